Context: an optimization exercise on an open-source flow, tuned for small area. The choices shown serve that exercise and are no tape-out recipe. At most, simulation tests tie the RTL to the original design; equivalence was not proved. Runs are listed by start time; runs that overlapped did not see each other's results, and the first one shown may already differ from the original design. The series may have gaps, and a smaller design here may also do less where the tests do not look. The RTL of run 3 was laid out without a check of its function. The flow treats the clock pin as an ideal source. Dropping or thinning the clock tree relies on that and would not hold on a real chip. No activity file was given, so power comes from the tool's default toggle rates.

<file path="design/flow/design.v">
module calculator(
	input newkey,
	input [4:0] keycode,
	input clk,
	input rst,
	output reg [19:0] x,
	output reg led							 
	);
	localparam PLUS = 1'd0;					 
	localparam TIMES = 1'd1;				 
	localparam CLEAR20 = 20'd0;				 
	localparam CLEAR2 = 2'd0;				 
	localparam CLEAR1 = 1'd0;				 
	reg [19:0] y;
	reg op;
	reg [19:0] nextX;
	reg [19:0] nextY;
	reg nextOp;
	reg nextLED;
	reg [2:0] select;
	wire [19:0] sum;
	wire [19:0] product;
	wire [19:0] result;
	wire [19:0] ovp;						 
	wire ovs;								 
	always @ (posedge clk)
		begin
			if (rst)
				begin
					x <= CLEAR20;
					y <= CLEAR20;
					op <= CLEAR1;
					led <= CLEAR1;
				end
			else
				begin
					x <= nextX;
					y <= nextY;
					op <= nextOp;
					led <= nextLED;
				end
		end
  always @ (select, x, y, op, led, result, ovp, ovs, keycode)
		case(select)
			3'd0:						 
				begin
              		nextX = x;
					nextY = y;
					nextOp = op;
					nextLED = led;
				end
			3'd1:						 
				begin
              		nextX = CLEAR20;
					nextY = x;
					nextOp = PLUS;
					nextLED = CLEAR1;
				end
			3'd2:						 
				begin
              		nextX = CLEAR20;
					nextY = x;
					nextOp = TIMES;
					nextLED = CLEAR1;
				end
			3'd3:						 
				begin
              		nextX = result;
					nextY = y;
					nextOp = op;
					nextLED = op ? (ovp != 0) : ovs;
				end	
			3'd4:						 
				begin
              		nextX = CLEAR20;
					nextY = CLEAR20;
					nextOp = CLEAR1;				 
					nextLED = CLEAR1;
				end
			3'd7:						 
				begin
              		nextX = {x[15:0],keycode[3:0]};	 
					nextY = y;
					nextOp = op;
					nextLED = CLEAR1;
				end
			default:					 
				begin
              		nextX = x;
					nextY = y;
					nextOp = op;
					nextLED = led;
				end
		endcase
	always @ (newkey, keycode)
		begin
			if(!newkey)	select <= 3'd0;				 
			else if(keycode[4]) select <= 3'd7;		 
			else select <= keycode[2:0];			 
		end
	assign result = op ? product : sum;				 
	assign {ovp, product} = x * y;					 
	assign {ovs, sum} = x + y;						 
endmodule	
</file>
<file path="design/flow/run.sh">
#!/bin/bash
# synth_recipe.tcl (not shown) runs the flow's synth.tcl, then flattens the netlist and writes it again
# the make line also repeats each setting of config.mk as NAME=value (left out here)
make -C /OpenROAD-flow-scripts/flow DESIGN_CONFIG=/design/flow/config.mk WORK_HOME=/design/flow/orfs CLKGATE_MAP_FILE= SYNTH_SCRIPT=/design/flow/synth_recipe.tcl finish
</file>
<file path="design/flow/config.mk">
export PLATFORM = sky130hd
export DESIGN_NAME = calculator
export DESIGN_NICKNAME = calculator
export VERILOG_FILES = /design/flow/design.v
export SDC_FILE = /design/flow/constraint.sdc
export NUM_CORES = 4
export LEC_CHECK = 0
export CAP_MARGIN = 20
export CORE_MARGIN = 2
export CORE_UTILIZATION = 40
export SLEW_MARGIN = 20
</file>
<file path="design/flow/constraint.sdc">
create_clock -name core_clock -period 10.0 [get_ports {clk}]
set_input_delay 2.0000 -clock core_clock [delete_from_list [all_inputs] [get_ports {clk}]]
set_output_delay 2.0000 -clock core_clock [all_outputs]
set_load 0.01 [all_outputs]
</file>
==> results.yml, run 1 <==
clock_tree:
  cts_tree: "done"
  postCtsSetupBuffers: 0
  clk_latency_ns: 0.30
  cts_buffer_depth: 2
  cts_resized: 0
  clock-sinks: 42
  clkSlewWorstSetupHoldPaths_ns: 0.07
  h-tree-depth: 2
  cts-root-buf: "clkbuf_16"
  cts-buffers-inserted: 5
  cts_hold_buffers: 0
worst_setup_path:
  crit_arrival_ns: 7.92
  crit_chain: "and2_1 -> fa_1 -> inv_1 -> fa_1 -> fa_1 -> fa_1 -> inv_1 -> fa_1 -> fa_1 -> inv_1 -> fa_1 -> inv_1 -> ha_1 -> nand3_1 -> or4b_1 -> and3b_1 -> a21oi_1 -> mux2i_1 -> a211oi_1 -> or4_4 -> nor4_2 -> a21oi_1"
  worstPathMaxFanout: 24
  path_buf_inv: 4
  crit_required_ns: 10.19
  rrSetupSlack_ns: 2.27
  worst-setup-path-type: "reg2reg"
  start_kind: "register"
  worstRegToRegCells: 22
  r2r_start: "x[9]"
  cp_top_family: "adder cells"
  crit_path_end_kind: "register"
  cp_common_cell: "fa_1"
  crit_path_top_delay_cell: "dfxtp_1"
  critical-path-max-stage-delay_ns: 1.08
  r2r_end: "led"
grt:
  grt_pass1_wl_mm: 79.67
  grt_pass1_vias: 13940
  grt_max_degree: 34
  grt_usage_pct: 24.47
  antenna_found_initial: 0
  grt_overflow: 0
synthesis:
  netlist_instances: 1871
  syn_nets: 2370
  synthFlopType: "dfxtp_1"
  syn-cell-area_mm2: 0.01634
  yosysSeqAreaShare_pct: 5.144
  synth_edf_count: 0
  ys_seq_elements: 42
  async_reset_ff_share_pct: 0
  ys_types: 81
  yosys_warnings: 1
  avgSynthCellArea_um2: 8.736
sta:
  finalSetupViolations: 0
  fin_setup_tns_ns: 0
  min_period_over_period_pct: 77.31
  rsz0062_at_grt: "false"
  min_period_ns: 7.731
  hold_viol_final: 0
  clock_skew_ns: 0.003346
  maxSlewViolCount: 0
  max_slew_margin_pct: 23.52
  fmax_mhz: 129.4
  tightest_slew_ns: 1.146
die:
  die_w_um: 206.1
  rows: 74
  die_h_um: 206.1
  fp.dieArea_mm2: 0.04249
  core_mm2: 0.04055
  pin_count: 29
  start_util_pct: 40.30
routing:
  postRouteAntennaNets: 0
  drc: 0
  vias_per_cell: 5.562
  wire_per_inst_um: 20.91
  drtIter0Drc: 946
  vias: 13130
  routed_wl_mm: 49.34
  firstDrtPassIters: 6
power:
  power_density_mw_per_mm2: 54.12
  power.total_uw: 934.4
  vdd_ir_drop_max_mv: 0.06264
  leakage_uw: 0.007801
finish:
  antenna_cells: 0
  num-fill-cells: 4102
  finalNetCount: 2326
  synthToLayoutAreaGrowth_pct: 5.634
  drive_gt1_share_pct: 4.486
  final_cells: 2360
placement:
  dp_hpwl_mm: 39.69
  port_buffers: 28
  globalplace.congestion: 0.9135
  dp_cells: 2352
min_path:
  hp-start: "x[1]"
  hp-class: "reg2reg"
  holdPathEnd: "y[1]"
  hold_depth: 1
status:
  outcome: "timing/DRC/antenna clean"
flow_run:
  maxCapViolations: 0
through the flow:
stage / hold WS, ns / setup slack, ns / cell area [um2] / utilization [%]
after global routing: 0.5560 / 1.975 / 17270 / 42.57
after global placement: 0.5089 / 2.400 / 17100 / 42.16
after CTS: 0.5336 / 2.296 / 17270 / 42.57
after detailed placement: 0.5129 / 2.357 / 17100 / 42.16
final: 0.5325 / 2.269 / 17270 / 42.57
after floorplan: 0.5345 / 3.096 / 16340 / -
cells in the final DEF, fill, tap and decap left out, drive strengths merged, types with 4 or more instances in the layout:
master / count
o211ai: 11
and3: 9
xor2: 16
a21oi: 64
nor2: 49
nand2: 224
o221a: 21
a221oi: 6
clkbuf: 6
xnor2: 23
and4: 4
or3: 6
a31oi: 13
a31o: 5
nor3: 25
dfxtp: 42
a311oi: 4
fa: 321
inv: 326
o2111ai: 5
o21ai: 47
a21o: 22
a211oi: 13
o21a: 12
and2: 217
ha: 170
nand4: 10
o21bai: 5
nor4: 6
clkdlybuf4s50: 28
nor2b: 5
buf: 33
nand3: 18
mux2i: 8
per-layer routing:
| metal | up-vias | GRT usage (%) | wire (um) |
|---|---|---|---|
| met5 | - | 0 | 0 |
| met4 | 0 | 6.888 | 1600 |
| met3 | 91 | 3.611 | 3327 |
| met2 | 500 | 41.14 | 23480 |
| met1 | 6676 | 32.80 | 20930 |
| li1 | 5860 | - | - |
registers in the layout, indices dropped and copies added, names as in the netlist:
name and cells:
y 20, led 1, x 20, op 1
cells by family (layout without fill, tap and decap cells):
logic type | Yosys count | count (layout) | share of synthesized area, %
AND/OR/NAND/NOR | 584 | 584 | 18.08
adder cells (fa/ha/maj) | 491 | 491 | 52.33
buffers and inverters | 438 | 395 | 10.20
AO/OA/AOI/OAI | 267 | 267 | 11.53
flip-flops | 42 | 42 | 5.144
XOR/XNOR | 39 | 39 | 2.090
multiplexers | 10 | 10 | 0.6277
how the worst max path moves through the flow:
stage | slack (ns) | end | depth (start not counted) | start
6_report | 2.27 | led | 22 | x[9]
5_1_grt | 1.97 | led | 22 | x[11]
4_1_cts | 2.30 | led | 22 | x[9]
3_5_place_dp | 2.36 | led | 22 | x[9]
3_3_place_gp | 2.40 | led | 22 | x[9]
2_1_floorplan | 3.10 | led | 24 | x[12]
power by group:
part           internal [uW]  switching, uW
Clock                    118           77.6
Sequential               178           51.8
Combinational            193            315
Total                    490            445
final cells by class:
type                    instances  area (um2)  share of cell area [%]
clock buffers                   6       128.9                  0.7464
inverters                     326        1224                   7.087
clock inverters                 2       37.54                  0.2174
multi-input cells            1391       13840                   80.17
flip-flops and latches         42       840.8                   4.870
well taps                     532       665.6                   3.855
repair buffers                 61       528.0                   3.058
synthesized netlist by cell type, drive strengths merged, types with 4 or more instances:
| cell type | instances | area [um2] |
|---|---|---|
| xnor2 | 23 | 201.4 |
| o21ai | 47 | 235.2 |
| fa | 321 | 6426 |
| a311oi | 4 | 35.03 |
| a21oi | 64 | 320.3 |
| xor2 | 16 | 140.1 |
| a31oi | 13 | 87.58 |
| o211ai | 11 | 87.58 |
| a21o | 22 | 167.7 |
| nor3 | 25 | 125.1 |
| or3 | 6 | 37.54 |
| and2 | 217 | 1358 |
| clkbuf | 109 | 420.4 |
| inv | 326 | 1224 |
| ha | 170 | 2127 |
| nor2b | 5 | 31.28 |
| o21bai | 5 | 37.54 |
| dfxtp | 42 | 840.8 |
| o2111ai | 5 | 43.79 |
| and4 | 4 | 36.29 |
| o221a | 21 | 236.5 |
| o21a | 12 | 90.09 |
| nor2 | 49 | 183.9 |
| and3 | 9 | 57.56 |
| a221oi | 6 | 52.55 |
| nand3 | 18 | 90.09 |
| nand4 | 10 | 62.56 |
| a31o | 5 | 43.79 |
| a211oi | 13 | 102.6 |
| nor4 | 6 | 43.79 |
| mux2i | 8 | 80.08 |
| nand2 | 224 | 840.8 |
==> run 2, diff against run 1 <==
==> design/flow/design.v (replaced) <==
module calculator(
	input newkey,
	input [4:0] keycode,
	input clk,
	input rst,
	output reg [19:0] x,
	output reg led
	);
	reg [19:0] y;
	reg op;				 
	reg [4:0] cnt;		 
	wire kdig = keycode[4] | (keycode[2:0] == 3'd7);
	wire kop  = ~keycode[4] & ((keycode[2:0] == 3'd1) | (keycode[2:0] == 3'd2));
	wire keq  = ~keycode[4] & (keycode[2:0] == 3'd3);
	wire kca  = ~keycode[4] & (keycode[2:0] == 3'd4);
	wire busy   = ~(cnt[4] & cnt[2]);
	wire eqmode = ~cnt[4] | ~(cnt[3] | cnt[2]);
	wire mul    = eqmode & op;
	wire [19:0] t = {x[18:0], x[19]};
	wire xi = t[0];
	wire en = eqmode & (op ? xi : (cnt == 5'd19));
	wire [20:0] m;
	genvar g;
	generate for (g = 0; g < 20; g = g + 1) begin : gm
		assign m[g] = (cnt >= g);
	end endgenerate
	assign m[20] = 1'b0;
	wire [19:0] yen = y & {20{en}};
	wire [20:0] c;
	wire [19:0] s;
	wire a0 = t[0] & ~mul;
	assign s[0] = a0 ^ yen[0];
	assign c[1] = a0 & yen[0];
	assign c[0] = 1'b0;
	generate for (g = 1; g < 20; g = g + 1) begin : ga
		wire ya = yen[g] & m[g];
		wire ci = c[g] & m[g];
		assign s[g] = t[g] ^ ya ^ ci;
		assign c[g+1] = (t[g] & ya) | (t[g] & ci) | (ya & ci);
	end endgenerate
	wire [20:0] drop = {1'b0, yen} & ~m;
	wire ovf = |(({c[20:1], 1'b0} | drop) & ~m);
	always @(posedge clk) begin
		if (rst) begin
			x <= 20'd0;
			y <= 20'd0;
			op <= 1'b0;
			led <= 1'b0;
			cnt <= 5'd20;
		end else if (newkey) begin
			if (kdig) begin
				x[19:16] <= keycode[3:0];
				led <= 1'b0;
				cnt <= 5'd24;
			end else if (kop) begin
				y <= x;
				x <= 20'd0;
				op <= keycode[1];
				led <= 1'b0;
			end else if (keq) begin
				led <= 1'b0;
				cnt <= 5'd0;
			end else if (kca) begin
				x <= 20'd0;
				y <= 20'd0;
				op <= 1'b0;
				led <= 1'b0;
			end
		end else if (busy) begin
			x <= s;
			led <= led | ovf;
			cnt <= cnt + 5'd1;
		end
	end
endmodule
==> run 2 against run 1 <==
The layout now fails its checks (negative setup slack). Clock-buffer cell count is the same. Combinational power shrank 87%. Clock power shrank 44%. First-iteration DRC count shrank 81%. Power shrank 60%. Register-to-register slack lost 3.5 ns. Routed wire length shrank 81%. Utilization grew 11 points. Sequential power shrank 16%. Setup slack lost 3.5 ns. Critical path type unchanged. Largest cell class unchanged.
==> results.yml, run 2 <==
synthesis:
  syn_nets: 428
  synthFlopType: "dfxtp_1"
  yosysMostFrequentCell: "nor2_1"
  syn-cell-area_mm2: 0.003209
  netlist_instances: 396
  ys_seq_elements: 47
  synth_top_area_share_pct: 29.32
  yosysSeqAreaShare_pct: 29.32
  ys_types: 58
  netlist_top_cells_count: "nor2_1, dfxtp_1, inv_1"
  async_reset_ff_share_pct: 0
  ys_top_cells_by_area: "dfxtp_1, fa_1, nor2_1"
  yosys_warnings: 1
  avgSynthCellArea_um2: 8.104
  synth_area_leader_cell: "dfxtp_1"
  synth_edf_count: 0
routing:
  routed_wl_mm: 9.325
  postRouteAntennaNets: 0
  wire_per_inst_um: 16.56
  firstDrtPassIters: 5
  drtIter0Drc: 182
  vias_per_cell: 5.586
  drc: 0
  vias: 3145
sta:
  finalSetupViolations: 5
  maxSlewViolCount: 0
  holdWs_ns: 0.5197
  setup_ws_ns: -1.277
  min_period_over_period_pct: 112.8
  tightest_slew_ns: 1.031
  fmax_mhz: 88.68
  hold_viol_final: 0
  fin_setup_tns_ns: -4.397
  rsz0062_at_grt: "true"
  clock_skew_ns: 0.006896
  min_period_ns: 11.28
  max_slew_margin_pct: 31.25
clock_tree:
  clkSlewWorstSetupHoldPaths_ns: 0.08
  cts-buffers-inserted: 5
  clk_latency_ns: 0.30
  h-tree-depth: 2
  cts_tree: "done"
  cts-root-buf: "clkbuf_8"
  clock-sinks: 47
  cts_buffer_depth: 2
grt:
  grt_max_degree: 48
  grt_pass1_wl_mm: 15.28
  grtUsageMet1_pct: 31.52
  use_met3_pct: 2.659
  use_met2_pct: 36.21
  grt_overflow: 0
  grt_usage_pct: 22.28
  grt_pass1_vias: 3047
  antenna_found_initial: 0
  top_usage_layer: "met2"
worst_setup_path:
  worstPathMaxFanout: 2
  crit_path_end_kind: "register"
  worstRegToRegCells: 46
  start_kind: "register"
  cp_common_cell: "fa_2"
  crit_arrival_ns: 11.43
  worst-setup-path-type: "reg2reg"
  crit_path_top_delay_cell: "fa_2"
  crit_required_ns: 10.15
  critical-path-max-stage-delay_ns: 0.55
finish:
  layout_common_cells: "nor2_1, buf_4, dfxtp_1"
  top_regs: "x x20, y x20, cnt x5"
  synthToLayoutAreaGrowth_pct: 29.79
  num-fill-cells: 775
  antenna_cells: 0
  final_cells: 563
  drive_gt1_share_pct: 27.98
  finalNetCount: 494
  mostFrequentLayoutCell: "nor2_1"
status:
  failed_checks: "negative setup slack"
  outcome: "finished with violations"
die:
  start_util_pct: 41.32
  rows: 32
  pin_count: 29
  fp.dieArea_mm2: 0.008755
  die_w_um: 93.57
  core_mm2: 0.007767
  die_h_um: 93.57
flow_run:
  maxCapViolations: 0
min_path:
  hp-class: "reg2reg"
  hold_depth: 2
placement:
  dp_cells: 540
  dp_hpwl_mm: 6.662
  globalplace.congestion: 0.9285
  port_buffers: 28
power:
  vdd_ir_drop_max_mv: 0.05043
  leakage_uw: 0.001443
  power_density_mw_per_mm2: 89.10
run 2: cell families after synthesis:
kind of cell / Yosys count / synth area share, %
flops: 47 / 29.32
compound gates: 114 / 25.42
fa+ha+maj: 24 / 13.80
mux: 2 / 0.6238
simple gates: 151 / 21.91
buf+inv: 55 / 8.109
xor+xnor: 3 / 0.8189
run 2: final timing paths:
check         start    end  slack (ns)
max reg2reg  cnt[1]  x[19]       -1.28
max          cnt[1]  x[19]       -1.28
min           y[11]  y[11]        0.52
min reg2reg   y[11]  y[11]        0.52
run 2: cell type report:
cell class,instances,area (um2),share of cell area [%]
well taps,102,127.6,3.064
repair buffers,88,725.7,17.42
inverters,26,97.59,2.343
multi-input cells,294,2196,52.72
clock buffers,6,72.57,1.742
flip-flops and latches,47,945.9,22.71
run 2: power by group:
group | switching (uW) | leakage (uW) | internal [uW]
combinational | 42.8 | 0.00102 | 24.6
clock | 63.2 | 0.0000371 | 46.8
sequential | 3.36 | 0.000381 | 190
total | 109 | 0.00144 | 262
run 2: routing by layer:
layer  routed length, um  part of all wire, %
met1                4514                   48
met4                 184                  2.0
met3                 322                  3.5
met2                4303                   46
met5                   0                    0
run 2: per-stage QoR:
| stage | area, um2 | worst slack (ns) | utilization (%) | power, uW |
|---|---|---|---|---|
| 6_report | 4165 | -1.277 | 53.62 | 371.1 |
| 2_1_floorplan | 3377 | -1.125 | - | 241.0 |
| 3_5_place_dp | 3941 | -1.315 | 50.74 | 263.9 |
| 5_1_grt | 4165 | -1.653 | 53.62 | 388.5 |
| 4_1_cts | 4084 | -1.283 | 52.58 | 374.1 |
| 3_3_place_gp | 3941 | -1.183 | 50.74 | 263.6 |
run 2: worst max-delay path: cells and delay by family, from the launching register on:
family                   cells  cell delay, ns
adder cells (fa/ha/maj)     21            6.67
AND/OR/NAND/NOR             20            3.48
AO/OA/AOI/OAI                4            0.57
flip-flops                   1            0.36
multiplexers                 1            0.07
run 2: timing repair:
item                       in CTS  in global routing
pin swaps                       3                  6
hold buffers                    0                  0
setup endpoints to repair       5                  6
setup buffers                   8                  9
gates resized for setup         3                  4
==> run 3, diff against run 2 <==
--- a/design/flow/design.v
+++ b/design/flow/design.v
@@ -20,25 +20,22 @@
 	wire xi = t[0];
 	wire en = eqmode & (op ? xi : (cnt == 5'd19));
-	wire [20:0] m;
+	wire [19:0] m;
 	genvar g;
 	generate for (g = 0; g < 20; g = g + 1) begin : gm
 		assign m[g] = (cnt >= g);
 	end endgenerate
-	assign m[20] = 1'b0;
-	wire [19:0] yen = y & {20{en}};
+	wire [19:0] ta = t & m;
+	wire [19:0] ya = y & m & {20{en}};
 	wire [20:0] c;
 	wire [19:0] s;
 	wire a0 = t[0] & ~mul;
-	assign s[0] = a0 ^ yen[0];
-	assign c[1] = a0 & yen[0];
+	assign s[0] = a0 ^ ya[0];
+	assign c[1] = a0 & ya[0];
 	assign c[0] = 1'b0;
 	generate for (g = 1; g < 20; g = g + 1) begin : ga
-		wire ya = yen[g] & m[g];
-		wire ci = c[g] & m[g];
-		assign s[g] = t[g] ^ ya ^ ci;
-		assign c[g+1] = (t[g] & ya) | (t[g] & ci) | (ya & ci);
+		assign {c[g+1], s[g]} = ta[g] + ya[g] + c[g];
 	end endgenerate
-	wire [20:0] drop = {1'b0, yen} & ~m;
-	wire ovf = |(({c[20:1], 1'b0} | drop) & ~m);
+	wire [19:0] nx = (s & m) | (t & ~m);
+	wire ovf = c[20] | |((c[19:1] | (y[19:1] & {19{en}})) & ~m[19:1]);
 	always @(posedge clk) begin
 		if (rst) begin
@@ -68,5 +65,5 @@
 			end
 		end else if (busy) begin
-			x <= s;
+			x <= nx;
 			led <= led | ovf;
 			cnt <= cnt + 5'd1;
==> run 3 against run 2 <==
Now clean on timing, DRC and antenna. First-iteration DRC count decreased by 14%. Routed wire length increased by 4.9%. Largest cell class unchanged. Via count decreased by 1.0%. Clock-buffer cell count unchanged. Sequential power grew 2%. Sequential share of layout area increased by 1.7 points. Highest routed layer unchanged. Cell count decreased by 4.4%. Clock power increased by 11%.
==> results.yml, run 3 <==
status:
  outcome: "timing/DRC/antenna clean"
finish:
  num-fill-cells: 820
  mostFrequentLayoutCell: "nor2_1"
  layout_common_cells: "nor2_1, dfxtp_1, a21oi_1"
  post-route-util_pct: 47.05
  antenna_cells: 0
  finalNetCount: 465
  synthToLayoutAreaGrowth_pct: 13.81
  top_regs: "x x20, y x20, cnt x5"
  drive_gt1_share_pct: 13.16
clock_tree:
  clkSlewWorstSetupHoldPaths_ns: 0.09
  h-tree-depth: 2
  clock-sinks: 47
  cts-root-buf: "clkbuf_8"
  clk_latency_ns: 0.31
  cts-buffers-inserted: 5
  cts_tree: "done"
  cts_hold_buffers: 0
  cts_buffer_depth: 2
synthesis:
  ys_top_cells_by_area: "dfxtp_1, fa_1, nor2_1"
  ys_types: 66
  synth_edf_count: 0
  yosysSeqAreaShare_pct: 27.70
  syn_nets: 443
  syn-cell-area_mm2: 0.003397
  netlist_top_cells_count: "nor2_1, dfxtp_1, a21oi_1"
  ys_seq_elements: 47
  avgSynthCellArea_um2: 8.265
  synth_area_leader_cell: "dfxtp_1"
  yosysMostFrequentCell: "nor2_1"
  synthFlopType: "dfxtp_1"
  synth_top_area_share_pct: 27.70
  netlist_instances: 411
  async_reset_ff_share_pct: 0
  yosys_warnings: 1
min_path:
  holdPathEnd: "x[5]"
  hp-class: "reg2reg"
  hold_depth: 2
  hp-start: "x[5]"
power:
  p_comb_share_pct: 22.8
  leakage_uw: 0.001509
  clock_power_share_pct: 29.4
  vdd_ir_drop_max_mv: 0.04058
  p_int_uw: 280.3
  p_switching_uw: 133.4
  pwr-share-seq_pct: 47.8
  swShare_pct: 32.24
  power_density_mw_per_mm2: 107.0
worst_setup_path:
  crit_path_end_kind: "register"
  crit_path_top_delay_cell: "fa_1"
  cp_common_cell: "fa_1"
  worstPathMaxFanout: 4
  r2r_end: "led"
  cp_top_family: "adder cells"
  crit_required_ns: 10.16
  worstRegToRegCells: 38
  crit_arrival_ns: 9.73
  rrSetupSlack_ns: 0.43
  r2r_start: "cnt[1]"
  critical-path-max-stage-delay_ns: 0.48
  start_kind: "register"
  path_buf_inv: 9
  worst-setup-path-type: "reg2reg"
sta:
  rsz0062_at_grt: "false"
  setup_ws_ns: 0.4252
  holdWs_ns: 0.5152
  finalSetupViolations: 0
  min_period_ns: 9.575
  maxSlewViolCount: 0
  fmax_mhz: 104.4
  max_slew_margin_pct: 34.34
  fin_setup_tns_ns: 0
  clock_skew_ns: 0.006768
  tightest_slew_ns: 0.9812
  hold_viol_final: 0
  min_period_over_period_pct: 95.75
routing:
  postRouteAntennaNets: 0
  wire_per_inst_um: 18.19
  firstDrtPassIters: 5
  vias: 3113
  vias_per_cell: 5.786
  routed_wl_mm: 9.784
  drtIter0Drc: 156
  drc: 0
die:
  fp.dieArea_mm2: 0.009246
  start_util_pct: 41.34
  die_w_um: 96.16
  pin_count: 29
  die_h_um: 96.16
  rows: 33
  core_mm2: 0.008217
grt:
  grt_max_degree: 48
  grt_pass1_wl_mm: 16.18
  grt_overflow: 0
  antenna_found_initial: 0
  grt_usage_pct: 22.77
  grt_pass1_vias: 3093
placement:
  globalplace.congestion: 0.9038
  dp_hpwl_mm: 7.079
  pre_cts_slack_ns: -0.03829
  port_buffers: 28
flow_run:
  maxCapViolations: 0
run 3: changes by cell type after synthesis, sizes merged, moves of 4 or more:
cell    previous run  this run
a21oi             25        33
nor2              73        59
a31oi             21         4
and2               2         8
nor3               6        16
inv               26        22
nand2             17        28
mux2i              2        14
nand3             18         9
nand2b             9         4
run 3: worst max path at each step:
stage          depth (start not counted)  slack (ns)  startpoint  end
2_1_floorplan                         39        0.21      cnt[1]  led
3_3_place_gp                          38        0.14      cnt[1]  led
3_5_place_dp                          38       -0.04      cnt[1]  led
4_1_cts                               38        0.04      cnt[1]  led
5_1_grt                               38       0.004      cnt[0]  led
6_report                              38        0.43      cnt[1]  led
run 3: stage by stage:
stage / std cells / instance area [um2] / total power, uW
6_report: 538 / 3866 / 413.7
2_1_floorplan: 411 / 3397 / 270.0
5_1_grt: 538 / 3866 / 434.6
4_1_cts: 537 / 3837 / 417.8
3_5_place_dp: 530 / 3741 / 295.7
3_3_place_gp: 530 / 3741 / 295.0
run 3: what timing repair did:
item	4_1_cts	5_1_grt
gates resized for setup	4	8
setup buffers	0	1
setup endpoints to repair	2	2
run 3: area by class of cell:
cell class,instances,area [um2],area share (%)
multi-input cells,309,2197,56.83
inverters,22,82.58,2.136
clock buffers,6,82.58,2.136
flip-flops and latches,47,942.2,24.37
well taps,105,131.4,3.398
clock inverters,1,5.005,0.1294
repair buffers,48,425.4,11.00
run 3: routing by layer:
layer / GRT usage (%) / up-vias / routed length [um]
met2: 37.33 / 90 / 4563
li1: - / 1485 / -
met1: 31.04 / 1522 / 4526
met3: 2.897 / 16 / 490
met5: 0 / - / 0
met4: 7.262 / 0 / 205
run 3: cell families (layout without fill, tap and decap cells):
kind of cell	Yosys count	in the layout	synth area share (%)
xor+xnor	2	2	0.7368
compound gates	114	114	23.28
simple gates	154	154	22.36
mux	14	14	4.125
fa+ha+maj	25	25	13.33
buf+inv	55	77	8.471
flops	47	47	27.70
run 3: tightest hold or removal path: stages, from the launching register on:
cell and delay [ns]:
dfxtp_1 0.35, nand2_1 0.07, a21oi_1 0.05
run 3: power groups by stage:
| stage | logic [uW] | clock network [uW] | registers (uW) |
|---|---|---|---|
| after floorplan | 69.3 | 0 | 201 |
| after global placement | 93.1 | 0 | 202 |
| after global routing | 103 | 133 | 199 |
| final | 94.4 | 122 | 198 |
| after detailed placement | 93.6 | 0 | 202 |
| after CTS | 94.0 | 126 | 198 |
==> run 4, diff against run 3 <==
--- a/design/flow/design.v
+++ b/design/flow/design.v
@@ -25,6 +25,5 @@
 		assign m[g] = (cnt >= g);
 	end endgenerate
-	wire [19:0] ta = t & m;
-	wire [19:0] ya = y & m & {20{en}};
+	wire [19:0] ya = y & {20{en}};
 	wire [20:0] c;
 	wire [19:0] s;
@@ -34,8 +33,8 @@
 	assign c[0] = 1'b0;
 	generate for (g = 1; g < 20; g = g + 1) begin : ga
-		assign {c[g+1], s[g]} = ta[g] + ya[g] + c[g];
+		assign {c[g+1], s[g]} = t[g] + ya[g] + c[g];
 	end endgenerate
 	wire [19:0] nx = (s & m) | (t & ~m);
-	wire ovf = c[20] | |((c[19:1] | (y[19:1] & {19{en}})) & ~m[19:1]);
+	wire ovf = c[20] | |((c[19:1] | ya[19:1]) & ~m[19:1]);
 	always @(posedge clk) begin
 		if (rst) begin
==> run 4 against run 3 <==
Power is 5.0% lower. Combinational power is 12% lower. Synthesized cell count down 3.2%. Sequential share of layout area grew 1.6 points. Area after synthesis decreased by 6.1%. Global-route usage down 0.64 points. Critical endpoint unchanged. Register-to-register slack better by 0.12 ns. Hold slack got worse by 0.0063 ns. Utilization is 0.065 points lower.
==> results.yml, run 4 <==
status:
  outcome: "timing/DRC/antenna clean"
finish:
  seq_area_um2: 942.2
  drive_gt1_share_pct: 9.615
  synthToLayoutAreaGrowth_pct: 13.80
  num-fill-cells: 750
  finalNetCount: 447
  final_area_mm2: 0.003631
  layout_common_cells: "nor2_1, nand2_1, dfxtp_1"
  antenna_cells: 0
  mostFrequentLayoutCell: "nor2_1"
  top_regs: "x x20, y x20, cnt x5"
  multi_input_area_mm2: 0.002024
clock_tree:
  clk_latency_ns: 0.30
  cts-buffers-inserted: 5
  clock-sinks: 47
  cts_tree: "done"
  clkSlewWorstSetupHoldPaths_ns: 0.09
  cts_hold_buffers: 0
  cts-root-buf: "clkbuf_8"
  cts_buffer_depth: 2
  h-tree-depth: 2
power:
  clock_power_share_pct: 28.8
  p_int_uw: 269.2
  p_switching_uw: 123.9
  swShare_pct: 31.53
  power_density_mw_per_mm2: 108.3
  leakage_uw: 0.001239
  vdd_ir_drop_max_mv: 0.07002
  p_comb_share_pct: 21.2
  pwr-share-seq_pct: 50.0
sta:
  rsz0062_at_grt: "false"
  max_slew_margin_pct: 33.67
  clock_skew_ns: 0.01439
  fin_setup_tns_ns: 0
  min_period_over_period_pct: 94.51
  holdWs_ns: 0.5089
  min_period_ns: 9.451
  maxSlewViolCount: 0
  tightest_slew_ns: 0.9949
  finalSetupViolations: 0
  hold_viol_final: 0
  fmax_mhz: 105.8
min_path:
  holdPathEnd: "x[6]"
  hold_depth: 2
  hp-start: "x[6]"
  hp-class: "reg2reg"
synthesis:
  syn-cell-area_mm2: 0.003191
  ys_types: 54
  async_reset_ff_share_pct: 0
  syn_nets: 430
  synthFlopType: "dfxtp_1"
  netlist_instances: 398
  synth_top_area_share_pct: 29.49
  yosysSeqAreaShare_pct: 29.49
  netlist_top_cells_count: "nor2_1, dfxtp_1, nand2_1"
  avgSynthCellArea_um2: 8.016
  synth_edf_count: 0
  yosysMostFrequentCell: "nor2_1"
  yosys_warnings: 1
  synth_area_leader_cell: "dfxtp_1"
  ys_seq_elements: 47
  ys_top_cells_by_area: "dfxtp_1, fa_1, a22oi_1"
placement:
  dp_hpwl_mm: 6.391
  port_buffers: 28
  globalplace.congestion: 0.9476
  place_area_mm2: 0.003526
grt:
  antenna_found_initial: 0
  grt_usage_pct: 22.13
  grt_pass1_wl_mm: 15.30
  grt_pass1_vias: 2972
  grt_overflow: 0
  grt_max_degree: 48
worst_setup_path:
  r2r_start: "cnt[0]"
  critical-path-max-stage-delay_ns: 0.46
  cp_common_cell: "fa_1"
  r2r_end: "led"
  crit_required_ns: 10.21
  worstPathMaxFanout: 3
  worstRegToRegCells: 35
  start_kind: "register"
  rrSetupSlack_ns: 0.55
  crit_path_top_delay_cell: "fa_1"
  worst-setup-path-type: "reg2reg"
  crit_path_end_kind: "register"
  crit_arrival_ns: 9.66
routing:
  firstDrtPassIters: 5
  postRouteAntennaNets: 0
  vias: 2972
  drc: 0
  wire_per_inst_um: 17.39
  drtIter0Drc: 207
  vias_per_cell: 5.737
  routed_wl_mm: 9.006
die:
  core_mm2: 0.007727
  fp.dieArea_mm2: 0.008707
  pin_count: 29
  die_w_um: 93.31
  rows: 32
  start_util_pct: 41.29
  die_h_um: 93.31
flow_run:
  maxCapViolations: 0
run 4: power groups by stage:
stage	clock network [uW]	logic, uW	registers, uW
5_1_grt	124	91.8	197
6_report	113	83.4	197
4_1_cts	115	82.4	197
3_3_place_gp	0	82.8	201
2_1_floorplan	0	56.7	201
3_5_place_dp	0	81.9	201
run 4: kinds of logic (layout without fill, tap and decap cells):
| group | Yosys count | after routing | share of synthesized area (%) |
|---|---|---|---|
| xor+xnor | 2 | 2 | 0.5491 |
| fa+ha+maj | 24 | 24 | 13.88 |
| compound gates | 123 | 123 | 26.27 |
| simple gates | 137 | 137 | 19.14 |
| mux | 9 | 9 | 2.902 |
| flops | 47 | 47 | 29.49 |
| buf+inv | 56 | 74 | 7.764 |
run 4: worst max-delay path, delay by kind of cell (launching register included):
family | cells | cell delay, ns
flops | 1 | 0.34
compound gates | 6 | 0.86
simple gates | 3 | 0.44
fa+ha+maj | 21 | 7.31
buf+inv | 5 | 0.39
run 4: layout make-up:
| class | count | share of cell area (%) |
|---|---|---|
| clock buffer | 7 | 2.102 |
| clock inverter | 1 | 0.1378 |
| inverter | 28 | 2.895 |
| multi-input combinational | 295 | 55.75 |
| sequential | 47 | 25.95 |
| tap | 102 | 3.515 |
| timing repair buffer | 38 | 9.649 |
run 4: how the worst max path moves through the flow:
stage / depth (start not counted) / start / slack, ns / to
2_1_floorplan: 36 / cnt[1] / 0.24 / led
3_3_place_gp: 34 / op / 0.38 / led
3_5_place_dp: 34 / op / 0.13 / led
4_1_cts: 34 / op / 0.09 / led
5_1_grt: 35 / cnt[1] / 0.02 / led
6_report: 35 / cnt[0] / 0.55 / led
run 4: layer usage:
metal / routed length [um] / global-route usage (%) / vias to the layer above
li1: - / - / 1418
met1: 4283 / 30.91 / 1435
met2: 4157 / 35.73 / 102
met3: 433 / 3.626 / 17
met4: 133 / 5.515 / 0
met5: 0 / 0 / -
run 4: repair_timing:
item / 4_1_cts / 5_1_grt
gates resized for setup: 0 / 11
setup endpoints to repair: 0 / 2
buffers inserted: 0 / 0
run 4: through the flow:
step	std cells	setup slack [ns]	power, uW	util (%)
3_5_place_dp	510	0.1297	282.9	45.63
2_1_floorplan	398	0.2403	257.7	-
6_report	518	0.5490	393.1	46.99
4_1_cts	518	0.08538	394.1	46.68
3_3_place_gp	510	0.3789	283.7	45.63
5_1_grt	518	0.01793	413.7	46.99
==> run 5, diff against run 4 <==
==> design/flow/flow/run.sh (new file) <==
#!/bin/bash
# Own flow: the standard synthesis, then the combinational logic between the
# registers is re-mapped for area (ABC deepsyn + area-oriented mapping); the
# registers stay exactly as the standard synthesis made them. The rest of the
# layout is the standard flow. Each tool's output goes to a log here.
set -euo pipefail
W=$PWD
F=$W/flow
R=$W/orfs/results/$FLOW_PLATFORM/calculator/base
LIB=$FLOW_HOME/platforms/sky130hd/lib/sky130_fd_sc_hd__tt_025C_1v80.lib
YOSYS=${YOSYS_EXE:-$(command -v yosys || echo $FLOW_HOME/../tools/install/yosys/bin/yosys)}

bash standard.sh synth > $W/log_1_standard_synth.log 2>&1

cp $R/1_2_yosys.v $W/std_1_2_yosys.v
python3 $F/genmodels.py $LIB $W/cellmodels.v > $W/log_2_models.log 2>&1
printf 'set_driving_cell sky130_fd_sc_hd__buf_1\nset_load 5\n' > $W/abc.constr
DU=$(sed 's/^/-dont_use /' $F/dont_use.txt | tr '\n' ' ')
cat > $W/remap.ys <<EOS
read_liberty -lib $LIB
read_verilog $W/std_1_2_yosys.v
hierarchy -top $FLOW_TOP
techmap -map $W/cellmodels.v
simplemap
opt -purge
abc -liberty $LIB $DU -script $F/area.abc -constr $W/abc.constr
opt_clean -purge
hilomap -singleton -hicell sky130_fd_sc_hd__conb_1 HI -locell sky130_fd_sc_hd__conb_1 LO
splitnets
opt_clean -purge
write_verilog -noattr -noexpr -nohex -nodec $W/remap_1_2_yosys.v
tee -o $W/remap_stat.txt stat -liberty $LIB
EOS
if $YOSYS -s $W/remap.ys > $W/log_3_remap.log 2>&1 \
   && python3 $F/samereg.py $W/std_1_2_yosys.v $W/remap_1_2_yosys.v > $W/log_4_samereg.log 2>&1; then
  cp $W/remap_1_2_yosys.v $R/1_2_yosys.v
  rm -f $R/1_synth.odb $R/1_synth.sdc
  echo "using the re-mapped netlist" > $W/log_5_choice.log
else
  echo "re-map failed; keeping the standard netlist" > $W/log_5_choice.log
fi

bash standard.sh finish > $W/log_6_standard_finish.log 2>&1
==> design/flow/flow/area.abc (new file) <==
strash; &get -n; &deepsyn -T 60 -S 1; &put; dch -f; &get -n; &nf -a; &put; topo; stime -c
==> design/flow/flow/dont_use.txt (new file) <==
sky130_fd_sc_hd__probe_p_8
sky130_fd_sc_hd__probec_p_8
sky130_fd_sc_hd__lpflow_bleeder_1
sky130_fd_sc_hd__lpflow_clkbufkapwr_1
sky130_fd_sc_hd__lpflow_clkbufkapwr_16
sky130_fd_sc_hd__lpflow_clkbufkapwr_2
sky130_fd_sc_hd__lpflow_clkbufkapwr_4
sky130_fd_sc_hd__lpflow_clkbufkapwr_8
sky130_fd_sc_hd__lpflow_clkinvkapwr_1
sky130_fd_sc_hd__lpflow_clkinvkapwr_16
sky130_fd_sc_hd__lpflow_clkinvkapwr_2
sky130_fd_sc_hd__lpflow_clkinvkapwr_4
sky130_fd_sc_hd__lpflow_clkinvkapwr_8
sky130_fd_sc_hd__lpflow_decapkapwr_12
sky130_fd_sc_hd__lpflow_decapkapwr_3
sky130_fd_sc_hd__lpflow_decapkapwr_4
sky130_fd_sc_hd__lpflow_decapkapwr_6
sky130_fd_sc_hd__lpflow_decapkapwr_8
sky130_fd_sc_hd__lpflow_inputiso0n_1
sky130_fd_sc_hd__lpflow_inputiso0p_1
sky130_fd_sc_hd__lpflow_inputiso1n_1
sky130_fd_sc_hd__lpflow_inputiso1p_1
sky130_fd_sc_hd__lpflow_inputisolatch_1
sky130_fd_sc_hd__lpflow_isobufsrc_1
sky130_fd_sc_hd__lpflow_isobufsrc_16
sky130_fd_sc_hd__lpflow_isobufsrc_2
sky130_fd_sc_hd__lpflow_isobufsrc_4
sky130_fd_sc_hd__lpflow_isobufsrc_8
sky130_fd_sc_hd__lpflow_isobufsrckapwr_16
sky130_fd_sc_hd__lpflow_lsbuf_lh_hl_isowell_tap_1
sky130_fd_sc_hd__lpflow_lsbuf_lh_hl_isowell_tap_2
sky130_fd_sc_hd__lpflow_lsbuf_lh_hl_isowell_tap_4
sky130_fd_sc_hd__lpflow_lsbuf_lh_isowell_4
sky130_fd_sc_hd__lpflow_lsbuf_lh_isowell_tap_1
sky130_fd_sc_hd__lpflow_lsbuf_lh_isowell_tap_2
sky130_fd_sc_hd__lpflow_lsbuf_lh_isowell_tap_4
==> design/flow/flow/genmodels.py (new file) <==
# Writes a Verilog model (assign statements) for every combinational cell of a liberty file.
# usage: genmodels.py LIB OUT.v
import re,sys
t=open(sys.argv[1]).read()
cells=re.split(r'\n\s*cell\s*\(',t)[1:]
out=[]
for c in cells:
    name=re.match(r'\s*"?(\w+)"?',c).group(1)
    if re.search(r'\b(ff|latch|statetable)\s*\(',c): continue
    pins=re.findall(r'\n\s*pin\s*\(\s*"?(\w+)"?\s*\)\s*\{(.*?)\n\s{8}\}',c,re.S)
    if not pins: continue
    ins=[];outs=[]
    for p,body in pins:
        d=re.search(r'direction\s*:\s*"?(\w+)',body)
        if not d: continue
        if d.group(1)=='input': ins.append(p)
        elif d.group(1)=='output':
            f=re.search(r'function\s*:\s*"([^"]*)"',body)
            if not f: break
            outs.append((p,f.group(1)))
    else:
        if not outs: continue
        if 'lpflow' in name or 'probe' in name: continue
        expr=lambda f: f.replace('!','~').replace('+','|').replace('*','&')
        ports=ins+[o for o,_ in outs]
        s=f"module {name}({', '.join(ports)});\n"
        for i in ins: s+=f"  input {i};\n"
        for o,f in outs: s+=f"  output {o};\n  assign {o} = {expr(f)};\n"
        s+="endmodule\n"
        out.append(s)
open(sys.argv[2],'w').write('\n'.join(out))
print(len(out), 'cell models')
==> design/flow/flow/samereg.py (new file) <==
# Checks that two netlists have the same sequential cells: same instance names,
# same cell types, same clock. usage: samereg.py std.v new.v
import re, sys
def regs(path):
    t = open(path).read()
    out = {}
    for m in re.finditer(r'(sky130_fd_sc_hd__(?:df|ed|sdf|dl)\w*)\s+(\S+)\s*\((.*?)\);', t, re.S):
        conns = dict(re.findall(r'\.(\w+)\(([^()]*)\)', m.group(3)))
        out[m.group(2)] = (m.group(1), conns.get('CLK','').strip())
    return out
a, b = regs(sys.argv[1]), regs(sys.argv[2])
print(len(a), 'registers in the standard netlist,', len(b), 'in the re-mapped one')
bad = [k for k in set(a) | set(b) if a.get(k) != b.get(k)]
for k in bad[:20]:
    print('differs:', k, a.get(k), b.get(k))
sys.exit(1 if bad or not a else 0)
==> design/flow/standard.sh (new file) <==
#!/bin/bash
# synth_recipe.tcl (not shown) runs the flow's synth.tcl, then flattens the netlist and writes it again
# the make line also repeats each setting of config.mk as NAME=value (left out here)
make -C /OpenROAD-flow-scripts/flow DESIGN_CONFIG=/design/flow/config.mk WORK_HOME=/design/flow/orfs CLKGATE_MAP_FILE= SYNTH_SCRIPT=/design/flow/synth_recipe.tcl "${@:-finish}"
removed: design/flow/run.sh
==> run 5 against run 4 <==
Largest cell class unchanged. Area after synthesis shrank 21%. Register-to-register slack gained 0.62 ns. Setup slack gained 0.62 ns. Clock-buffer cell count grew 1. Cell area shrank 17%. Power shrank 11%. Still clean. Routed wire length shrank 24%. Utilization grew 3.2 points. Combinational power shrank 67%. Synthesized cell count shrank 24%. Via count shrank 17%. Die area shrank 20%.
==> results.yml, run 5 <==
clock_tree:
  cts_tree: "done"
  cts-root-buf: "clkbuf_8"
  h-tree-depth: 2
  cts_buffer_depth: 2
  cts-buffers-inserted: 5
  cts_hold_buffers: 0
  clk_latency_ns: 0.30
  cts_resized: 0
  clkSlewWorstSetupHoldPaths_ns: 0.09
  clock-sinks: 47
  postCtsSetupBuffers: 0
sta:
  fmax_mhz: 113.2
  holdWs_ns: 0.5032
  min_period_over_period_pct: 88.35
  rsz0062_at_grt: "false"
  max_slew_margin_pct: 40.14
  hold_viol_final: 0
  fin_setup_tns_ns: 0
  finalSetupViolations: 0
  tightest_slew_ns: 0.8979
  maxSlewViolCount: 0
  clock_skew_ns: 0.01138
  min_period_ns: 8.835
min_path:
  holdPathEnd: "x[12]"
  hp-class: "reg2reg"
  hold_depth: 2
  hp-start: "x[12]"
finish:
  multi_input_area_mm2: 0.001577
  mostFrequentLayoutCell: "dfxtp_1"
  finalNetCount: 348
  seq_area_um2: 940.9
  top_regs: "x x20, y x20, cnt x5"
  num-fill-cells: 628
  synthToLayoutAreaGrowth_pct: 19.64
  drive_gt1_share_pct: 3.226
  antenna_cells: 0
  final_cells: 416
  layout_common_cells: "dfxtp_1, a21oi_1, o21ai_0"
die:
  pin_count: 29
  core_mm2: 0.006026
  rows: 28
  die_h_um: 83.51
  start_util_pct: 41.96
  fp.dieArea_mm2: 0.006974
  die_w_um: 83.51
placement:
  port_buffers: 28
  dp_cells: 408
  dp_hpwl_mm: 4.757
  globalplace.congestion: 0.8378
status:
  outcome: "timing/DRC/antenna clean"
worst_setup_path:
  worstPathMaxFanout: 6
  worstRegToRegCells: 22
  worst-setup-path-type: "reg2reg"
  r2r_end: "x[19]"
  crit_arrival_ns: 9.05
  r2r_start: "x[19]"
  rrSetupSlack_ns: 1.17
  start_kind: "register"
  crit_required_ns: 10.22
  crit_path_end_kind: "register"
grt:
  grt_pass1_vias: 2303
  grt_overflow: 0
  antenna_found_initial: 0
  grt_usage_pct: 20.46
  grt_max_degree: 23
  grt_pass1_wl_mm: 11.67
power:
  power_density_mw_per_mm2: 116.0
  vdd_ir_drop_max_mv: 0.07907
  leakage_uw: 0.001117
routing:
  drc: 0
  vias_per_cell: 5.930
  drtIter0Drc: 170
  firstDrtPassIters: 4
  postRouteAntennaNets: 0
  wire_per_inst_um: 16.37
  routed_wl_mm: 6.809
  vias: 2467
synthesis:
  avgSynthCellArea_um2: 8.345
  syn-cell-area_mm2: 0.002529
  netlist_instances: 303
  syn_nets: 311
  yosys_warnings: 1
flow_run:
  maxCapViolations: 0
run 5: per-layer routing:
layer | global-route usage [%] | wire (um) | vias to the layer above
met4 | 5.132 | 72 | 0
met1 | 28.64 | 3383 | 1152
met2 | 31.89 | 3070 | 59
li1 | - | - | 1248
met5 | 0 | 0 | -
met3 | 4.748 | 283 | 8
run 5: worst max path at each step:
stage | endpoint | startpoint | cells past startpoint
floorplan | x[19] | x[19] | 22
global placement | x[19] | op | 22
detailed placement | x[19] | op | 22
CTS | x[19] | x[19] | 22
global route | x[19] | op | 22
finish | x[19] | x[19] | 22
run 5: power by group:
group | leakage [uW] | internal [uW] | total (uW) | switching (uW)
sequential | 0.000380 | 190 | 196 | 6.40
combinational | 0.000685 | 11.2 | 27.7 | 16.5
clock | 0.0000515 | 63.2 | 127 | 64.1
run 5: cell type report:
| class | instances | share of cell area, % |
|---|---|---|
| Clock buffer | 8 | 3.309 |
| Inverter | 5 | 0.6203 |
| Multi-Input combinational cell | 251 | 52.11 |
| Sequential cell | 47 | 31.10 |
| Tap cell | 75 | 3.102 |
| Timing Repair Buffer | 30 | 9.760 |
run 5: through the flow:
step / power (uW) / area, um2 / utilization [%] / setup WS, ns
after floorplan: 212.6 / 2529 / - / 1.601
after global placement: 227.8 / 2923 / 48.50 / 1.403
after detailed placement: 227.9 / 2923 / 48.50 / 1.209
after CTS: 353.6 / 3023 / 50.17 / 1.166
after global routing: 366.5 / 3025 / 50.21 / 0.7840
final: 351.0 / 3025 / 50.21 / 1.165
run 5: critical path: stages (launching register included):
cell and delay (ns):
dfxtp_1 0.38, and3b_1 0.22, maj3_1 0.40, maj3_1 0.42
maj3_1 0.41, maj3_1 0.43, maj3_1 0.43, maj3_1 0.42
maj3_1 0.42, maj3_1 0.42, maj3_1 0.42, maj3_1 0.40
maj3_1 0.42, maj3_1 0.40, maj3_1 0.40, maj3_1 0.40
maj3_1 0.41, maj3_1 0.44, maj3_1 0.42, maj3_1 0.40
or2_0 0.24, and4_1 0.20, o31ai_1 0.23
==> run 6, diff against run 5 <==
--- a/design/flow/design.v
+++ b/design/flow/design.v
@@ -26,4 +26,5 @@
 	end endgenerate
 	wire [19:0] ya = y & {20{en}};
+	wire [19:0] ta = t | ~m;
 	wire [20:0] c;
 	wire [19:0] s;
@@ -33,8 +34,8 @@
 	assign c[0] = 1'b0;
 	generate for (g = 1; g < 20; g = g + 1) begin : ga
-		assign {c[g+1], s[g]} = t[g] + ya[g] + c[g];
+		assign {c[g+1], s[g]} = ta[g] + ya[g] + c[g];
 	end endgenerate
 	wire [19:0] nx = (s & m) | (t & ~m);
-	wire ovf = c[20] | |((c[19:1] | ya[19:1]) & ~m[19:1]);
+	wire ovf = c[20];
 	always @(posedge clk) begin
 		if (rst) begin
--- a/design/flow/flow/run.sh
+++ b/design/flow/flow/run.sh
@@ -41,3 +41,7 @@
 fi
 
-bash standard.sh finish > $W/log_6_standard_finish.log 2>&1
+# Port buffers: the smallest buffer; clock tree: small clock buffers, no dummy loads.
+bash standard.sh \
+  "BUFFER_PORTS_ARGS=-buffer_cell sky130_fd_sc_hd__buf_1" \
+  "CTS_ARGS=-sink_clustering_enable -repair_clock_nets -dont_use_dummy_load -buf_list sky130_fd_sc_hd__clkbuf_8 -root_buf sky130_fd_sc_hd__clkbuf_8" \
+  finish > $W/log_6_standard_finish.log 2>&1
==> run 6 against run 5 <==
Routed wire length down 10%. Non-clock buffer count up 4. Setup slack worse by 0.14 ns. Critical endpoint unchanged.
==> results.yml, run 6 <==
worst_setup_path:
  start_kind: "register"
  crit_path_top_delay_cell: "dfxtp_1"
  worst-setup-path-type: "reg2reg"
  crit_required_ns: 10.15
  crit_arrival_ns: 9.12
  crit_path_end_kind: "register"
  critical-path-max-stage-delay_ns: 0.57
  worstPathMaxFanout: 12
grt:
  grt_overflow: 0
  grt_max_degree: 23
  antenna_found_initial: 0
  grt_usage_pct: 19.07
  grt_pass1_wl_mm: 10.16
  grt_pass1_vias: 2129
placement:
  place_area_mm2: 0.002724
  pre_cts_slack_ns: 0.5929
  dp_hpwl_mm: 4.166
  globalplace.congestion: 0.8414
  port_buffers: 28
  dp_cells: 412
synthesis:
  yosys_warnings: 1
  syn_nets: 313
  avgSynthCellArea_um2: 8.143
  syn-cell-area_mm2: 0.002484
  netlist_instances: 305
power:
  power_density_mw_per_mm2: 118.0
  leakage_uw: 0.001051
  vdd_ir_drop_max_mv: 0.07446
flow_run:
  maxCapViolations: 0
sta:
  min_period_over_period_pct: 89.71
  max_slew_margin_pct: 54.84
  min_period_ns: 8.971
  hold_viol_final: 0
  finalSetupViolations: 0
  fmax_mhz: 111.5
  tightest_slew_ns: 0.6758
  clock_skew_ns: 0.02025
  setup_ws_ns: 1.029
  maxSlewViolCount: 0
routing:
  firstDrtPassIters: 5
  routed_wl_mm: 6.095
  wire_per_inst_um: 14.55
  drc: 0
  drtIter0Drc: 100
  vias: 2381
  postRouteAntennaNets: 0
  vias_per_cell: 5.683
die:
  die_w_um: 82.80
  start_util_pct: 41.70
  pin_count: 29
  rows: 28
  core_mm2: 0.005956
  die_h_um: 82.80
  fp.dieArea_mm2: 0.006855
clock_tree:
  clkSlewWorstSetupHoldPaths_ns: 0.07
  cts_tree: "done"
  h-tree-depth: 2
  cts_buffer_depth: 2
  clock-sinks: 47
  cts-root-buf: "clkbuf_8"
  clk_latency_ns: 0.30
  cts_hold_buffers: 0
  cts-buffers-inserted: 5
finish:
  final_cells: 419
  antenna_cells: 0
  drive_gt1_share_pct: 4.360
  layout_common_cells: "nand2_1, dfxtp_1, buf_1"
  final_area_mm2: 0.002811
  mostFrequentLayoutCell: "nand2_1"
  finalNetCount: 354
  synthToLayoutAreaGrowth_pct: 13.20
  top_regs: "x x20, y x20, cnt x5"
min_path:
  hp-class: "reg2reg"
status:
  outcome: "timing/DRC/antenna clean"
-- run 6: worst max-delay path: cells and delay by family, from the launching register on --
| family | cells | cell delay (ns) |
|---|---|---|
| and+or+nand+nor | 9 | 1.69 |
| AOI/OAI and AO/OA | 23 | 6.13 |
| buffers and inverters | 2 | 0.33 |
| DFF | 1 | 0.57 |
| xor gates and xnor gates | 1 | 0.14 |
-- run 6: per-layer routing --
layer	wire [um]	vias up	global-route usage (%)
met2	2729	38	29.60
met5	0	-	0
met3	225	4	3.571
met1	3091	1100	27.04
met4	49	0	5.246
li1	-	1239	-
-- run 6: area by class of cell --
cell class	instances	area [um2]
Fill cell	597	3144
Multi-Input combinational cell	248	1519
Sequential cell	47	942.2
Timing Repair Buffer	34	150.1
Tap cell	75	93.84
Clock buffer	5	68.82
Inverter	10	37.54
-- run 6: worst paths after layout --
| path | depth (start not counted) | from | slack (ns) | to |
|---|---|---|---|---|
| max | 35 | cnt[2] | 1.03 | x[19] |
| min reg2reg | 1 | y[1] | 0.50 | y[1] |
| max reg2reg | 35 | cnt[2] | 1.03 | x[19] |
| min | 1 | y[1] | 0.50 | y[1] |
-- run 6: power breakdown --
group	switching (uW)	total, uW	leakage (uW)	internal [uW]
Combinational	21.3	31.3	0.000635	9.94
Clock	59.4	105	0.0000359	45.2
Sequential	5.98	196	0.000379	190
-- run 6: repair_timing --
action                                 4_1_cts  5_1_grt
gates resized for setup                      0        3
setup buffers                                0        2
endpoints found under the hold margin        0        0
setup endpoints to repair                    0        3
-- run 6: per-stage QoR --
stage | setup TNS (ns) | power, uW | hold slack, ns | utilization (%)
after global routing | -0.05349 | 346.2 | 0.5331 | 47.21
after CTS | 0 | 336.4 | 0.5082 | 46.89
final | 0 | 331.9 | 0.5038 | 47.21
after global placement | 0 | 231.2 | 0.4647 | 45.74
after floorplan | 0 | 218.5 | 0.4495 | -
after detailed placement | 0 | 231.3 | 0.4849 | 45.74
==> run 7, diff against run 6 <==
--- a/design/flow/config.mk
+++ b/design/flow/config.mk
@@ -9,3 +9,4 @@
 export CORE_MARGIN = 2
 export CORE_UTILIZATION = 40
+export GPL_TIMING_DRIVEN = 0
 export SLEW_MARGIN = 20
==> run 7 against run 6 <==
Still clean on timing, DRC and antenna. Sequential share of layout area down 0.25 points. Flip-flop and latch count unchanged. First-iteration DRC count up 40%. Clock power about the same. Setup slack worse by 0.086 ns. Die area unchanged. Clock skew up 0.0044 ns. Hold slack worse by 0.019 ns. Critical path depth down 1. Global-route usage up 0.44 points. Cell area up 1.0%. Combinational power up 6%. Critical path type unchanged. Largest power group unchanged.
==> results.yml, run 7 <==
power:
  swShare_pct: 26.21
  p_switching_uw: 87.44
  p_comb_share_pct: 10.0
  power_density_mw_per_mm2: 117.5
  leakage_uw: 0.001045
  vdd_ir_drop_max_mv: 0.05954
  clock_power_share_pct: 31.2
  p_int_uw: 246.2
  pwr-share-seq_pct: 58.8
worst_setup_path:
  crit_cells: 34
  crit_required_ns: 10.13
  cp_top_family: "compound AO/OA/AOI/OAI gates"
  critical-path-max-stage-delay_ns: 0.49
  crit_path_top_delay_cell: "dfxtp_2"
  path_buf_inv: 1
  worst-setup-path-type: "reg2reg"
  worstPathMaxFanout: 28
  start_kind: "register"
  crit_arrival_ns: 9.19
  worstRegToRegCells: 34
  crit_path_end_kind: "register"
routing:
  vias_per_cell: 5.816
  wire_per_inst_um: 14.93
  drc: 0
  vias: 2431
  firstDrtPassIters: 4
  postRouteAntennaNets: 0
  routed_wl_mm: 6.240
  drtIter0Drc: 140
clock_tree:
  clock-sinks: 47
  cts_hold_buffers: 0
  clk_latency_ns: 0.30
  h-tree-depth: 2
  cts-root-buf: "clkbuf_8"
  clkSlewWorstSetupHoldPaths_ns: 0.09
  cts_tree: "done"
  postCtsSetupBuffers: 0
  cts_buffer_depth: 2
  cts-buffers-inserted: 5
placement:
  dp_hpwl_mm: 4.384
  port_buffers: 28
  pre_cts_slack_ns: -0.3198
  place_area_mm2: 0.002731
  globalplace.congestion: 0.8529
finish:
  drive_gt1_share_pct: 5.248
  layout_common_cells: "nand2_1, dfxtp_1, buf_1"
  top_regs: "x x20, y x20, cnt x5"
  finalNetCount: 353
  post-route-util_pct: 47.69
  antenna_cells: 0
  synthToLayoutAreaGrowth_pct: 14.36
  mostFrequentLayoutCell: "nand2_1"
  final_area_mm2: 0.002840
synthesis:
  netlist_instances: 305
  syn_nets: 313
  yosys_warnings: 1
  syn-cell-area_mm2: 0.002484
  avgSynthCellArea_um2: 8.143
sta:
  maxSlewViolCount: 0
  tightest_slew_ns: 0.7209
  setup_ws_ns: 0.9432
  hold_viol_final: 0
  min_period_over_period_pct: 90.57
  max_slew_margin_pct: 51.94
  clock_skew_ns: 0.02463
  rsz0062_at_grt: "false"
  finalSetupViolations: 0
  fmax_mhz: 110.4
  min_period_ns: 9.057
grt:
  grt_overflow: 0
  grt_pass1_wl_mm: 10.34
  grt_pass1_vias: 2160
  grt_max_degree: 29
  grt_usage_pct: 19.51
  antenna_found_initial: 0
die:
  pin_count: 29
  fp.dieArea_mm2: 0.006855
  core_mm2: 0.005956
  die_w_um: 82.80
  die_h_um: 82.80
  start_util_pct: 41.70
  rows: 28
min_path:
  hp-class: "reg2reg"
  hold_depth: 1
flow_run:
  maxCapViolations: 0
status:
  outcome: "timing/DRC/antenna clean"
run 7: cell count changes in the layout (fill, tap and decap cells not counted), sizes merged:
cell | previous run | this run
buf | 34 | 33
run 7: routing by layer:
metal  global-route usage (%)  routed length (um)
met1                    26.06                3063
met2                    32.90                2911
met3                    3.247                 231
met4                    4.590                  33
met5                        0                   0
run 7: power by group through the flow:
stage               Sequential (uW)  Clock [uW]  Combinational (uW)
detailed placement              200           0                32.5
global placement                200           0                30.2
CTS                             196         109                32.6
floorplan                       199           0                19.5
global route                    197         116                37.1
finish                          196         104                33.2
run 7: metrics by stage:
stage	TNS (ns)	cells	hold slack, ns	power (uW)
floorplan	0	305	0.4495	218.5
finish	0	418	0.4853	333.6
detailed placement	-0.4780	413	0.4639	232.7
global route	0	418	0.5002	350.0
global placement	0	408	0.4638	230.3
CTS	0	418	0.4867	337.8
run 7: final cells by class:
class | count | area, um2
clock buffers | 5 | 68.82
flip-flops and latches | 47 | 944.7
fillers | 605 | 3115
inverters | 10 | 37.54
repair buffers | 33 | 142.6
well taps | 75 | 93.84
multi-input cells | 248 | 1553
run 7: path summary, 6_finish.rpt:
path	from	slack [ns]	endpoint
max	cnt[4]	0.94	x[19]
min	y[19]	0.49	y[19]
max reg2reg	cnt[4]	0.94	x[19]
min reg2reg	y[19]	0.49	y[19]
run 7: timing repair:
item                       4_1_cts  5_1_grt
resized for setup                2        9
setup endpoints to repair        3        3
cloned                           0        0
==> run 8, diff against run 7 <==
--- a/design/flow/flow/run.sh
+++ b/design/flow/flow/run.sh
@@ -44,4 +44,4 @@
 bash standard.sh \
   "BUFFER_PORTS_ARGS=-buffer_cell sky130_fd_sc_hd__buf_1" \
-  "CTS_ARGS=-sink_clustering_enable -repair_clock_nets -dont_use_dummy_load -buf_list sky130_fd_sc_hd__clkbuf_8 -root_buf sky130_fd_sc_hd__clkbuf_8" \
+  "CTS_ARGS=-sink_clustering_enable -repair_clock_nets -dont_use_dummy_load -buf_list sky130_fd_sc_hd__clkbuf_16 -root_buf sky130_fd_sc_hd__clkbuf_16" \
   finish > $W/log_6_standard_finish.log 2>&1
--- a/design/flow/config.mk
+++ b/design/flow/config.mk
@@ -9,4 +9,3 @@
 export CORE_MARGIN = 2
 export CORE_UTILIZATION = 40
-export GPL_TIMING_DRIVEN = 0
 export SLEW_MARGIN = 20
==> run 8 against run 7 <==
Fmax is 1.6% higher. First-iteration DRC count is 35% lower. Critical path depth stayed put. Routed wire length is 2.6% lower. Clock power is 46% higher. Flip-flop and latch count stayed put. Sequential share of layout area is 0.41 points lower. Die area stayed put. Sequential power hardly changed. Non-clock buffer count is 1 higher.
==> results.yml, run 8 <==
status:
  outcome: "timing/DRC/antenna clean"
power:
  p_int_uw: 288.6
  power_density_mw_per_mm2: 132.2
  leakage_uw: 0.001077
  power.total_uw: 379.2
  p_switching_uw: 90.64
  swShare_pct: 23.90
  pwr-share-seq_pct: 51.8
  p_comb_share_pct: 8.2
  vdd_ir_drop_max_mv: 0.08055
  clock_power_share_pct: 40.0
die:
  core_mm2: 0.005956
  rows: 28
  fp.dieArea_mm2: 0.006855
  die_h_um: 82.80
  pin_count: 29
  start_util_pct: 41.70
  die_w_um: 82.80
worst_setup_path:
  worst-setup-path-type: "reg2reg"
  path_buf_inv: 1
  crit_required_ns: 10.13
  cp_top_family: "compound AO/OA/AOI/OAI gates"
  crit_path_top_delay_cell: "dfxtp_1"
  start_kind: "register"
  crit_path_end_kind: "register"
  worstPathMaxFanout: 12
  cp_common_cell: "o21ai_0"
  critical-path-max-stage-delay_ns: 0.56
  crit_arrival_ns: 9.05
clock_tree:
  h-tree-depth: 2
  cts_hold_buffers: 0
  clkSlewWorstSetupHoldPaths_ns: 0.07
  cts_tree: "done"
  clock-sinks: 47
  cts-buffers-inserted: 5
  cts_buffer_depth: 2
  clk_latency_ns: 0.28
  cts-root-buf: "clkbuf_16"
sta:
  rsz0062_at_grt: "false"
  max_slew_margin_pct: 55.31
  hold_viol_final: 0
  setup_ws_ns: 1.089
  fmax_mhz: 112.2
  min_period_ns: 8.911
  maxSlewViolCount: 0
  clock_skew_ns: 0.01441
  finalSetupViolations: 0
  tightest_slew_ns: 0.6704
  fin_setup_tns_ns: 0
  min_period_over_period_pct: 89.11
finish:
  top_regs: "x x20, y x20, cnt x5"
  antenna_cells: 0
  layout_common_cells: "nand2_1, dfxtp_1, buf_1"
  final_cells: 419
  mostFrequentLayoutCell: "nand2_1"
  finalNetCount: 354
  synthToLayoutAreaGrowth_pct: 15.47
  num-fill-cells: 593
  drive_gt1_share_pct: 4.360
routing:
  routed_wl_mm: 6.078
  drtIter0Drc: 91
  firstDrtPassIters: 4
  postRouteAntennaNets: 0
  wire_per_inst_um: 14.51
  vias: 2386
  vias_per_cell: 5.695
  drc: 0
synthesis:
  syn-cell-area_mm2: 0.002484
  syn_nets: 313
  yosys_warnings: 1
  netlist_instances: 305
  avgSynthCellArea_um2: 8.143
grt:
  use_met3_pct: 3.247
  grt_overflow: 0
  grt_pass1_wl_mm: 10.22
  antenna_found_initial: 0
  grtUsageMet1_pct: 27.18
  use_met2_pct: 30.16
  top_usage_layer: "met2"
  grt_pass1_vias: 2138
  grt_usage_pct: 19.00
  grt_max_degree: 23
placement:
  dp_hpwl_mm: 4.166
  globalplace.congestion: 0.8414
  pre_cts_slack_ns: 0.5929
  port_buffers: 28
  dp_cells: 412
flow_run:
  maxCapViolations: 0
min_path:
  hp-class: "reg2reg"
## run 8: area by class of cell
| type | instances | area, um2 | area share (%) |
|---|---|---|---|
| clock buffer | 5 | 125.1 | 4.363 |
| inverter | 10 | 37.54 | 1.309 |
| multi-input combinational | 248 | 1519 | 52.97 |
| sequential | 47 | 942.2 | 32.85 |
| tap | 75 | 93.84 | 3.272 |
| timing repair buffer | 34 | 150.1 | 5.236 |
## run 8: what timing repair did
| item | CTS | global route |
|---|---|---|
| resized for setup | 0 | 3 |
| setup endpoints to repair | 0 | 3 |
| hold endpoints to repair | 0 | 0 |
| buffers inserted | 0 | 2 |
## run 8: routing by layer
layer	share of wire (%)	wire [um]	up-vias
met4	0.31	19	0
met3	4.0	243	2
met1	50	3062	1110
met2	45	2753	37
li1	-	-	1237
met5	0	0	-
## run 8: worst paths after layout
path	slack, ns	from	endpoint	cells after the start
hold reg to reg	0.50	x[12]	x[12]	2
hold / removal	0.50	x[12]	x[12]	2
setup reg to reg	1.09	cnt[2]	x[19]	34
setup / recovery	1.09	cnt[2]	x[19]	34
## run 8: worst min-delay path, stage by stage, from the launching register on
cell and delay (ns):
dfxtp_1 0.33, nand2_1 0.06, o21ai_0 0.06
## run 8: stage by stage
| stage | instance area, um2 | hold slack [ns] | util [%] |
|---|---|---|---|
| after global placement | 2724 | 0.4647 | 45.74 |
| after detailed placement | 2724 | 0.4849 | 45.74 |
| after floorplan | 2484 | 0.4495 | - |
| after global routing | 2868 | 0.5288 | 48.15 |
| after CTS | 2849 | 0.5038 | 47.84 |
| final | 2868 | 0.4976 | 48.15 |
## run 8: power by group through the flow
stage / Combinational, uW / Clock (uW) / Sequential [uW]
after global placement: 31.1 / 0 / 200
after detailed placement: 31.1 / 0 / 200
final: 31.2 / 152 / 196
after global routing: 35.6 / 163 / 197
after CTS: 31.3 / 157 / 196
after floorplan: 19.5 / 0 / 199
==> run 9, diff against run 8 <==
--- a/design/flow/flow/run.sh
+++ b/design/flow/flow/run.sh
@@ -17,5 +17,8 @@
 printf 'set_driving_cell sky130_fd_sc_hd__buf_1\nset_load 5\n' > $W/abc.constr
 DU=$(sed 's/^/-dont_use /' $F/dont_use.txt | tr '\n' ' ')
-cat > $W/remap.ys <<EOS
+remap() {
+  local k=$1
+  echo "strash; &get -n; &deepsyn -T 150 -S $k; &put; dch -f; &get -n; &nf -a; &put; topo; stime -c" > $W/area_$k.abc
+  cat > $W/remap_$k.ys <<EOS
 read_liberty -lib $LIB
 read_verilog $W/std_1_2_yosys.v
@@ -24,17 +27,27 @@
 simplemap
 opt -purge
-abc -liberty $LIB $DU -script $F/area.abc -constr $W/abc.constr
+abc -liberty $LIB $DU -script $W/area_$k.abc -constr $W/abc.constr
 opt_clean -purge
 hilomap -singleton -hicell sky130_fd_sc_hd__conb_1 HI -locell sky130_fd_sc_hd__conb_1 LO
 splitnets
 opt_clean -purge
-write_verilog -noattr -noexpr -nohex -nodec $W/remap_1_2_yosys.v
-tee -o $W/remap_stat.txt stat -liberty $LIB
+write_verilog -noattr -noexpr -nohex -nodec $W/remap_$k.v
+tee -o $W/remap_stat_$k.txt stat -liberty $LIB
 EOS
-if $YOSYS -s $W/remap.ys > $W/log_3_remap.log 2>&1 \
-   && python3 $F/samereg.py $W/std_1_2_yosys.v $W/remap_1_2_yosys.v > $W/log_4_samereg.log 2>&1; then
-  cp $W/remap_1_2_yosys.v $R/1_2_yosys.v
+  $YOSYS -s $W/remap_$k.ys > $W/log_3_remap_$k.log 2>&1 \
+    && python3 $F/samereg.py $W/std_1_2_yosys.v $W/remap_$k.v > $W/log_4_samereg_$k.log 2>&1 \
+    && awk '/Chip area/ {print $NF}' $W/remap_stat_$k.txt > $W/remap_area_$k.txt
+}
+for k in 1 2 3 4; do remap $k & done
+wait || true
+best=""
+for k in 1 2 3 4; do
+  if [[ -s $W/remap_area_$k.txt ]]; then echo "$(cat $W/remap_area_$k.txt) $k"; fi
+done > $W/remap_areas.txt
+if [[ -s $W/remap_areas.txt ]]; then best=$(sort -n $W/remap_areas.txt | head -1 | cut -d' ' -f2); fi
+if [[ -n "$best" ]]; then
+  cp $W/remap_$best.v $R/1_2_yosys.v
   rm -f $R/1_synth.odb $R/1_synth.sdc
-  echo "using the re-mapped netlist" > $W/log_5_choice.log
+  echo "using the re-mapped netlist $best" > $W/log_5_choice.log
 else
   echo "re-map failed; keeping the standard netlist" > $W/log_5_choice.log
@@ -44,4 +57,4 @@
 bash standard.sh \
   "BUFFER_PORTS_ARGS=-buffer_cell sky130_fd_sc_hd__buf_1" \
-  "CTS_ARGS=-sink_clustering_enable -repair_clock_nets -dont_use_dummy_load -buf_list sky130_fd_sc_hd__clkbuf_16 -root_buf sky130_fd_sc_hd__clkbuf_16" \
+  "CTS_ARGS=-sink_clustering_enable -repair_clock_nets -dont_use_dummy_load -buf_list sky130_fd_sc_hd__clkbuf_8 -root_buf sky130_fd_sc_hd__clkbuf_8" \
   finish > $W/log_6_standard_finish.log 2>&1
removed: design/flow/flow/area.abc
==> run 9 against run 8 <==
Highest routed layer unchanged. Routed wire length up 1.2%. Still clean. First-iteration DRC count up 33%. Largest power group unchanged. Synthesized cell count down 0.33%. Sequential share of layout area up 1.2 points. Combinational power down 24%. Setup slack worse by 0.068 ns. Critical path depth down 1. Non-clock buffer count down 3. Flip-flop and latch count unchanged.
==> results.yml, run 9 <==
finish:
  drive_gt1_share_pct: 2.647
  mostFrequentLayoutCell: "dfxtp_1"
  antenna_cells: 0
  top_regs: "x x20, y x20, cnt x5"
  post-route-util_pct: 46.41
  layout_common_cells: "dfxtp_1, nand2_1, o21ai_0"
  synthToLayoutAreaGrowth_pct: 11.96
  finalNetCount: 350
routing:
  top_layer_used: "met4"
  drc: 0
  drtIter0Drc: 121
  routed_wl_mm: 6.149
  postRouteAntennaNets: 0
  vias: 2375
  wire_per_inst_um: 14.82
  met1_length_mm: 3.123
  firstDrtPassIters: 4
  met2_length_mm: 2.711
  vias_per_cell: 5.723
  route.met3.wl_um: 217
clock_tree:
  cts_tree: "done"
  postCtsSetupBuffers: 0
  cts-buffers-inserted: 5
  clk_latency_ns: 0.30
  clock-sinks: 47
  h-tree-depth: 2
  cts_buffer_depth: 2
  cts-root-buf: "clkbuf_8"
  cts_hold_buffers: 0
  cts_resized: 0
  clkSlewWorstSetupHoldPaths_ns: 0.08
die:
  core_mm2: 0.005956
  pin_count: 29
  fp.dieArea_mm2: 0.006816
  start_util_pct: 41.45
  die_h_um: 82.56
  die_w_um: 82.56
  rows: 28
power:
  clock_power_share_pct: 32.8
  p_comb_share_pct: 7.3
  p_switching_uw: 82.00
  p_int_uw: 241.7
  swShare_pct: 25.33
  power.total_uw: 323.7
  vdd_ir_drop_max_mv: 0.05786
  pwr-share-seq_pct: 59.9
  leakage_uw: 0.0009761
  power_density_mw_per_mm2: 117.1
sta:
  fin_setup_tns_ns: 0
  maxSlewViolCount: 0
  finalSetupViolations: 0
  rsz0062_at_grt: "false"
  clock_skew_ns: 0.009014
  max_slew_margin_pct: 50.11
  tightest_slew_ns: 0.7468
  hold_viol_final: 0
  min_period_over_period_pct: 89.80
  fmax_mhz: 111.4
  min_period_ns: 8.980
grt:
  grt_pass1_wl_mm: 10.18
  antenna_found_initial: 0
  grt_max_degree: 22
  grt_usage_pct: 19.74
  grt_overflow: 0
  grt_pass1_vias: 2113
worst_setup_path:
  crit_arrival_ns: 9.14
  critical-path-max-stage-delay_ns: 0.64
  crit_path_end_kind: "register"
  crit_required_ns: 10.16
  worst-setup-path-type: "reg2reg"
  cp_common_cell: "o21ai_0"
  crit_path_top_delay_cell: "dfxtp_1"
  worstPathMaxFanout: 18
  start_kind: "register"
synthesis:
  avgSynthCellArea_um2: 8.120
  netlist_instances: 304
  syn_nets: 312
  syn-cell-area_mm2: 0.002469
  yosys_warnings: 1
flow_run:
  maxCapViolations: 0
placement:
  globalplace.congestion: 0.8199
  dp_hpwl_mm: 4.268
  port_buffers: 28
status:
  outcome: "timing/DRC/antenna clean"
min_path:
  hp-class: "reg2reg"
[run 9: final cells by class]
cell class,instances,area [um2]
multi-input combinational,243,1480
clock buffer,5,68.82
tap,75,93.84
timing repair buffer,31,127.6
fill,621,3192
sequential,47,940.9
inverter,14,52.55
[run 9: through the flow]
step | hold WS [ns] | instances | worst slack, ns | cell area, um2
global placement | 0.4438 | 410 | 1.404 | 2695
detailed placement | 0.4502 | 410 | 1.107 | 2695
global route | 0.4909 | 415 | 0.04551 | 2764
finish | 0.4641 | 415 | 1.020 | 2764
CTS | 0.4672 | 415 | 1.059 | 2764
floorplan | 0.4329 | 304 | 2.114 | 2469
[run 9: worst paths after layout]
path                            depth (start not counted)  slack, ns  startpoint  endpoint
worst max-delay path                                   33       1.02      cnt[4]     x[19]
worst min register to register                          2       0.46        y[9]      y[9]
worst max register to register                         33       1.02      cnt[4]     x[19]
worst min-delay path                                    2       0.46        y[9]      y[9]
[run 9: power groups by stage]
stage | registers [uW] | logic (uW) | clock network, uW
after floorplan | 197 | 13.4 | 0
after global placement | 198 | 23.6 | 0
after detailed placement | 198 | 23.6 | 0
after CTS | 194 | 23.8 | 109
after global routing | 195 | 26.6 | 117
final | 194 | 23.6 | 106
[run 9: critical path, delay by kind of cell, from the launching register on]
family                   cells  cell delay [ns]
XOR/XNOR                     1             0.13
AO/OA/AOI/OAI               23             5.69
flip-flops                   1             0.64
AND/OR/NAND/NOR              5             0.83
adder cells (fa/ha/maj)      3             1.15
multiplexers                 1             0.39
[run 9: routing by layer]
layer,up-vias,global-route usage (%)
met4,0,5.902
met2,52,31.13
li1,1217,-
met1,1096,27.39
met5,-,0
met3,10,3.587
==> run 10, diff against run 9 <==
--- a/design/flow/config.mk
+++ b/design/flow/config.mk
@@ -8,4 +8,4 @@
 export CAP_MARGIN = 20
 export CORE_MARGIN = 2
-export CORE_UTILIZATION = 40
+export CORE_UTILIZATION = 65
 export SLEW_MARGIN = 20
==> run 10 against run 9 <==
Still clean. Clock-buffer cell count stayed put. Routed wire length is 5.7% lower. Sequential share of layout area is 0.48 points higher. Critical path depth stayed put. Critical endpoint unchanged. Clock skew is 0.0048 ns higher. Setup slack worse by 0.27 ns. Largest power group unchanged. Fmax is 2.9% lower.
==> results.yml, run 10 <==
status:
  outcome: "timing/DRC/antenna clean"
power:
  clock_power_share_pct: 32.0
  pwr-share-seq_pct: 60.8
  vdd_ir_drop_max_mv: 0.1047
  leakage_uw: 0.0009749
  p_int_uw: 241.7
  p_switching_uw: 76.91
  swShare_pct: 24.14
  power_density_mw_per_mm2: 116.9
  power.total_uw: 318.6
  p_comb_share_pct: 7.2
die:
  die_h_um: 65.63
  pin_count: 29
  fp.dieArea_mm2: 0.004307
  die_w_um: 65.63
  core_mm2: 0.003661
  rows: 22
  start_util_pct: 67.43
routing:
  postRouteAntennaNets: 0
  firstDrtPassIters: 4
  vias_per_cell: 6.191
  drtIter0Drc: 181
  wire_per_inst_um: 14.95
  routed_wl_mm: 5.801
  vias: 2402
  drc: 0
grt:
  antenna_found_initial: 0
  grt_max_degree: 22
  grt_pass1_vias: 2146
  grt_overflow: 0
  grt_usage_pct: 29.34
  grt_pass1_wl_mm: 9.729
synthesis:
  yosys_warnings: 1
  syn-cell-area_mm2: 0.002469
  netlist_instances: 304
  syn_nets: 312
  avgSynthCellArea_um2: 8.120
worst_setup_path:
  worst-setup-path-type: "reg2reg"
  startpoint: "cnt[4]"
  critPathCapture: "x[19]"
  r2r_end: "x[19]"
  cp_common_cell: "o21ai_0"
  worstPathMaxFanout: 18
  rrSetupSlack_ns: 0.75
  crit_path_end_kind: "register"
  worstRegToRegCells: 33
  start_kind: "register"
  r2r_start: "cnt[4]"
  critical-path-max-stage-delay_ns: 0.65
  crit_arrival_ns: 9.40
  crit_required_ns: 10.15
  crit_path_top_delay_cell: "dfxtp_1"
finish:
  finalNetCount: 350
  top_regs: "x x20, y x20, cnt x5"
  antenna_cells: 0
  synthToLayoutAreaGrowth_pct: 10.39
  drive_gt1_share_pct: 2.353
  num-fill-cells: 308
  mostFrequentLayoutCell: "dfxtp_1"
  layout_common_cells: "dfxtp_1, nand2_1, o21ai_0"
  final_cells: 388
clock_tree:
  cts-buffers-inserted: 5
  clkSlewWorstSetupHoldPaths_ns: 0.08
  cts-root-buf: "clkbuf_8"
  postCtsSetupBuffers: 0
  cts_tree: "done"
  h-tree-depth: 2
  cts_resized: 0
  cts_buffer_depth: 2
  cts_hold_buffers: 0
  clock-sinks: 47
  clk_latency_ns: 0.29
placement:
  globalplace.congestion: 0.8631
  port_buffers: 28
  dp_hpwl_mm: 4.022
  dp_cells: 383
min_path:
  hp-class: "reg2reg"
sta:
  max_slew_margin_pct: 50.23
  clock_skew_ns: 0.01377
  min_period_over_period_pct: 92.46
  rsz0062_at_grt: "false"
  fmax_mhz: 108.2
  holdWs_ns: 0.4714
  min_period_ns: 9.246
  hold_viol_final: 0
  tightest_slew_ns: 0.7450
  fin_setup_tns_ns: 0
  finalSetupViolations: 0
  maxSlewViolCount: 0
flow_run:
  maxCapViolations: 0
run 10: worst max-delay path, delay by kind of cell (launching register included):
kind | cells | cell delay [ns]
AND/OR/NAND/NOR | 5 | 0.84
multiplexers | 1 | 0.40
AO/OA/AOI/OAI | 23 | 5.91
XOR/XNOR | 1 | 0.12
flip-flops | 1 | 0.65
adder cells (fa/ha/maj) | 3 | 1.16
run 10: cell type report:
class | count | area [um2] | share of cell area (%)
repair buffers | 31 | 127.6 | 4.683
multi-input cells | 243 | 1475 | 54.13
inverters | 14 | 52.55 | 1.928
clock buffers | 5 | 68.82 | 2.525
well taps | 48 | 60.06 | 2.204
flip-flops and latches | 47 | 940.9 | 34.53
run 10: power by group through the flow:
stage	sequential, uW	clock (uW)	combinational [uW]
2_1_floorplan	197	0	13.4
3_3_place_gp	198	0	22.5
3_5_place_dp	198	0	22.8
4_1_cts	194	104	22.9
5_1_grt	194	111	25.7
6_report	194	102	23.0
run 10: layer usage:
metal / wire (um) / share of wire, % / track usage (%)
met1: 2642 / 46 / 38.30
met4: 104 / 1.8 / 12.76
met3: 304 / 5.2 / 4.281
met5: 0 / 0 / 0
met2: 2749 / 47 / 47.98
run 10: worst min-delay path by stage:
stage,cells after the start,start,endpoint,slack [ns]
after floorplan,2,y[9],y[9],0.43
after global placement,2,y[9],y[9],0.44
after detailed placement,2,y[9],y[9],0.47
after CTS,2,x[13],x[13],0.48
after global routing,2,x[13],x[13],0.50
final,2,x[13],x[13],0.47
run 10: per-stage QoR:
step | instance area, um2 | util, % | setup WS, ns
detailed placement | 2656 | 72.56 | 1.059
global placement | 2656 | 72.56 | 1.484
finish | 2725 | 74.44 | 0.7539
CTS | 2725 | 74.44 | 0.8812
global route | 2725 | 74.44 | 0.05482
floorplan | 2469 | - | 2.114
==> run 11, diff against run 10 <==
--- a/design/flow/flow/run.sh
+++ b/design/flow/flow/run.sh
@@ -10,4 +10,5 @@
 LIB=$FLOW_HOME/platforms/sky130hd/lib/sky130_fd_sc_hd__tt_025C_1v80.lib
 YOSYS=${YOSYS_EXE:-$(command -v yosys || echo $FLOW_HOME/../tools/install/yosys/bin/yosys)}
+OPENROAD=${OPENROAD_EXE:-$(command -v openroad || echo $FLOW_HOME/../tools/install/OpenROAD/bin/openroad)}
 
 bash standard.sh synth > $W/log_1_standard_synth.log 2>&1
@@ -54,7 +55,18 @@
 fi
 
-# Port buffers: the smallest buffer; clock tree: small clock buffers, no dummy loads.
-bash standard.sh \
-  "BUFFER_PORTS_ARGS=-buffer_cell sky130_fd_sc_hd__buf_1" \
-  "CTS_ARGS=-sink_clustering_enable -repair_clock_nets -dont_use_dummy_load -buf_list sky130_fd_sc_hd__clkbuf_8 -root_buf sky130_fd_sc_hd__clkbuf_8" \
-  finish > $W/log_6_standard_finish.log 2>&1
+# Port buffers: the smallest buffer; clock tree: no dummy loads.
+ARGS=("BUFFER_PORTS_ARGS=-buffer_cell sky130_fd_sc_hd__buf_1"
+      "CTS_ARGS=-sink_clustering_enable -repair_clock_nets -dont_use_dummy_load -buf_list sky130_fd_sc_hd__clkbuf_8 -root_buf sky130_fd_sc_hd__clkbuf_8")
+bash standard.sh "${ARGS[@]}" cts > $W/log_6_standard_cts.log 2>&1
+
+# The clock tree's root buffer drives only the leaf buffers: make it small.
+cp $R/4_cts.odb $W/cts_before_root.odb
+if ODB=$R/4_cts.odb CLK_PORT=clk ROOT_CELL=sky130_fd_sc_hd__clkbuf_2 \
+   $OPENROAD -no_init -exit $F/rootbuf.tcl > $W/log_7_rootbuf.log 2>&1; then
+  touch $R/4_cts.sdc
+else
+  cp $W/cts_before_root.odb $R/4_cts.odb
+  touch $R/4_cts.sdc
+fi
+
+bash standard.sh "${ARGS[@]}" finish > $W/log_8_standard_finish.log 2>&1
==> design/flow/flow/rootbuf.tcl (new file) <==
# After CTS: the clock tree's root buffer only drives the few leaf buffers, so
# it is resized to a small clock buffer. Environment: ODB (read and written),
# CLK_PORT, ROOT_CELL.
read_db $::env(ODB)
set block [ord::get_db_block]
set its [[$block findNet $::env(CLK_PORT)] getITerms]
if {[llength $its] != 1} { error "clock port does not drive exactly one cell" }
set root [[lindex $its 0] getInst]
if {![string match "sky130_fd_sc_hd__clkbuf_*" [[$root getMaster] getName]]} { error "clock root is not a clock buffer" }
set n 0
foreach it [[[$root findITerm X] getNet] getITerms] {
  set m [[[$it getInst] getMaster] getName]
  if {[$it getInst] != $root && ![string match "sky130_fd_sc_hd__clkbuf_*" $m]} { error "clock root drives $m" }
  incr n
}
puts "root [$root getName] ([[$root getMaster] getName]) drives [expr {$n - 1}] buffers"
$root swapMaster [[ord::get_db] findMaster $::env(ROOT_CELL)]
detailed_placement
check_placement -verbose
write_db $::env(ODB)
--- a/design/flow/config.mk
+++ b/design/flow/config.mk
@@ -8,4 +8,4 @@
 export CAP_MARGIN = 20
 export CORE_MARGIN = 2
-export CORE_UTILIZATION = 65
+export CORE_UTILIZATION = 40
 export SLEW_MARGIN = 20
==> run 11 against run 10 <==
Routed wire length rose by 6.7%. Flip-flop and latch count unchanged. Combinational power rose by 3%. Via count is 1.9% lower. Die area rose by 58%. Non-clock buffer count is the same. Critical endpoint unchanged. Clock power decreased by 5%. Hold slack got worse by 0.0070 ns. Utilization fell by 28 points. Cell area increased by 1.1%. Global-route usage down 9.6 points. First-iteration DRC count fell by 31%.
==> results.yml, run 11 <==
power:
  power.total_uw: 314.5
  vdd_ir_drop_max_mv: 0.05756
  power_density_mw_per_mm2: 114.2
  leakage_uw: 0.0009730
worst_setup_path:
  worstRegToRegCells: 33
  crit_path_top_delay_cell: "a32oi_1"
  worst-setup-path-type: "reg2reg"
  crit_cells: 33
  worstPathMaxFanout: 18
  cp_common_cell: "o21ai_0"
  critical-path-max-stage-delay_ns: 0.66
  crit_arrival_ns: 9.28
  start_kind: "register"
  rrSetupSlack_ns: 0.96
  r2r_start: "cnt[4]"
  cp_top_family: "compound AO/OA/AOI/OAI gates"
  crit_required_ns: 10.24
  crit_path_end_kind: "register"
  path_buf_inv: 0
  r2r_end: "x[19]"
sta:
  max_slew_margin_pct: 48.61
  min_period_ns: 9.041
  fin_setup_tns_ns: 0
  tightest_slew_ns: 0.7709
  setup_ws_ns: 0.9585
  fmax_mhz: 110.6
  clock_skew_ns: 0.005330
  finalSetupViolations: 0
  holdWs_ns: 0.4644
  min_period_over_period_pct: 90.41
  hold_viol_final: 0
  rsz0062_at_grt: "false"
  maxSlewViolCount: 0
min_path:
  hp-start: "y[9]"
  holdPathEnd: "y[9]"
  hp-class: "reg2reg"
  hold_depth: 2
placement:
  port_buffers: 28
  globalplace.congestion: 0.8199
  dp_hpwl_mm: 4.268
  dp_cells: 410
  pre_cts_slack_ns: 1.107
die:
  start_util_pct: 41.45
  fp.dieArea_mm2: 0.006816
  core_mm2: 0.005956
  rows: 28
  die_h_um: 82.56
  die_w_um: 82.56
  pin_count: 29
synthesis:
  netlist_instances: 304
  syn_nets: 312
  avgSynthCellArea_um2: 8.120
  syn-cell-area_mm2: 0.002469
  yosys_warnings: 1
finish:
  final_cells: 415
  antenna_cells: 0
  mostFrequentLayoutCell: "dfxtp_1"
  num-fill-cells: 621
  finalNetCount: 350
  synthToLayoutAreaGrowth_pct: 11.61
  top_regs: "x x20, y x20, cnt x5"
  layout_common_cells: "dfxtp_1, nand2_1, o21ai_0"
  drive_gt1_share_pct: 2.647
routing:
  wire_per_inst_um: 14.91
  vias: 2357
  vias_per_cell: 5.680
  drtIter0Drc: 125
  drc: 0
  routed_wl_mm: 6.189
  firstDrtPassIters: 4
  postRouteAntennaNets: 0
clock_tree:
  cts_buffer_depth: 2
  clkSlewWorstSetupHoldPaths_ns: 0.08
  postCtsSetupBuffers: 0
  cts_hold_buffers: 0
  cts-buffers-inserted: 5
  cts_resized: 0
  clock-sinks: 47
  cts-root-buf: "clkbuf_8"
  h-tree-depth: 2
  cts_tree: "done"
  clk_latency_ns: 0.38
grt:
  grt_pass1_vias: 2111
  antenna_found_initial: 0
  grt_pass1_wl_mm: 10.18
  grt_max_degree: 22
  grt_usage_pct: 19.74
  grt_overflow: 0
flow_run:
  maxCapViolations: 0
status:
  outcome: "timing/DRC/antenna clean"
==> run 11: worst max path at each step <==
stage / startpoint / to
after floorplan: cnt[4] / x[19]
after global placement: cnt[4] / x[19]
after detailed placement: cnt[4] / x[19]
after CTS: cnt[4] / x[19]
after global routing: cnt[4] / x[19]
final: cnt[4] / x[19]
==> run 11: layer usage <==
| metal | track usage [%] | vias to the layer above | wire length [um] |
|---|---|---|---|
| met5 | 0 | - | 0 |
| met1 | 27.39 | 1097 | 3185 |
| met3 | 3.587 | 8 | 167 |
| met4 | 5.902 | 0 | 77 |
| met2 | 31.13 | 38 | 2758 |
| li1 | - | 1214 | - |
==> run 11: metrics by stage <==
step / instance area, um2 / util (%)
2_1_floorplan: 2469 / -
3_3_place_gp: 2695 / 45.25
3_5_place_dp: 2695 / 45.25
4_1_cts: 2764 / 46.41
5_1_grt: 2755 / 46.26
6_report: 2755 / 46.26
==> run 11: report_power, final <==
group | leakage, uW | internal [uW] | switching (uW)
Combinational | 0.000561 | 7.27 | 16.3
Sequential | 0.000380 | 189 | 4.65
Clock | 0.0000329 | 38.3 | 58.9
Total | 0.000973 | 235 | 79.8
==> run 11: area by class of cell <==
cell class,instances,area (um2),share of cell area [%]
clock buffer,5,60.06,2.180
tap,75,93.84,3.406
multi-input combinational,243,1480,53.72
timing repair buffer,31,127.6,4.632
sequential,47,940.9,34.15
inverter,14,52.55,1.907
==> run 11: worst register-to-register path, delay by kind of cell, from the launching register on <==
family,cells,cell delay [ns]
compound gates,23,5.75
fa+ha+maj,3,1.15
simple gates,5,0.83
flops,1,0.64
mux,1,0.40
xor+xnor,1,0.13
==> run 12, diff against run 11 <==
--- a/design/flow/design.v
+++ b/design/flow/design.v
@@ -14,14 +14,14 @@
 	wire keq  = ~keycode[4] & (keycode[2:0] == 3'd3);
 	wire kca  = ~keycode[4] & (keycode[2:0] == 3'd4);
-	wire busy   = ~(cnt[4] & cnt[2]);
-	wire eqmode = ~cnt[4] | ~(cnt[3] | cnt[2]);
+	wire eqmode = (cnt >= 5'd12);
+	wire busy   = eqmode | (cnt[4:2] == 3'b001);
 	wire mul    = eqmode & op;
 	wire [19:0] t = {x[18:0], x[19]};
 	wire xi = t[0];
-	wire en = eqmode & (op ? xi : (cnt == 5'd19));
+	wire en = eqmode & (op ? xi : (cnt == 5'd31));
 	wire [19:0] m;
 	genvar g;
 	generate for (g = 0; g < 20; g = g + 1) begin : gm
-		assign m[g] = (cnt >= g);
+		assign m[g] = ~eqmode | (cnt >= g + 12);
 	end endgenerate
 	wire [19:0] ya = y & {20{en}};
@@ -44,10 +44,10 @@
 			op <= 1'b0;
 			led <= 1'b0;
-			cnt <= 5'd20;
+			cnt <= 5'd0;
 		end else if (newkey) begin
 			if (kdig) begin
 				x[19:16] <= keycode[3:0];
 				led <= 1'b0;
-				cnt <= 5'd24;
+				cnt <= 5'd4;
 			end else if (kop) begin
 				y <= x;
@@ -57,5 +57,5 @@
 			end else if (keq) begin
 				led <= 1'b0;
-				cnt <= 5'd0;
+				cnt <= 5'd12;
 			end else if (kca) begin
 				x <= 20'd0;
--- a/design/flow/flow/run.sh
+++ b/design/flow/flow/run.sh
@@ -20,5 +20,5 @@
 remap() {
   local k=$1
-  echo "strash; &get -n; &deepsyn -T 150 -S $k; &put; dch -f; &get -n; &nf -a; &put; topo; stime -c" > $W/area_$k.abc
+  echo "strash; &get -n; &deepsyn -T 100 -S $k; &put; dch -f; &get -n; &nf -a; &put; topo; stime -c" > $W/area_$k.abc
   cat > $W/remap_$k.ys <<EOS
 read_liberty -lib $LIB
@@ -42,6 +42,8 @@
 for k in 1 2 3 4; do remap $k & done
 wait || true
+for k in 5 6 7 8; do remap $k & done
+wait || true
 best=""
-for k in 1 2 3 4; do
+for k in 1 2 3 4 5 6 7 8; do
   if [[ -s $W/remap_area_$k.txt ]]; then echo "$(cat $W/remap_area_$k.txt) $k"; fi
 done > $W/remap_areas.txt
==> run 12 against run 11 <==
Still clean. Non-clock buffer count up 1. Cell area decreased by 1.7%. Global-route usage fell by 0.20 points. Via count decreased by 4.4%. Power up 1.2%. Critical path depth fell by 1. Die area shrank 2.5%. Clock skew up 0.022 ns. Register-to-register slack gained 0.28 ns. Setup slack improved by 0.28 ns. Critical path type unchanged. Highest routed layer unchanged.
==> results.yml, run 12 <==
finish:
  multi_input_area_mm2: 0.001440
  drive_gt1_share_pct: 3.738
  layout_common_cells: "dfxtp_1, buf_1, a22o_1"
  num-fill-cells: 601
  synthToLayoutAreaGrowth_pct: 12.65
  antenna_cells: 0
  top_regs: "x x20, y x20, cnt x5"
  seq_area_um2: 940.9
  finalNetCount: 331
  mostFrequentLayoutCell: "dfxtp_1"
  final_cells: 396
grt:
  grt_usage_pct: 19.54
  grt_max_degree: 22
  grt_overflow: 0
  grt_pass1_vias: 2138
  grt_pass1_wl_mm: 10.25
  antenna_found_initial: 0
min_path:
  hp-class: "reg2reg"
  hp-start: "led"
  holdPathEnd: "led"
  hold_depth: 2
clock_tree:
  postCtsSetupBuffers: 0
  cts_buffer_depth: 2
  cts_tree: "done"
  clock-sinks: 47
  cts_hold_buffers: 0
  cts_resized: 0
  h-tree-depth: 2
  cts-buffers-inserted: 5
  cts-root-buf: "clkbuf_8"
  clkSlewWorstSetupHoldPaths_ns: 0.10
  clk_latency_ns: 0.39
routing:
  vias_per_cell: 5.692
  routed_wl_mm: 5.875
  postRouteAntennaNets: 0
  wire_per_inst_um: 14.84
  firstDrtPassIters: 4
  vias: 2254
  drtIter0Drc: 145
  drc: 0
worst_setup_path:
  worstPathMaxFanout: 16
  rrSetupSlack_ns: 1.24
  crit_path_end_kind: "register"
  crit_required_ns: 10.29
  path_buf_inv: 0
  cp_top_family: "compound AO/OA/AOI/OAI gates"
  crit_path_top_delay_cell: "a2111oi_0"
  start_kind: "register"
  worst-setup-path-type: "reg2reg"
  critical-path-max-stage-delay_ns: 0.64
  r2r_end: "x[19]"
  r2r_start: "cnt[4]"
  startpoint: "cnt[4]"
  worstRegToRegCells: 32
  crit_arrival_ns: 9.04
sta:
  clock_skew_ns: 0.02704
  hold_viol_final: 0
  maxSlewViolCount: 0
  rsz0062_at_grt: "false"
  max_slew_margin_pct: 41.18
  min_period_over_period_pct: 87.57
  finalSetupViolations: 0
  min_period_ns: 8.757
  tightest_slew_ns: 0.8791
  fmax_mhz: 114.2
  setup_ws_ns: 1.243
  fin_setup_tns_ns: 0
placement:
  pre_cts_slack_ns: 1.296
  dp_hpwl_mm: 4.268
  port_buffers: 28
  globalplace.congestion: 0.8527
  dp_cells: 391
power:
  leakage_uw: 0.0009878
  vdd_ir_drop_max_mv: 0.05189
  pwr-share-seq_pct: 60.9
  p_int_uw: 236.6
  power.total_uw: 318.3
  clock_power_share_pct: 30.6
  swShare_pct: 25.69
  p_switching_uw: 81.78
  power_density_mw_per_mm2: 117.6
  p_comb_share_pct: 8.5
synthesis:
  syn_nets: 292
  yosys_warnings: 1
  syn-cell-area_mm2: 0.002404
  netlist_instances: 284
  avgSynthCellArea_um2: 8.463
die:
  core_mm2: 0.005851
  die_w_um: 81.52
  rows: 28
  pin_count: 29
  fp.dieArea_mm2: 0.006645
  start_util_pct: 41.08
  die_h_um: 81.52
flow_run:
  maxCapViolations: 0
status:
  outcome: "timing/DRC/antenna clean"
==> run 12: changes by cell type in the layout (fill, tap and decap cells not counted), moves of 5 or more <==
cell / before / now
and2_0: 8 / 2
o21ai_0: 41 / 19
nor3_1: 5 / 11
a21oi_1: 20 / 25
nor2_1: 15 / 24
a22o_1: 15 / 27
nand3_1: 4 / 13
nand2_1: 43 / 20
==> run 12: layout make-up <==
class,instances,area share [%]
Tap cell,75,3.466
Sequential cell,47,34.75
Clock buffer,5,2.218
Multi-Input combinational cell,227,53.19
Inverter,10,1.386
Timing Repair Buffer,32,4.991
==> run 12: stage by stage <==
step                hold WS [ns]  utilization (%)  area [um2]
floorplan                 0.4571                -        2404
global placement          0.4413            45.25        2648
detailed placement        0.4509            45.25        2648
CTS                       0.4637            46.43        2716
global route              0.4959            46.28        2708
finish                    0.4597            46.28        2708
==> run 12: worst max path at each step <==
stage                        to  slack [ns]  cells past startpoint
after floorplan           x[19]        2.16                     32
after CTS                 x[19]        1.26                     32
after global placement    x[19]        1.53                     32
after detailed placement  x[19]        1.30                     32
after global routing      x[19]        0.29                     32
final                     x[19]        1.24                     32
==> run 12: per-layer routing <==
layer,up-vias,global-route usage [%],part of all wire (%)
met5,-,0,0
met4,0,6.780,1.6
met3,9,2.967,3.5
met1,1027,26.89,51
li1,1175,-,-
met2,43,31.07,44
==> run 12: power groups by stage <==
stage | Sequential, uW | Clock [uW] | Combinational [uW]
final | 194 | 97.3 | 27.1
after global routing | 195 | 108 | 30.4
after CTS | 194 | 107 | 27.1
after detailed placement | 198 | 0 | 26.9
after global placement | 198 | 0 | 26.7
after floorplan | 197 | 0 | 16.1
==> run 12: worst min-delay path: stages, from the launching register on <==
cell and delay (ns):
dfxtp_1 0.32, nand3_1 0.06, nand2_1 0.04
==> run 13, diff against run 12 <==
--- a/design/flow/design.v
+++ b/design/flow/design.v
@@ -45,4 +45,8 @@
 			led <= 1'b0;
 			cnt <= 5'd0;
+		end else if (busy) begin
+			x <= nx;
+			led <= led | ovf;
+			cnt <= cnt + 5'd1;
 		end else if (newkey) begin
 			if (kdig) begin
@@ -64,8 +68,4 @@
 				led <= 1'b0;
 			end
-		end else if (busy) begin
-			x <= nx;
-			led <= led | ovf;
-			cnt <= cnt + 5'd1;
 		end
 	end
--- a/design/flow/flow/run.sh
+++ b/design/flow/flow/run.sh
@@ -44,6 +44,8 @@
 for k in 5 6 7 8; do remap $k & done
 wait || true
+for k in 9 10 11 12; do remap $k & done
+wait || true
 best=""
-for k in 1 2 3 4 5 6 7 8; do
+for k in 1 2 3 4 5 6 7 8 9 10 11 12; do
   if [[ -s $W/remap_area_$k.txt ]]; then echo "$(cat $W/remap_area_$k.txt) $k"; fi
 done > $W/remap_areas.txt
==> run 13 against run 12 <==
Combinational power increased by 140%. Die area increased by 37%. Sequential share of layout area decreased by 8.6 points. Hold slack improved by 0.036 ns. Via count increased by 29%. Fmax decreased by 8.5%. Setup slack got worse by 0.82 ns. First-iteration DRC count increased by 43%. Clock skew decreased by 0.016 ns. Clock-buffer cell count unchanged. Highest routed layer unchanged.
==> results.yml, run 13 <==
worst_setup_path:
  crit_path_end_kind: "register"
  rrSetupSlack_ns: 0.43
  worstRegToRegCells: 33
  crit_arrival_ns: 9.78
  worstPathMaxFanout: 2
  cp_common_cell: "fa_2"
  startpoint: "cnt[0]"
  r2r_end: "x[19]"
  worst-setup-path-type: "reg2reg"
  critPathCapture: "x[19]"
  crit_required_ns: 10.21
  critical-path-max-stage-delay_ns: 0.46
  r2r_start: "cnt[0]"
  start_kind: "register"
  crit_path_top_delay_cell: "fa_1"
synthesis:
  netlist_top_cells_count: "dfxtp_1, nor2_1, nand2_1"
  yosysSeqAreaShare_pct: 28.23
  synth_top_area_share_pct: 28.23
  synth_edf_count: 0
  synthFlopType: "dfxtp_1"
  ys_types: 71
  avgSynthCellArea_um2: 8.960
  syn_nets: 405
  async_reset_ff_share_pct: 0
  yosysMostFrequentCell: "dfxtp_1"
  synth_area_leader_cell: "dfxtp_1"
  netlist_instances: 372
  yosys_warnings: 1
  syn-cell-area_mm2: 0.003333
  ys_top_cells_by_area: "dfxtp_1, fa_1, a22oi_1"
  ys_seq_elements: 47
placement:
  pre_cts_slack_ns: 0.03383
  dp_hpwl_mm: 6.045
  globalplace.congestion: 0.8252
  port_buffers: 28
  dp_cells: 488
  place_area_mm2: 0.003530
sta:
  rsz0062_at_grt: "false"
  maxSlewViolCount: 0
  min_period_over_period_pct: 95.72
  setup_ws_ns: 0.4279
  min_period_ns: 9.572
  tightest_slew_ns: 0.9337
  fin_setup_tns_ns: 0
  fmax_mhz: 104.5
  hold_viol_final: 0
  max_slew_margin_pct: 37.75
  clock_skew_ns: 0.01075
  finalSetupViolations: 0
status:
  outcome: "timing/DRC/antenna clean"
clock_tree:
  cts_hold_buffers: 0
  cts-root-buf: "clkbuf_8"
  cts_buffer_depth: 2
  postCtsSetupBuffers: 0
  cts-buffers-inserted: 5
  clkSlewWorstSetupHoldPaths_ns: 0.08
  cts_tree: "done"
  clk_latency_ns: 0.37
  h-tree-depth: 2
  clock-sinks: 47
die:
  fp.dieArea_mm2: 0.009079
  rows: 33
  start_util_pct: 40.98
  pin_count: 29
  core_mm2: 0.008134
  die_w_um: 95.29
  die_h_um: 95.29
routing:
  route.met3.wl_um: 366
  postRouteAntennaNets: 0
  routed_wl_mm: 8.956
  met1_length_mm: 4.146
  vias: 2902
  met2_length_mm: 4.349
  top_layer_used: "met4"
  vias_per_cell: 5.886
  firstDrtPassIters: 5
  drc: 0
  wire_per_inst_um: 18.17
  drtIter0Drc: 208
power:
  power_density_mw_per_mm2: 99.64
  vdd_ir_drop_max_mv: 0.04632
  leakage_uw: 0.001414
finish:
  post-route-util_pct: 44.32
  antenna_cells: 0
  num-fill-cells: 799
  final_area_mm2: 0.003605
  layout_common_cells: "dfxtp_1, nor2_1, buf_1"
  drive_gt1_share_pct: 12.89
  finalNetCount: 423
  final_cells: 493
  top_regs: "x x20, y x20, cnt x5"
  synthToLayoutAreaGrowth_pct: 8.146
  mostFrequentLayoutCell: "dfxtp_1"
grt:
  grt_overflow: 0
  antenna_found_initial: 0
  grt_pass1_wl_mm: 14.72
  grt_usage_pct: 21.06
  grt_max_degree: 41
  grt_pass1_vias: 2873
min_path:
  hp-class: "reg2reg"
flow_run:
  maxCapViolations: 0
-- run 13: worst min-delay path by stage --
stage | startpoint | end | slack (ns) | cells after the start
after floorplan | y[0] | y[0] | 0.46 | 2
after global placement | y[13] | y[13] | 0.47 | 2
after detailed placement | y[14] | y[14] | 0.48 | 2
after CTS | y[19] | y[19] | 0.50 | 2
after global routing | led | led | 0.53 | 2
final | y[14] | y[14] | 0.50 | 2
-- run 13: per-layer routing --
metal	vias up	track usage, %
met5	-	0
met4	0	5.193
met3	10	3.004
met2	79	35.45
met1	1443	28.46
li1	1370	-
-- run 13: metrics by stage --
stage	hold slack (ns)	total power [uW]
global placement	0.4721	262.6
floorplan	0.4571	245.7
detailed placement	0.4791	263.9
global route	0.5321	379.4
CTS	0.5016	371.3
finish	0.4961	359.2
-- run 13: report_power, final --
group	internal (uW)	switching (uW)
Clock	38.4	60.3
Combinational	22.8	42.5
Sequential	191	4.53
Total	252	107
-- run 13: worst max-delay path: cells and delay by family (launching register included) --
family / cells / cell delay (ns)
flops: 1 / 0.32
mux: 2 / 0.28
buf+inv: 4 / 0.26
fa+ha+maj: 22 / 7.83
compound gates: 1 / 0.11
simple gates: 4 / 0.60
-- run 13: cell families after synthesis --
| kind of cell | share of synthesized area (%) |
|---|---|
| compound gates | 25.08 |
| xor+xnor | 1.727 |
| fa+ha+maj | 13.66 |
| buf+inv | 7.245 |
| flops | 28.23 |
| mux | 3.453 |
| simple gates | 20.61 |
-- run 13: cell type report --
| cell class | count | area [um2] | share of cell area (%) |
|---|---|---|---|
| inverter | 12 | 45.04 | 1.250 |
| timing repair buffer | 44 | 234.0 | 6.491 |
| tap | 105 | 131.4 | 3.645 |
| clock buffer | 5 | 60.06 | 1.666 |
| sequential | 47 | 940.9 | 26.10 |
| multi-input combinational | 280 | 2193 | 60.85 |
-- run 13: what timing repair did --
item,CTS,global route
resized for setup,0,6
setup endpoints to repair,0,3
endpoints found under the hold margin,0,0
==> run 14, diff against run 13 <==
--- a/design/flow/flow/samereg.py
+++ b/design/flow/flow/samereg.py
@@ -5,5 +5,5 @@
     t = open(path).read()
     out = {}
-    for m in re.finditer(r'(sky130_fd_sc_hd__(?:df|ed|sdf|dl)\w*)\s+(\S+)\s*\((.*?)\);', t, re.S):
+    for m in re.finditer(r'(sky130_fd_sc_hd__(?:df|edf|sdf|sedf|dlx|dlr|dlclkp|sdlclkp)\w*)\s+(\S+)\s*\((.*?)\);', t, re.S):
         conns = dict(re.findall(r'\.(\w+)\(([^()]*)\)', m.group(3)))
         out[m.group(2)] = (m.group(1), conns.get('CLK','').strip())
==> run 14 against run 13 <==
Clock-buffer cell count did not move. Synthesized cell count down 22%. Die area down 27%. Combinational power decreased by about 50%. Critical endpoint unchanged.
==> results.yml, run 14 <==
placement:
  port_buffers: 28
  dp_cells: 397
  globalplace.congestion: 0.8435
  dp_hpwl_mm: 4.231
sta:
  fmax_mhz: 123.5
  clock_skew_ns: 0.01212
  fin_setup_tns_ns: 0
  maxSlewViolCount: 0
  max_slew_margin_pct: 45.23
  min_period_over_period_pct: 80.99
  rsz0062_at_grt: "false"
  finalSetupViolations: 0
  hold_viol_final: 0
  min_period_ns: 8.099
  tightest_slew_ns: 0.8186
  holdWs_ns: 0.4874
worst_setup_path:
  worstRegToRegCells: 34
  r2r_start: "op"
  path_buf_inv: 0
  r2r_end: "x[19]"
  rrSetupSlack_ns: 1.90
  crit_path_end_kind: "register"
  crit_path_top_delay_cell: "or4_1"
  worst-setup-path-type: "reg2reg"
  cp_top_family: "compound AO/OA/AOI/OAI gates"
  crit_arrival_ns: 8.39
  crit_required_ns: 10.29
  critical-path-max-stage-delay_ns: 0.53
  worstPathMaxFanout: 5
  start_kind: "register"
routing:
  vias_per_cell: 5.520
  wire_per_inst_um: 14.62
  postRouteAntennaNets: 0
  vias: 2219
  drc: 0
  drtIter0Drc: 79
  firstDrtPassIters: 4
  routed_wl_mm: 5.876
finish:
  top_regs: "x x20, y x20, cnt x5"
  synthToLayoutAreaGrowth_pct: 12.28
  antenna_cells: 0
  layout_common_cells: "dfxtp_1, nor2_1, a22o_1, buf_1"
  final_cells: 402
  drive_gt1_share_pct: 3.058
  mostFrequentLayoutCell: "dfxtp_1"
  finalNetCount: 337
clock_tree:
  postCtsSetupBuffers: 0
  cts-root-buf: "clkbuf_8"
  clock-sinks: 47
  cts_tree: "done"
  clk_latency_ns: 0.38
  cts-buffers-inserted: 5
  cts_buffer_depth: 2
  cts_resized: 0
  h-tree-depth: 2
  cts_hold_buffers: 0
  clkSlewWorstSetupHoldPaths_ns: 0.09
synthesis:
  avgSynthCellArea_um2: 8.254
  syn_nets: 298
  yosys_warnings: 1
  netlist_instances: 290
  syn-cell-area_mm2: 0.002394
grt:
  grt_pass1_wl_mm: 9.811
  antenna_found_initial: 0
  grt_pass1_vias: 2035
  grt_max_degree: 19
  grt_overflow: 0
  grt_usage_pct: 19.00
flow_run:
  maxCapViolations: 0
min_path:
  hold_depth: 2
  hp-class: "reg2reg"
  holdPathEnd: "y[19]"
  hp-start: "y[19]"
die:
  core_mm2: 0.005851
  fp.dieArea_mm2: 0.006619
  die_h_um: 81.36
  rows: 28
  pin_count: 29
  die_w_um: 81.36
  start_util_pct: 40.91
power:
  leakage_uw: 0.0009616
  power_density_mw_per_mm2: 121.2
  vdd_ir_drop_max_mv: 0.05351
status:
  outcome: "timing/DRC/antenna clean"
==> run 14: cell count changes in the layout (fill, tap and decap cells not counted), sizes merged, moves of 9 or more <==
| cell | change |
|---|---|
| a22o | +23 |
| a22oi | -19 |
| o21ai | +14 |
| inv | -12 |
| and2 | -16 |
| buf | -11 |
| o2bb2ai | -9 |
| clkinv | +15 |
| fa | -19 |
==> run 14: through the flow <==
| stage | utilization (%) | cell area (um2) | worst slack, ns | total power, uW |
|---|---|---|---|---|
| after detailed placement | 44.91 | 2628 | 2.013 | 232.8 |
| final | 45.94 | 2688 | 1.901 | 325.7 |
| after CTS | 46.09 | 2696 | 1.948 | 337.4 |
| after floorplan | - | 2394 | 2.689 | 218.7 |
| after global routing | 45.94 | 2688 | 1.206 | 341.2 |
| after global placement | 44.91 | 2628 | 2.209 | 232.7 |
==> run 14: worst max path at each step <==
stage | from | end | slack (ns) | cells after the start
global placement | op | x[19] | 2.21 | 34
detailed placement | op | x[19] | 2.01 | 34
global route | op | x[19] | 1.21 | 34
CTS | op | x[19] | 1.95 | 34
floorplan | x[19] | x[19] | 2.69 | 34
finish | op | x[19] | 1.90 | 34
==> run 14: metal layers <==
layer | part of all wire, % | up-vias | global-route usage [%]
met3 | 3.5 | 6 | 3.333
met2 | 44 | 42 | 30.00
met1 | 52 | 1015 | 26.78
li1 | - | 1156 | -
met5 | 0 | - | 0
met4 | 0.95 | 0 | 4.576
==> run 14: where the power goes <==
| group | internal [uW] | switching [uW] |
|---|---|---|
| Sequential | 190 | 5.65 |
| Combinational | 10.7 | 21.9 |
| Clock | 38.3 | 58.7 |
==> run 14: worst register-to-register path: cells and delay by family, from the launching register on <==
| kind | cells | cell delay [ns] |
|---|---|---|
| AOI/OAI and AO/OA | 18 | 4.44 |
| DFF | 1 | 0.40 |
| adders and majority gates | 1 | 0.41 |
| and+or+nand+nor | 15 | 2.75 |
==> run 14: area by class of cell <==
| class | instances | area, um2 |
|---|---|---|
| fill | 592 | 3163 |
| timing repair buffer | 32 | 135.1 |
| tap | 75 | 93.84 |
| multi-input combinational | 228 | 1401 |
| sequential | 47 | 940.9 |
| inverter | 15 | 56.30 |
| clock buffer | 5 | 60.06 |
==> run 15, diff against run 14 <==
--- a/design/flow/flow/run.sh
+++ b/design/flow/flow/run.sh
@@ -64,11 +64,12 @@
 bash standard.sh "${ARGS[@]}" cts > $W/log_6_standard_cts.log 2>&1
 
-# The clock tree's root buffer drives only the leaf buffers: make it small.
-cp $R/4_cts.odb $W/cts_before_root.odb
-if ODB=$R/4_cts.odb CLK_PORT=clk ROOT_CELL=sky130_fd_sc_hd__clkbuf_2 \
-   $OPENROAD -no_init -exit $F/rootbuf.tcl > $W/log_7_rootbuf.log 2>&1; then
+# The clock tree: half as many leaf buffers, each a clkbuf_16, and a small
+# root buffer that only drives them.
+cp $R/4_cts.odb $W/cts_before_edit.odb
+if ODB=$R/4_cts.odb CLK_PORT=clk ROOT_CELL=sky130_fd_sc_hd__clkbuf_2 LEAF_CELL=sky130_fd_sc_hd__clkbuf_16 \
+   $OPENROAD -no_init -exit $F/clocktree.tcl > $W/log_7_clocktree.log 2>&1; then
   touch $R/4_cts.sdc
 else
-  cp $W/cts_before_root.odb $R/4_cts.odb
+  cp $W/cts_before_edit.odb $R/4_cts.odb
   touch $R/4_cts.sdc
 fi
==> design/flow/flow/clocktree.tcl (new file) <==
# Shrinks the clock tree that CTS built (a root buffer driving leaf buffers)
# to a root buffer and half as many leaf buffers: the sinks of each pair of
# leaves (taken in order of position) go to one of them. Environment: ODB,
# CLK_PORT, ROOT_CELL, LEAF_CELL (ODB is read and written).
read_db $::env(ODB)
set db [ord::get_db]
set block [ord::get_db_block]
set clknet [$block findNet $::env(CLK_PORT)]
set its [$clknet getITerms]
if {[llength $its] != 1} { error "clock port does not drive exactly one cell" }
set root [[lindex $its 0] getInst]
set rootnet [[$root findITerm X] getNet]
set leaves {}
foreach it [$rootnet getITerms] {
  set inst [$it getInst]
  if {$inst == $root} continue
  if {![string match "sky130_fd_sc_hd__clkbuf_*" [[$inst getMaster] getName]]} { error "root drives a non-buffer" }
  set on [[$inst findITerm X] getNet]
  foreach s [$on getITerms] {
    set si [$s getInst]
    if {$si != $inst && [string match "sky130_fd_sc_hd__clkbuf_*" [[$si getMaster] getName]]} { error "tree deeper than two levels" }
  }
  lappend leaves [list [lindex [$inst getLocation] 0] [lindex [$inst getLocation] 1] $inst]
}
set leaves [lsort -real -index 0 $leaves]
puts "root [$root getName] drives [llength $leaves] leaf buffers"
if {[llength $leaves] % 2 != 0} { error "odd number of leaves" }
for {set i 0} {$i < [llength $leaves]} {incr i 2} {
  set keep [lindex [lindex $leaves $i] 2]
  set gone [lindex [lindex $leaves [expr {$i+1}]] 2]
  set keepnet [[$keep findITerm X] getNet]
  set gonenet [[$gone findITerm X] getNet]
  foreach s [$gonenet getITerms] {
    if {[$s getInst] == $gone} continue
    $s disconnect
    $s connect $keepnet
  }
  odb::dbInst_destroy $gone
  odb::dbNet_destroy $gonenet
  $keep swapMaster [$db findMaster $::env(LEAF_CELL)]
}
$root swapMaster [$db findMaster $::env(ROOT_CELL)]
detailed_placement
check_placement -verbose
write_db $::env(ODB)
removed: design/flow/flow/rootbuf.tcl
==> run 15 against run 14 <==
Sequential share of layout area rose by 0.065 points. Still clean. Largest cell class unchanged. Highest routed layer unchanged. Area after synthesis did not move. Clock-buffer cell count fell by 2.
==> results.yml, run 15 <==
worst_setup_path:
  path_buf_inv: 0
  worstPathMaxFanout: 5
  startpoint: "op"
  r2r_end: "x[19]"
  crit_cells: 34
  crit_path_top_delay_cell: "or4_1"
  crit_arrival_ns: 8.39
  worst-setup-path-type: "reg2reg"
  start_kind: "register"
  critPathCapture: "x[19]"
  crit_path_end_kind: "register"
  rrSetupSlack_ns: 1.87
  crit_required_ns: 10.27
  cp_top_family: "compound AO/OA/AOI/OAI gates"
  worstRegToRegCells: 34
  r2r_start: "op"
  critical-path-max-stage-delay_ns: 0.53
sta:
  clock_skew_ns: 0.01698
  min_period_ns: 8.125
  fmax_mhz: 123.1
  max_slew_margin_pct: 44.96
  tightest_slew_ns: 0.8226
  maxSlewViolCount: 0
  rsz0062_at_grt: "false"
  finalSetupViolations: 0
  min_period_over_period_pct: 81.25
  setup_ws_ns: 1.875
  hold_viol_final: 0
  fin_setup_tns_ns: 0
routing:
  firstDrtPassIters: 4
  wire_per_inst_um: 14.65
  drc: 0
  vias_per_cell: 5.505
  postRouteAntennaNets: 0
  routed_wl_mm: 5.858
  drtIter0Drc: 96
  vias: 2202
die:
  die_h_um: 81.36
  rows: 28
  fp.dieArea_mm2: 0.006619
  die_w_um: 81.36
  core_mm2: 0.005851
  start_util_pct: 40.91
  pin_count: 29
grt:
  grt_overflow: 0
  grt_pass1_vias: 2052
  antenna_found_initial: 0
  grt_usage_pct: 18.67
  grt_max_degree: 26
  grt_pass1_wl_mm: 9.770
finish:
  synthToLayoutAreaGrowth_pct: 12.08
  post-route-util_pct: 45.85
  top_regs: "x x20, y x20, cnt x5"
  num-fill-cells: 590
  layout_common_cells: "dfxtp_1, nor2_1, a22o_1, buf_1"
  mostFrequentLayoutCell: "dfxtp_1"
  antenna_cells: 0
  finalNetCount: 335
  drive_gt1_share_pct: 2.462
  final_area_mm2: 0.002683
placement:
  place_area_mm2: 0.002628
  globalplace.congestion: 0.8435
  dp_hpwl_mm: 4.231
  pre_cts_slack_ns: 2.013
  port_buffers: 28
clock_tree:
  clk_latency_ns: 0.35
  postCtsSetupBuffers: 0
  clkSlewWorstSetupHoldPaths_ns: 0.10
  cts_hold_buffers: 0
  cts_resized: 0
  clock-sinks: 47
min_path:
  hp-class: "reg2reg"
synthesis:
  syn-cell-area_mm2: 0.002394
  netlist_instances: 290
  syn_nets: 298
  yosys_warnings: 1
  avgSynthCellArea_um2: 8.254
power:
  leakage_uw: 0.0009574
  vdd_ir_drop_max_mv: 0.07285
  power_density_mw_per_mm2: 120.6
flow_run:
  maxCapViolations: 0
status:
  outcome: "timing/DRC/antenna clean"
==> run 15: stage by stage <==
step | hold slack, ns | power (uW) | instances
floorplan | 0.4504 | 218.7 | 290
global placement | 0.4683 | 232.7 | 397
detailed placement | 0.4757 | 232.8 | 397
CTS | 0.4891 | 337.4 | 402
global route | 0.5311 | 337.9 | 400
finish | 0.4897 | 323.5 | 400
==> run 15: worst reg2reg max path, delay by kind of cell, from the launching register on <==
kind | cells | cell delay (ns)
fa+ha+maj | 1 | 0.41
flops | 1 | 0.41
compound gates | 18 | 4.43
simple gates | 15 | 2.76
==> run 15: power by group <==
part           internal [uW]  switching, uW
clock network           38.8           56.1
logic                   10.7           21.8
registers                191           5.63
==> run 15: cell type report <==
type,count,area [um2],area share [%]
multi-input combinational,228,1401,52.24
sequential,47,940.9,35.07
clock buffer,3,55.05,2.052
inverter,15,56.30,2.099
timing repair buffer,32,135.1,5.037
tap,75,93.84,3.498
==> run 15: metal layers <==
metal / GRT usage [%] / vias to the layer above / part of all wire, %
li1: - / 1154 / -
met1: 26.10 / 1006 / 51
met4: 3.220 / 0 / 0.58
met3: 2.444 / 4 / 3.6
met5: 0 / - / 0
met2: 30.98 / 38 / 45
==> run 15: how the worst min path moves through the flow <==
stage          start  endpoint  slack, ns  cells after the start
2_1_floorplan   y[5]      y[5]       0.45                      2
3_3_place_gp   y[19]     y[19]       0.47                      2
3_5_place_dp   y[19]     y[19]       0.48                      2
4_1_cts        y[19]     y[19]       0.49                      2
5_1_grt         y[8]      y[8]       0.53                      1
6_report       y[19]     y[19]       0.49                      2

static timing again, ports no longer ideal:
How much do the figures lean on ideal ports? The routed layouts below were timed once more, with nothing changed but the port constraints.
Step 1 sets driving cells, clkbuf_16 on the clock port and buf_2 on the other inputs (assumed; they add their load-dependent delay and slew).
Step 2 times the ports against the registers' clock, not the clock port: input delays grow and output delays shrink by t, the midpoint of the rising clock arrivals with the driver on.
Slacks: no drivers / after step 1 / after step 2; pairs: no drivers / after step 1.
run	t (ns)	slack for setup (ns)	worst hold slack (ns)	worst slew at a driven data input, ns	cell pins on the clock port's net
run 1	0.334	2.269 / 2.269 / 2.269	0.532 / 0.532 / 0.532	0.06	1
run 2	0.333	-1.277 / -1.277 / -1.277	0.520 / 0.520 / 0.520	0.03	1
run 3	0.340	0.425 / 0.425 / 0.425	0.515 / 0.515 / 0.515	0.03	1
run 4	0.327	0.549 / 0.549 / 0.549	0.509 / 0.509 / 0.509	0.03	1
run 5	0.325	1.165 / 1.165 / 1.165	0.503 / 0.503 / 0.503	0.03	1
run 6	0.322	1.029 / 1.029 / 1.029	0.504 / 0.504 / 0.504	0.03	1
run 7	0.315	0.943 / 0.943 / 0.943	0.485 / 0.485 / 0.485	0.03	1
run 8	0.306	1.089 / 1.089 / 1.089	0.498 / 0.498 / 0.498	0.03	1
run 9	0.329	1.020 / 1.020 / 1.020	0.464 / 0.464 / 0.464	0.04	1
run 10	0.319	0.754 / 0.754 / 0.754	0.471 / 0.471 / 0.471	0.03	1
run 11	0.404	0.959 / 0.959 / 0.959	0.464 / 0.464 / 0.464	0.04	1
run 12	0.396	1.243 / 1.243 / 1.243	0.460 / 0.460 / 0.460	0.03	1
run 13	0.392	0.428 / 0.428 / 0.428	0.496 / 0.496 / 0.496	0.03	1
run 14	0.396	1.901 / 1.901 / 1.901	0.487 / 0.487 / 0.487	0.03	1
run 15	0.372	1.875 / 1.875 / 1.875	0.490 / 0.490 / 0.490	0.03	1
